This is an optimization exercise on Yosys and OpenROAD, whose aim is small area, not a production implementation.
Function was checked by simulation only, so behaviour that the tests miss may differ from the original.
The runs stand in the order in which they began. Some may have run side by side, so a run need not build on the results above it, and the first need not be the original design.
Some runs may be left out. An edit can pass the tests and still lose a function that they never use.
No activity file was given, so power comes from the tool's default toggle rates. The flow treats the clock pin as an ideal source, which a real chip does not have.

==> flow/design.v <==
module mul32(input [31:0] a, input [31:0] b, output [31:0] p);
  wire ng1 = b[1];
  wire on2 = b[0] ^ 1'b0;
  wire tw3 = (b[1] & ~b[0] & ~1'b0) | (~b[1] & b[0] & 1'b0);
  wire pp4 = ((on2 & a[0]) | (tw3 & 1'b0)) ^ ng1;
  wire pp5 = ((on2 & a[1]) | (tw3 & a[0])) ^ ng1;
  wire pp6 = ((on2 & a[2]) | (tw3 & a[1])) ^ ng1;
  wire pp7 = ((on2 & a[3]) | (tw3 & a[2])) ^ ng1;
  wire pp8 = ((on2 & a[4]) | (tw3 & a[3])) ^ ng1;
  wire pp9 = ((on2 & a[5]) | (tw3 & a[4])) ^ ng1;
  wire pp10 = ((on2 & a[6]) | (tw3 & a[5])) ^ ng1;
  wire pp11 = ((on2 & a[7]) | (tw3 & a[6])) ^ ng1;
  wire pp12 = ((on2 & a[8]) | (tw3 & a[7])) ^ ng1;
  wire pp13 = ((on2 & a[9]) | (tw3 & a[8])) ^ ng1;
  wire pp14 = ((on2 & a[10]) | (tw3 & a[9])) ^ ng1;
  wire pp15 = ((on2 & a[11]) | (tw3 & a[10])) ^ ng1;
  wire pp16 = ((on2 & a[12]) | (tw3 & a[11])) ^ ng1;
  wire pp17 = ((on2 & a[13]) | (tw3 & a[12])) ^ ng1;
  wire pp18 = ((on2 & a[14]) | (tw3 & a[13])) ^ ng1;
  wire pp19 = ((on2 & a[15]) | (tw3 & a[14])) ^ ng1;
  wire pp20 = ((on2 & a[16]) | (tw3 & a[15])) ^ ng1;
  wire pp21 = ((on2 & a[17]) | (tw3 & a[16])) ^ ng1;
  wire pp22 = ((on2 & a[18]) | (tw3 & a[17])) ^ ng1;
  wire pp23 = ((on2 & a[19]) | (tw3 & a[18])) ^ ng1;
  wire pp24 = ((on2 & a[20]) | (tw3 & a[19])) ^ ng1;
  wire pp25 = ((on2 & a[21]) | (tw3 & a[20])) ^ ng1;
  wire pp26 = ((on2 & a[22]) | (tw3 & a[21])) ^ ng1;
  wire pp27 = ((on2 & a[23]) | (tw3 & a[22])) ^ ng1;
  wire pp28 = ((on2 & a[24]) | (tw3 & a[23])) ^ ng1;
  wire pp29 = ((on2 & a[25]) | (tw3 & a[24])) ^ ng1;
  wire pp30 = ((on2 & a[26]) | (tw3 & a[25])) ^ ng1;
  wire pp31 = ((on2 & a[27]) | (tw3 & a[26])) ^ ng1;
  wire pp32 = ((on2 & a[28]) | (tw3 & a[27])) ^ ng1;
  wire pp33 = ((on2 & a[29]) | (tw3 & a[28])) ^ ng1;
  wire pp34 = ((on2 & a[30]) | (tw3 & a[29])) ^ ng1;
  wire pp35 = ((on2 & a[31]) | (tw3 & a[30])) ^ ng1;
  wire ng36 = b[3];
  wire on37 = b[2] ^ b[1];
  wire tw38 = (b[3] & ~b[2] & ~b[1]) | (~b[3] & b[2] & b[1]);
  wire pp39 = ((on37 & a[0]) | (tw38 & 1'b0)) ^ ng36;
  wire pp40 = ((on37 & a[1]) | (tw38 & a[0])) ^ ng36;
  wire pp41 = ((on37 & a[2]) | (tw38 & a[1])) ^ ng36;
  wire pp42 = ((on37 & a[3]) | (tw38 & a[2])) ^ ng36;
  wire pp43 = ((on37 & a[4]) | (tw38 & a[3])) ^ ng36;
  wire pp44 = ((on37 & a[5]) | (tw38 & a[4])) ^ ng36;
  wire pp45 = ((on37 & a[6]) | (tw38 & a[5])) ^ ng36;
  wire pp46 = ((on37 & a[7]) | (tw38 & a[6])) ^ ng36;
  wire pp47 = ((on37 & a[8]) | (tw38 & a[7])) ^ ng36;
  wire pp48 = ((on37 & a[9]) | (tw38 & a[8])) ^ ng36;
  wire pp49 = ((on37 & a[10]) | (tw38 & a[9])) ^ ng36;
  wire pp50 = ((on37 & a[11]) | (tw38 & a[10])) ^ ng36;
  wire pp51 = ((on37 & a[12]) | (tw38 & a[11])) ^ ng36;
  wire pp52 = ((on37 & a[13]) | (tw38 & a[12])) ^ ng36;
  wire pp53 = ((on37 & a[14]) | (tw38 & a[13])) ^ ng36;
  wire pp54 = ((on37 & a[15]) | (tw38 & a[14])) ^ ng36;
  wire pp55 = ((on37 & a[16]) | (tw38 & a[15])) ^ ng36;
  wire pp56 = ((on37 & a[17]) | (tw38 & a[16])) ^ ng36;
  wire pp57 = ((on37 & a[18]) | (tw38 & a[17])) ^ ng36;
  wire pp58 = ((on37 & a[19]) | (tw38 & a[18])) ^ ng36;
  wire pp59 = ((on37 & a[20]) | (tw38 & a[19])) ^ ng36;
  wire pp60 = ((on37 & a[21]) | (tw38 & a[20])) ^ ng36;
  wire pp61 = ((on37 & a[22]) | (tw38 & a[21])) ^ ng36;
  wire pp62 = ((on37 & a[23]) | (tw38 & a[22])) ^ ng36;
  wire pp63 = ((on37 & a[24]) | (tw38 & a[23])) ^ ng36;
  wire pp64 = ((on37 & a[25]) | (tw38 & a[24])) ^ ng36;
  wire pp65 = ((on37 & a[26]) | (tw38 & a[25])) ^ ng36;
  wire pp66 = ((on37 & a[27]) | (tw38 & a[26])) ^ ng36;
  wire pp67 = ((on37 & a[28]) | (tw38 & a[27])) ^ ng36;
  wire pp68 = ((on37 & a[29]) | (tw38 & a[28])) ^ ng36;
  wire ng69 = b[5];
  wire on70 = b[4] ^ b[3];
  wire tw71 = (b[5] & ~b[4] & ~b[3]) | (~b[5] & b[4] & b[3]);
  wire pp72 = ((on70 & a[0]) | (tw71 & 1'b0)) ^ ng69;
  wire pp73 = ((on70 & a[1]) | (tw71 & a[0])) ^ ng69;
  wire pp74 = ((on70 & a[2]) | (tw71 & a[1])) ^ ng69;
  wire pp75 = ((on70 & a[3]) | (tw71 & a[2])) ^ ng69;
  wire pp76 = ((on70 & a[4]) | (tw71 & a[3])) ^ ng69;
  wire pp77 = ((on70 & a[5]) | (tw71 & a[4])) ^ ng69;
  wire pp78 = ((on70 & a[6]) | (tw71 & a[5])) ^ ng69;
  wire pp79 = ((on70 & a[7]) | (tw71 & a[6])) ^ ng69;
  wire pp80 = ((on70 & a[8]) | (tw71 & a[7])) ^ ng69;
  wire pp81 = ((on70 & a[9]) | (tw71 & a[8])) ^ ng69;
  wire pp82 = ((on70 & a[10]) | (tw71 & a[9])) ^ ng69;
  wire pp83 = ((on70 & a[11]) | (tw71 & a[10])) ^ ng69;
  wire pp84 = ((on70 & a[12]) | (tw71 & a[11])) ^ ng69;
  wire pp85 = ((on70 & a[13]) | (tw71 & a[12])) ^ ng69;
  wire pp86 = ((on70 & a[14]) | (tw71 & a[13])) ^ ng69;
  wire pp87 = ((on70 & a[15]) | (tw71 & a[14])) ^ ng69;
  wire pp88 = ((on70 & a[16]) | (tw71 & a[15])) ^ ng69;
  wire pp89 = ((on70 & a[17]) | (tw71 & a[16])) ^ ng69;
  wire pp90 = ((on70 & a[18]) | (tw71 & a[17])) ^ ng69;
  wire pp91 = ((on70 & a[19]) | (tw71 & a[18])) ^ ng69;
  wire pp92 = ((on70 & a[20]) | (tw71 & a[19])) ^ ng69;
  wire pp93 = ((on70 & a[21]) | (tw71 & a[20])) ^ ng69;
  wire pp94 = ((on70 & a[22]) | (tw71 & a[21])) ^ ng69;
  wire pp95 = ((on70 & a[23]) | (tw71 & a[22])) ^ ng69;
  wire pp96 = ((on70 & a[24]) | (tw71 & a[23])) ^ ng69;
  wire pp97 = ((on70 & a[25]) | (tw71 & a[24])) ^ ng69;
  wire pp98 = ((on70 & a[26]) | (tw71 & a[25])) ^ ng69;
  wire pp99 = ((on70 & a[27]) | (tw71 & a[26])) ^ ng69;
  wire ng100 = b[7];
  wire on101 = b[6] ^ b[5];
  wire tw102 = (b[7] & ~b[6] & ~b[5]) | (~b[7] & b[6] & b[5]);
  wire pp103 = ((on101 & a[0]) | (tw102 & 1'b0)) ^ ng100;
  wire pp104 = ((on101 & a[1]) | (tw102 & a[0])) ^ ng100;
  wire pp105 = ((on101 & a[2]) | (tw102 & a[1])) ^ ng100;
  wire pp106 = ((on101 & a[3]) | (tw102 & a[2])) ^ ng100;
  wire pp107 = ((on101 & a[4]) | (tw102 & a[3])) ^ ng100;
  wire pp108 = ((on101 & a[5]) | (tw102 & a[4])) ^ ng100;
  wire pp109 = ((on101 & a[6]) | (tw102 & a[5])) ^ ng100;
  wire pp110 = ((on101 & a[7]) | (tw102 & a[6])) ^ ng100;
  wire pp111 = ((on101 & a[8]) | (tw102 & a[7])) ^ ng100;
  wire pp112 = ((on101 & a[9]) | (tw102 & a[8])) ^ ng100;
  wire pp113 = ((on101 & a[10]) | (tw102 & a[9])) ^ ng100;
  wire pp114 = ((on101 & a[11]) | (tw102 & a[10])) ^ ng100;
  wire pp115 = ((on101 & a[12]) | (tw102 & a[11])) ^ ng100;
  wire pp116 = ((on101 & a[13]) | (tw102 & a[12])) ^ ng100;
  wire pp117 = ((on101 & a[14]) | (tw102 & a[13])) ^ ng100;
  wire pp118 = ((on101 & a[15]) | (tw102 & a[14])) ^ ng100;
  wire pp119 = ((on101 & a[16]) | (tw102 & a[15])) ^ ng100;
  wire pp120 = ((on101 & a[17]) | (tw102 & a[16])) ^ ng100;
  wire pp121 = ((on101 & a[18]) | (tw102 & a[17])) ^ ng100;
  wire pp122 = ((on101 & a[19]) | (tw102 & a[18])) ^ ng100;
  wire pp123 = ((on101 & a[20]) | (tw102 & a[19])) ^ ng100;
  wire pp124 = ((on101 & a[21]) | (tw102 & a[20])) ^ ng100;
  wire pp125 = ((on101 & a[22]) | (tw102 & a[21])) ^ ng100;
  wire pp126 = ((on101 & a[23]) | (tw102 & a[22])) ^ ng100;
  wire pp127 = ((on101 & a[24]) | (tw102 & a[23])) ^ ng100;
  wire pp128 = ((on101 & a[25]) | (tw102 & a[24])) ^ ng100;
  wire ng129 = b[9];
  wire on130 = b[8] ^ b[7];
  wire tw131 = (b[9] & ~b[8] & ~b[7]) | (~b[9] & b[8] & b[7]);
  wire pp132 = ((on130 & a[0]) | (tw131 & 1'b0)) ^ ng129;
  wire pp133 = ((on130 & a[1]) | (tw131 & a[0])) ^ ng129;
  wire pp134 = ((on130 & a[2]) | (tw131 & a[1])) ^ ng129;
  wire pp135 = ((on130 & a[3]) | (tw131 & a[2])) ^ ng129;
  wire pp136 = ((on130 & a[4]) | (tw131 & a[3])) ^ ng129;
  wire pp137 = ((on130 & a[5]) | (tw131 & a[4])) ^ ng129;
  wire pp138 = ((on130 & a[6]) | (tw131 & a[5])) ^ ng129;
  wire pp139 = ((on130 & a[7]) | (tw131 & a[6])) ^ ng129;
  wire pp140 = ((on130 & a[8]) | (tw131 & a[7])) ^ ng129;
  wire pp141 = ((on130 & a[9]) | (tw131 & a[8])) ^ ng129;
  wire pp142 = ((on130 & a[10]) | (tw131 & a[9])) ^ ng129;
  wire pp143 = ((on130 & a[11]) | (tw131 & a[10])) ^ ng129;
  wire pp144 = ((on130 & a[12]) | (tw131 & a[11])) ^ ng129;
  wire pp145 = ((on130 & a[13]) | (tw131 & a[12])) ^ ng129;
  wire pp146 = ((on130 & a[14]) | (tw131 & a[13])) ^ ng129;
  wire pp147 = ((on130 & a[15]) | (tw131 & a[14])) ^ ng129;
  wire pp148 = ((on130 & a[16]) | (tw131 & a[15])) ^ ng129;
  wire pp149 = ((on130 & a[17]) | (tw131 & a[16])) ^ ng129;
  wire pp150 = ((on130 & a[18]) | (tw131 & a[17])) ^ ng129;
  wire pp151 = ((on130 & a[19]) | (tw131 & a[18])) ^ ng129;
  wire pp152 = ((on130 & a[20]) | (tw131 & a[19])) ^ ng129;
  wire pp153 = ((on130 & a[21]) | (tw131 & a[20])) ^ ng129;
  wire pp154 = ((on130 & a[22]) | (tw131 & a[21])) ^ ng129;
  wire pp155 = ((on130 & a[23]) | (tw131 & a[22])) ^ ng129;
  wire ng156 = b[11];
  wire on157 = b[10] ^ b[9];
  wire tw158 = (b[11] & ~b[10] & ~b[9]) | (~b[11] & b[10] & b[9]);
  wire pp159 = ((on157 & a[0]) | (tw158 & 1'b0)) ^ ng156;
  wire pp160 = ((on157 & a[1]) | (tw158 & a[0])) ^ ng156;
  wire pp161 = ((on157 & a[2]) | (tw158 & a[1])) ^ ng156;
  wire pp162 = ((on157 & a[3]) | (tw158 & a[2])) ^ ng156;
  wire pp163 = ((on157 & a[4]) | (tw158 & a[3])) ^ ng156;
  wire pp164 = ((on157 & a[5]) | (tw158 & a[4])) ^ ng156;
  wire pp165 = ((on157 & a[6]) | (tw158 & a[5])) ^ ng156;
  wire pp166 = ((on157 & a[7]) | (tw158 & a[6])) ^ ng156;
  wire pp167 = ((on157 & a[8]) | (tw158 & a[7])) ^ ng156;
  wire pp168 = ((on157 & a[9]) | (tw158 & a[8])) ^ ng156;
  wire pp169 = ((on157 & a[10]) | (tw158 & a[9])) ^ ng156;
  wire pp170 = ((on157 & a[11]) | (tw158 & a[10])) ^ ng156;
  wire pp171 = ((on157 & a[12]) | (tw158 & a[11])) ^ ng156;
  wire pp172 = ((on157 & a[13]) | (tw158 & a[12])) ^ ng156;
  wire pp173 = ((on157 & a[14]) | (tw158 & a[13])) ^ ng156;
  wire pp174 = ((on157 & a[15]) | (tw158 & a[14])) ^ ng156;
  wire pp175 = ((on157 & a[16]) | (tw158 & a[15])) ^ ng156;
  wire pp176 = ((on157 & a[17]) | (tw158 & a[16])) ^ ng156;
  wire pp177 = ((on157 & a[18]) | (tw158 & a[17])) ^ ng156;
  wire pp178 = ((on157 & a[19]) | (tw158 & a[18])) ^ ng156;
  wire pp179 = ((on157 & a[20]) | (tw158 & a[19])) ^ ng156;
  wire pp180 = ((on157 & a[21]) | (tw158 & a[20])) ^ ng156;
  wire ng181 = b[13];
  wire on182 = b[12] ^ b[11];
  wire tw183 = (b[13] & ~b[12] & ~b[11]) | (~b[13] & b[12] & b[11]);
  wire pp184 = ((on182 & a[0]) | (tw183 & 1'b0)) ^ ng181;
  wire pp185 = ((on182 & a[1]) | (tw183 & a[0])) ^ ng181;
  wire pp186 = ((on182 & a[2]) | (tw183 & a[1])) ^ ng181;
  wire pp187 = ((on182 & a[3]) | (tw183 & a[2])) ^ ng181;
  wire pp188 = ((on182 & a[4]) | (tw183 & a[3])) ^ ng181;
  wire pp189 = ((on182 & a[5]) | (tw183 & a[4])) ^ ng181;
  wire pp190 = ((on182 & a[6]) | (tw183 & a[5])) ^ ng181;
  wire pp191 = ((on182 & a[7]) | (tw183 & a[6])) ^ ng181;
  wire pp192 = ((on182 & a[8]) | (tw183 & a[7])) ^ ng181;
  wire pp193 = ((on182 & a[9]) | (tw183 & a[8])) ^ ng181;
  wire pp194 = ((on182 & a[10]) | (tw183 & a[9])) ^ ng181;
  wire pp195 = ((on182 & a[11]) | (tw183 & a[10])) ^ ng181;
  wire pp196 = ((on182 & a[12]) | (tw183 & a[11])) ^ ng181;
  wire pp197 = ((on182 & a[13]) | (tw183 & a[12])) ^ ng181;
  wire pp198 = ((on182 & a[14]) | (tw183 & a[13])) ^ ng181;
  wire pp199 = ((on182 & a[15]) | (tw183 & a[14])) ^ ng181;
  wire pp200 = ((on182 & a[16]) | (tw183 & a[15])) ^ ng181;
  wire pp201 = ((on182 & a[17]) | (tw183 & a[16])) ^ ng181;
  wire pp202 = ((on182 & a[18]) | (tw183 & a[17])) ^ ng181;
  wire pp203 = ((on182 & a[19]) | (tw183 & a[18])) ^ ng181;
  wire ng204 = b[15];
  wire on205 = b[14] ^ b[13];
  wire tw206 = (b[15] & ~b[14] & ~b[13]) | (~b[15] & b[14] & b[13]);
  wire pp207 = ((on205 & a[0]) | (tw206 & 1'b0)) ^ ng204;
  wire pp208 = ((on205 & a[1]) | (tw206 & a[0])) ^ ng204;
  wire pp209 = ((on205 & a[2]) | (tw206 & a[1])) ^ ng204;
  wire pp210 = ((on205 & a[3]) | (tw206 & a[2])) ^ ng204;
  wire pp211 = ((on205 & a[4]) | (tw206 & a[3])) ^ ng204;
  wire pp212 = ((on205 & a[5]) | (tw206 & a[4])) ^ ng204;
  wire pp213 = ((on205 & a[6]) | (tw206 & a[5])) ^ ng204;
  wire pp214 = ((on205 & a[7]) | (tw206 & a[6])) ^ ng204;
  wire pp215 = ((on205 & a[8]) | (tw206 & a[7])) ^ ng204;
  wire pp216 = ((on205 & a[9]) | (tw206 & a[8])) ^ ng204;
  wire pp217 = ((on205 & a[10]) | (tw206 & a[9])) ^ ng204;
  wire pp218 = ((on205 & a[11]) | (tw206 & a[10])) ^ ng204;
  wire pp219 = ((on205 & a[12]) | (tw206 & a[11])) ^ ng204;
  wire pp220 = ((on205 & a[13]) | (tw206 & a[12])) ^ ng204;
  wire pp221 = ((on205 & a[14]) | (tw206 & a[13])) ^ ng204;
  wire pp222 = ((on205 & a[15]) | (tw206 & a[14])) ^ ng204;
  wire pp223 = ((on205 & a[16]) | (tw206 & a[15])) ^ ng204;
  wire pp224 = ((on205 & a[17]) | (tw206 & a[16])) ^ ng204;
  wire ng225 = b[17];
  wire on226 = b[16] ^ b[15];
  wire tw227 = (b[17] & ~b[16] & ~b[15]) | (~b[17] & b[16] & b[15]);
  wire pp228 = ((on226 & a[0]) | (tw227 & 1'b0)) ^ ng225;
  wire pp229 = ((on226 & a[1]) | (tw227 & a[0])) ^ ng225;
  wire pp230 = ((on226 & a[2]) | (tw227 & a[1])) ^ ng225;
  wire pp231 = ((on226 & a[3]) | (tw227 & a[2])) ^ ng225;
  wire pp232 = ((on226 & a[4]) | (tw227 & a[3])) ^ ng225;
  wire pp233 = ((on226 & a[5]) | (tw227 & a[4])) ^ ng225;
  wire pp234 = ((on226 & a[6]) | (tw227 & a[5])) ^ ng225;
  wire pp235 = ((on226 & a[7]) | (tw227 & a[6])) ^ ng225;
  wire pp236 = ((on226 & a[8]) | (tw227 & a[7])) ^ ng225;
  wire pp237 = ((on226 & a[9]) | (tw227 & a[8])) ^ ng225;
  wire pp238 = ((on226 & a[10]) | (tw227 & a[9])) ^ ng225;
  wire pp239 = ((on226 & a[11]) | (tw227 & a[10])) ^ ng225;
  wire pp240 = ((on226 & a[12]) | (tw227 & a[11])) ^ ng225;
  wire pp241 = ((on226 & a[13]) | (tw227 & a[12])) ^ ng225;
  wire pp242 = ((on226 & a[14]) | (tw227 & a[13])) ^ ng225;
  wire pp243 = ((on226 & a[15]) | (tw227 & a[14])) ^ ng225;
  wire ng244 = b[19];
  wire on245 = b[18] ^ b[17];
  wire tw246 = (b[19] & ~b[18] & ~b[17]) | (~b[19] & b[18] & b[17]);
  wire pp247 = ((on245 & a[0]) | (tw246 & 1'b0)) ^ ng244;
  wire pp248 = ((on245 & a[1]) | (tw246 & a[0])) ^ ng244;
  wire pp249 = ((on245 & a[2]) | (tw246 & a[1])) ^ ng244;
  wire pp250 = ((on245 & a[3]) | (tw246 & a[2])) ^ ng244;
  wire pp251 = ((on245 & a[4]) | (tw246 & a[3])) ^ ng244;
  wire pp252 = ((on245 & a[5]) | (tw246 & a[4])) ^ ng244;
  wire pp253 = ((on245 & a[6]) | (tw246 & a[5])) ^ ng244;
  wire pp254 = ((on245 & a[7]) | (tw246 & a[6])) ^ ng244;
  wire pp255 = ((on245 & a[8]) | (tw246 & a[7])) ^ ng244;
  wire pp256 = ((on245 & a[9]) | (tw246 & a[8])) ^ ng244;
  wire pp257 = ((on245 & a[10]) | (tw246 & a[9])) ^ ng244;
  wire pp258 = ((on245 & a[11]) | (tw246 & a[10])) ^ ng244;
  wire pp259 = ((on245 & a[12]) | (tw246 & a[11])) ^ ng244;
  wire pp260 = ((on245 & a[13]) | (tw246 & a[12])) ^ ng244;
  wire ng261 = b[21];
  wire on262 = b[20] ^ b[19];
  wire tw263 = (b[21] & ~b[20] & ~b[19]) | (~b[21] & b[20] & b[19]);
  wire pp264 = ((on262 & a[0]) | (tw263 & 1'b0)) ^ ng261;
  wire pp265 = ((on262 & a[1]) | (tw263 & a[0])) ^ ng261;
  wire pp266 = ((on262 & a[2]) | (tw263 & a[1])) ^ ng261;
  wire pp267 = ((on262 & a[3]) | (tw263 & a[2])) ^ ng261;
  wire pp268 = ((on262 & a[4]) | (tw263 & a[3])) ^ ng261;
  wire pp269 = ((on262 & a[5]) | (tw263 & a[4])) ^ ng261;
  wire pp270 = ((on262 & a[6]) | (tw263 & a[5])) ^ ng261;
  wire pp271 = ((on262 & a[7]) | (tw263 & a[6])) ^ ng261;
  wire pp272 = ((on262 & a[8]) | (tw263 & a[7])) ^ ng261;
  wire pp273 = ((on262 & a[9]) | (tw263 & a[8])) ^ ng261;
  wire pp274 = ((on262 & a[10]) | (tw263 & a[9])) ^ ng261;
  wire pp275 = ((on262 & a[11]) | (tw263 & a[10])) ^ ng261;
  wire ng276 = b[23];
  wire on277 = b[22] ^ b[21];
  wire tw278 = (b[23] & ~b[22] & ~b[21]) | (~b[23] & b[22] & b[21]);
  wire pp279 = ((on277 & a[0]) | (tw278 & 1'b0)) ^ ng276;
  wire pp280 = ((on277 & a[1]) | (tw278 & a[0])) ^ ng276;
  wire pp281 = ((on277 & a[2]) | (tw278 & a[1])) ^ ng276;
  wire pp282 = ((on277 & a[3]) | (tw278 & a[2])) ^ ng276;
  wire pp283 = ((on277 & a[4]) | (tw278 & a[3])) ^ ng276;
  wire pp284 = ((on277 & a[5]) | (tw278 & a[4])) ^ ng276;
  wire pp285 = ((on277 & a[6]) | (tw278 & a[5])) ^ ng276;
  wire pp286 = ((on277 & a[7]) | (tw278 & a[6])) ^ ng276;
  wire pp287 = ((on277 & a[8]) | (tw278 & a[7])) ^ ng276;
  wire pp288 = ((on277 & a[9]) | (tw278 & a[8])) ^ ng276;
  wire ng289 = b[25];
  wire on290 = b[24] ^ b[23];
  wire tw291 = (b[25] & ~b[24] & ~b[23]) | (~b[25] & b[24] & b[23]);
  wire pp292 = ((on290 & a[0]) | (tw291 & 1'b0)) ^ ng289;
  wire pp293 = ((on290 & a[1]) | (tw291 & a[0])) ^ ng289;
  wire pp294 = ((on290 & a[2]) | (tw291 & a[1])) ^ ng289;
  wire pp295 = ((on290 & a[3]) | (tw291 & a[2])) ^ ng289;
  wire pp296 = ((on290 & a[4]) | (tw291 & a[3])) ^ ng289;
  wire pp297 = ((on290 & a[5]) | (tw291 & a[4])) ^ ng289;
  wire pp298 = ((on290 & a[6]) | (tw291 & a[5])) ^ ng289;
  wire pp299 = ((on290 & a[7]) | (tw291 & a[6])) ^ ng289;
  wire ng300 = b[27];
  wire on301 = b[26] ^ b[25];
  wire tw302 = (b[27] & ~b[26] & ~b[25]) | (~b[27] & b[26] & b[25]);
  wire pp303 = ((on301 & a[0]) | (tw302 & 1'b0)) ^ ng300;
  wire pp304 = ((on301 & a[1]) | (tw302 & a[0])) ^ ng300;
  wire pp305 = ((on301 & a[2]) | (tw302 & a[1])) ^ ng300;
  wire pp306 = ((on301 & a[3]) | (tw302 & a[2])) ^ ng300;
  wire pp307 = ((on301 & a[4]) | (tw302 & a[3])) ^ ng300;
  wire pp308 = ((on301 & a[5]) | (tw302 & a[4])) ^ ng300;
  wire ng309 = b[29];
  wire on310 = b[28] ^ b[27];
  wire tw311 = (b[29] & ~b[28] & ~b[27]) | (~b[29] & b[28] & b[27]);
  wire pp312 = ((on310 & a[0]) | (tw311 & 1'b0)) ^ ng309;
  wire pp313 = ((on310 & a[1]) | (tw311 & a[0])) ^ ng309;
  wire pp314 = ((on310 & a[2]) | (tw311 & a[1])) ^ ng309;
  wire pp315 = ((on310 & a[3]) | (tw311 & a[2])) ^ ng309;
  wire ng316 = b[31];
  wire on317 = b[30] ^ b[29];
  wire tw318 = (b[31] & ~b[30] & ~b[29]) | (~b[31] & b[30] & b[29]);
  wire pp319 = ((on317 & a[0]) | (tw318 & 1'b0)) ^ ng316;
  wire pp320 = ((on317 & a[1]) | (tw318 & a[0])) ^ ng316;
  wire s321 = pp28 ^ pp61;
  wire c322 = pp28 & pp61;
  wire s323 = pp29 ^ pp62;
  wire c324 = pp29 & pp62;
  wire s325 = pp30 ^ pp63 ^ pp94;
  wire c326 = (pp30 & pp63) | (pp30 & pp94) | (pp63 & pp94);
  wire s327 = pp123 ^ pp150;
  wire c328 = pp123 & pp150;
  wire s329 = pp31 ^ pp64 ^ pp95;
  wire c330 = (pp31 & pp64) | (pp31 & pp95) | (pp64 & pp95);
  wire s331 = pp124 ^ pp151;
  wire c332 = pp124 & pp151;
  wire s333 = pp32 ^ pp65 ^ pp96;
  wire c334 = (pp32 & pp65) | (pp32 & pp96) | (pp65 & pp96);
  wire s335 = pp125 ^ pp152 ^ pp177;
  wire c336 = (pp125 & pp152) | (pp125 & pp177) | (pp152 & pp177);
  wire s337 = pp200 ^ pp221;
  wire c338 = pp200 & pp221;
  wire s339 = pp33 ^ pp66 ^ pp97;
  wire c340 = (pp33 & pp66) | (pp33 & pp97) | (pp66 & pp97);
  wire s341 = pp126 ^ pp153 ^ pp178;
  wire c342 = (pp126 & pp153) | (pp126 & pp178) | (pp153 & pp178);
  wire s343 = pp201 ^ pp222;
  wire c344 = pp201 & pp222;
  wire s345 = pp34 ^ pp67 ^ pp98;
  wire c346 = (pp34 & pp67) | (pp34 & pp98) | (pp67 & pp98);
  wire s347 = pp127 ^ pp154 ^ pp179;
  wire c348 = (pp127 & pp154) | (pp127 & pp179) | (pp154 & pp179);
  wire s349 = pp202 ^ pp223 ^ pp242;
  wire c350 = (pp202 & pp223) | (pp202 & pp242) | (pp223 & pp242);
  wire s351 = pp259 ^ pp274;
  wire c352 = pp259 & pp274;
  wire s353 = pp35 ^ pp68 ^ pp99;
  wire c354 = (pp35 & pp68) | (pp35 & pp99) | (pp68 & pp99);
  wire s355 = pp128 ^ pp155 ^ pp180;
  wire c356 = (pp128 & pp155) | (pp128 & pp180) | (pp155 & pp180);
  wire s357 = pp203 ^ pp224 ^ pp243;
  wire c358 = (pp203 & pp224) | (pp203 & pp243) | (pp224 & pp243);
  wire s359 = pp260 ^ pp275;
  wire c360 = pp260 & pp275;
  wire s361 = pp20 ^ pp53;
  wire c362 = pp20 & pp53;
  wire s363 = pp21 ^ pp54;
  wire c364 = pp21 & pp54;
  wire s365 = pp22 ^ pp55 ^ pp86;
  wire c366 = (pp22 & pp55) | (pp22 & pp86) | (pp55 & pp86);
  wire s367 = pp115 ^ pp142;
  wire c368 = pp115 & pp142;
  wire s369 = pp23 ^ pp56 ^ pp87;
  wire c370 = (pp23 & pp56) | (pp23 & pp87) | (pp56 & pp87);
  wire s371 = pp116 ^ pp143;
  wire c372 = pp116 & pp143;
  wire s373 = pp24 ^ pp57 ^ pp88;
  wire c374 = (pp24 & pp57) | (pp24 & pp88) | (pp57 & pp88);
  wire s375 = pp117 ^ pp144 ^ pp169;
  wire c376 = (pp117 & pp144) | (pp117 & pp169) | (pp144 & pp169);
  wire s377 = pp192 ^ pp213;
  wire c378 = pp192 & pp213;
  wire s379 = pp25 ^ pp58 ^ pp89;
  wire c380 = (pp25 & pp58) | (pp25 & pp89) | (pp58 & pp89);
  wire s381 = pp118 ^ pp145 ^ pp170;
  wire c382 = (pp118 & pp145) | (pp118 & pp170) | (pp145 & pp170);
  wire s383 = pp193 ^ pp214;
  wire c384 = pp193 & pp214;
  wire s385 = pp26 ^ pp59 ^ pp90;
  wire c386 = (pp26 & pp59) | (pp26 & pp90) | (pp59 & pp90);
  wire s387 = pp119 ^ pp146 ^ pp171;
  wire c388 = (pp119 & pp146) | (pp119 & pp171) | (pp146 & pp171);
  wire s389 = pp194 ^ pp215 ^ pp234;
  wire c390 = (pp194 & pp215) | (pp194 & pp234) | (pp215 & pp234);
  wire s391 = pp251 ^ pp266;
  wire c392 = pp251 & pp266;
  wire s393 = pp27 ^ pp60 ^ pp91;
  wire c394 = (pp27 & pp60) | (pp27 & pp91) | (pp60 & pp91);
  wire s395 = pp120 ^ pp147 ^ pp172;
  wire c396 = (pp120 & pp147) | (pp120 & pp172) | (pp147 & pp172);
  wire s397 = pp195 ^ pp216 ^ pp235;
  wire c398 = (pp195 & pp216) | (pp195 & pp235) | (pp216 & pp235);
  wire s399 = pp252 ^ pp267;
  wire c400 = pp252 & pp267;
  wire s401 = pp92 ^ pp121 ^ pp148;
  wire c402 = (pp92 & pp121) | (pp92 & pp148) | (pp121 & pp148);
  wire s403 = pp173 ^ pp196 ^ pp217;
  wire c404 = (pp173 & pp196) | (pp173 & pp217) | (pp196 & pp217);
  wire s405 = pp236 ^ pp253 ^ pp268;
  wire c406 = (pp236 & pp253) | (pp236 & pp268) | (pp253 & pp268);
  wire s407 = pp281 ^ pp292 ^ ng289;
  wire c408 = (pp281 & pp292) | (pp281 & ng289) | (pp292 & ng289);
  wire s409 = pp93 ^ pp122 ^ pp149;
  wire c410 = (pp93 & pp122) | (pp93 & pp149) | (pp122 & pp149);
  wire s411 = pp174 ^ pp197 ^ pp218;
  wire c412 = (pp174 & pp197) | (pp174 & pp218) | (pp197 & pp218);
  wire s413 = pp237 ^ pp254 ^ pp269;
  wire c414 = (pp237 & pp254) | (pp237 & pp269) | (pp254 & pp269);
  wire s415 = pp282 ^ pp293 ^ s323;
  wire c416 = (pp282 & pp293) | (pp282 & s323) | (pp293 & s323);
  wire s417 = pp175 ^ pp198 ^ pp219;
  wire c418 = (pp175 & pp198) | (pp175 & pp219) | (pp198 & pp219);
  wire s419 = pp238 ^ pp255 ^ pp270;
  wire c420 = (pp238 & pp255) | (pp238 & pp270) | (pp255 & pp270);
  wire s421 = pp283 ^ pp294 ^ pp303;
  wire c422 = (pp283 & pp294) | (pp283 & pp303) | (pp294 & pp303);
  wire s423 = ng300 ^ s325 ^ s327;
  wire c424 = (ng300 & s325) | (ng300 & s327) | (s325 & s327);
  wire s425 = pp176 ^ pp199 ^ pp220;
  wire c426 = (pp176 & pp199) | (pp176 & pp220) | (pp199 & pp220);
  wire s427 = pp239 ^ pp256 ^ pp271;
  wire c428 = (pp239 & pp256) | (pp239 & pp271) | (pp256 & pp271);
  wire s429 = pp284 ^ pp295 ^ pp304;
  wire c430 = (pp284 & pp295) | (pp284 & pp304) | (pp295 & pp304);
  wire s431 = s329 ^ s331 ^ c326;
  wire c432 = (s329 & s331) | (s329 & c326) | (s331 & c326);
  wire s433 = pp240 ^ pp257 ^ pp272;
  wire c434 = (pp240 & pp257) | (pp240 & pp272) | (pp257 & pp272);
  wire s435 = pp285 ^ pp296 ^ pp305;
  wire c436 = (pp285 & pp296) | (pp285 & pp305) | (pp296 & pp305);
  wire s437 = pp312 ^ ng309 ^ s333;
  wire c438 = (pp312 & ng309) | (pp312 & s333) | (ng309 & s333);
  wire s439 = s335 ^ s337 ^ c330;
  wire c440 = (s335 & s337) | (s335 & c330) | (s337 & c330);
  wire s441 = pp241 ^ pp258 ^ pp273;
  wire c442 = (pp241 & pp258) | (pp241 & pp273) | (pp258 & pp273);
  wire s443 = pp286 ^ pp297 ^ pp306;
  wire c444 = (pp286 & pp297) | (pp286 & pp306) | (pp297 & pp306);
  wire s445 = pp313 ^ s339 ^ s341;
  wire c446 = (pp313 & s339) | (pp313 & s341) | (s339 & s341);
  wire s447 = s343 ^ c334 ^ c336;
  wire c448 = (s343 & c334) | (s343 & c336) | (c334 & c336);
  wire s449 = pp287 ^ pp298 ^ pp307;
  wire c450 = (pp287 & pp298) | (pp287 & pp307) | (pp298 & pp307);
  wire s451 = pp314 ^ pp319 ^ ng316;
  wire c452 = (pp314 & pp319) | (pp314 & ng316) | (pp319 & ng316);
  wire s453 = s345 ^ s347 ^ s349;
  wire c454 = (s345 & s347) | (s345 & s349) | (s347 & s349);
  wire s455 = s351 ^ c340 ^ c342;
  wire c456 = (s351 & c340) | (s351 & c342) | (c340 & c342);
  wire s457 = pp288 ^ pp299 ^ pp308;
  wire c458 = (pp288 & pp299) | (pp288 & pp308) | (pp299 & pp308);
  wire s459 = pp315 ^ pp320 ^ s353;
  wire c460 = (pp315 & pp320) | (pp315 & s353) | (pp320 & s353);
  wire s461 = s355 ^ s357 ^ s359;
  wire c462 = (s355 & s357) | (s355 & s359) | (s357 & s359);
  wire s463 = c346 ^ c348 ^ c350;
  wire c464 = (c346 & c348) | (c346 & c350) | (c348 & c350);
  wire s465 = pp14 ^ pp47;
  wire c466 = pp14 & pp47;
  wire s467 = pp15 ^ pp48;
  wire c468 = pp15 & pp48;
  wire s469 = pp16 ^ pp49 ^ pp80;
  wire c470 = (pp16 & pp49) | (pp16 & pp80) | (pp49 & pp80);
  wire s471 = pp109 ^ pp136;
  wire c472 = pp109 & pp136;
  wire s473 = pp17 ^ pp50 ^ pp81;
  wire c474 = (pp17 & pp50) | (pp17 & pp81) | (pp50 & pp81);
  wire s475 = pp110 ^ pp137;
  wire c476 = pp110 & pp137;
  wire s477 = pp18 ^ pp51 ^ pp82;
  wire c478 = (pp18 & pp51) | (pp18 & pp82) | (pp51 & pp82);
  wire s479 = pp111 ^ pp138 ^ pp163;
  wire c480 = (pp111 & pp138) | (pp111 & pp163) | (pp138 & pp163);
  wire s481 = pp186 ^ pp207;
  wire c482 = pp186 & pp207;
  wire s483 = pp19 ^ pp52 ^ pp83;
  wire c484 = (pp19 & pp52) | (pp19 & pp83) | (pp52 & pp83);
  wire s485 = pp112 ^ pp139 ^ pp164;
  wire c486 = (pp112 & pp139) | (pp112 & pp164) | (pp139 & pp164);
  wire s487 = pp187 ^ pp208;
  wire c488 = pp187 & pp208;
  wire s489 = pp84 ^ pp113 ^ pp140;
  wire c490 = (pp84 & pp113) | (pp84 & pp140) | (pp113 & pp140);
  wire s491 = pp165 ^ pp188 ^ pp209;
  wire c492 = (pp165 & pp188) | (pp165 & pp209) | (pp188 & pp209);
  wire s493 = pp228 ^ ng225 ^ s361;
  wire c494 = (pp228 & ng225) | (pp228 & s361) | (ng225 & s361);
  wire s495 = pp85 ^ pp114 ^ pp141;
  wire c496 = (pp85 & pp114) | (pp85 & pp141) | (pp114 & pp141);
  wire s497 = pp166 ^ pp189 ^ pp210;
  wire c498 = (pp166 & pp189) | (pp166 & pp210) | (pp189 & pp210);
  wire s499 = pp229 ^ s363 ^ c362;
  wire c500 = (pp229 & s363) | (pp229 & c362) | (s363 & c362);
  wire s501 = pp167 ^ pp190 ^ pp211;
  wire c502 = (pp167 & pp190) | (pp167 & pp211) | (pp190 & pp211);
  wire s503 = pp230 ^ pp247 ^ ng244;
  wire c504 = (pp230 & pp247) | (pp230 & ng244) | (pp247 & ng244);
  wire s505 = s365 ^ s367 ^ c364;
  wire c506 = (s365 & s367) | (s365 & c364) | (s367 & c364);
  wire s507 = pp168 ^ pp191 ^ pp212;
  wire c508 = (pp168 & pp191) | (pp168 & pp212) | (pp191 & pp212);
  wire s509 = pp231 ^ pp248 ^ s369;
  wire c510 = (pp231 & pp248) | (pp231 & s369) | (pp248 & s369);
  wire s511 = s371 ^ c366 ^ c368;
  wire c512 = (s371 & c366) | (s371 & c368) | (c366 & c368);
  wire s513 = pp232 ^ pp249 ^ pp264;
  wire c514 = (pp232 & pp249) | (pp232 & pp264) | (pp249 & pp264);
  wire s515 = ng261 ^ s373 ^ s375;
  wire c516 = (ng261 & s373) | (ng261 & s375) | (s373 & s375);
  wire s517 = s377 ^ c370 ^ c372;
  wire c518 = (s377 & c370) | (s377 & c372) | (c370 & c372);
  wire s519 = pp233 ^ pp250 ^ pp265;
  wire c520 = (pp233 & pp250) | (pp233 & pp265) | (pp250 & pp265);
  wire s521 = s379 ^ s381 ^ s383;
  wire c522 = (s379 & s381) | (s379 & s383) | (s381 & s383);
  wire s523 = c374 ^ c376 ^ c378;
  wire c524 = (c374 & c376) | (c374 & c378) | (c376 & c378);
  wire s525 = pp279 ^ ng276 ^ s385;
  wire c526 = (pp279 & ng276) | (pp279 & s385) | (ng276 & s385);
  wire s527 = s387 ^ s389 ^ s391;
  wire c528 = (s387 & s389) | (s387 & s391) | (s389 & s391);
  wire s529 = c380 ^ c382 ^ c384;
  wire c530 = (c380 & c382) | (c380 & c384) | (c382 & c384);
  wire s531 = pp280 ^ s393 ^ s395;
  wire c532 = (pp280 & s393) | (pp280 & s395) | (s393 & s395);
  wire s533 = s397 ^ s399 ^ c386;
  wire c534 = (s397 & s399) | (s397 & c386) | (s399 & c386);
  wire s535 = c388 ^ c390 ^ c392;
  wire c536 = (c388 & c390) | (c388 & c392) | (c390 & c392);
  wire s537 = s321 ^ s401 ^ s403;
  wire c538 = (s321 & s401) | (s321 & s403) | (s401 & s403);
  wire s539 = s405 ^ s407 ^ c394;
  wire c540 = (s405 & s407) | (s405 & c394) | (s407 & c394);
  wire s541 = c396 ^ c398 ^ c400;
  wire c542 = (c396 & c398) | (c396 & c400) | (c398 & c400);
  wire s543 = c322 ^ s409 ^ s411;
  wire c544 = (c322 & s409) | (c322 & s411) | (s409 & s411);
  wire s545 = s413 ^ s415 ^ c402;
  wire c546 = (s413 & s415) | (s413 & c402) | (s415 & c402);
  wire s547 = c404 ^ c406 ^ c408;
  wire c548 = (c404 & c406) | (c404 & c408) | (c406 & c408);
  wire s549 = c324 ^ s417 ^ s419;
  wire c550 = (c324 & s417) | (c324 & s419) | (s417 & s419);
  wire s551 = s421 ^ s423 ^ c410;
  wire c552 = (s421 & s423) | (s421 & c410) | (s423 & c410);
  wire s553 = c412 ^ c414 ^ c416;
  wire c554 = (c412 & c414) | (c412 & c416) | (c414 & c416);
  wire s555 = c328 ^ s425 ^ s427;
  wire c556 = (c328 & s425) | (c328 & s427) | (s425 & s427);
  wire s557 = s429 ^ s431 ^ c418;
  wire c558 = (s429 & s431) | (s429 & c418) | (s431 & c418);
  wire s559 = c420 ^ c422 ^ c424;
  wire c560 = (c420 & c422) | (c420 & c424) | (c422 & c424);
  wire s561 = c332 ^ s433 ^ s435;
  wire c562 = (c332 & s433) | (c332 & s435) | (s433 & s435);
  wire s563 = s437 ^ s439 ^ c426;
  wire c564 = (s437 & s439) | (s437 & c426) | (s439 & c426);
  wire s565 = c428 ^ c430 ^ c432;
  wire c566 = (c428 & c430) | (c428 & c432) | (c430 & c432);
  wire s567 = c338 ^ s441 ^ s443;
  wire c568 = (c338 & s441) | (c338 & s443) | (s441 & s443);
  wire s569 = s445 ^ s447 ^ c434;
  wire c570 = (s445 & s447) | (s445 & c434) | (s447 & c434);
  wire s571 = c436 ^ c438 ^ c440;
  wire c572 = (c436 & c438) | (c436 & c440) | (c438 & c440);
  wire s573 = c344 ^ s449 ^ s451;
  wire c574 = (c344 & s449) | (c344 & s451) | (s449 & s451);
  wire s575 = s453 ^ s455 ^ c442;
  wire c576 = (s453 & s455) | (s453 & c442) | (s455 & c442);
  wire s577 = c444 ^ c446 ^ c448;
  wire c578 = (c444 & c446) | (c444 & c448) | (c446 & c448);
  wire s579 = c352 ^ s457 ^ s459;
  wire c580 = (c352 & s457) | (c352 & s459) | (s457 & s459);
  wire s581 = s461 ^ s463 ^ c450;
  wire c582 = (s461 & s463) | (s461 & c450) | (s463 & c450);
  wire s583 = c452 ^ c454 ^ c456;
  wire c584 = (c452 & c454) | (c452 & c456) | (c454 & c456);
  wire s585 = pp10 ^ pp43;
  wire c586 = pp10 & pp43;
  wire s587 = pp11 ^ pp44;
  wire c588 = pp11 & pp44;
  wire s589 = pp12 ^ pp45 ^ pp76;
  wire c590 = (pp12 & pp45) | (pp12 & pp76) | (pp45 & pp76);
  wire s591 = pp105 ^ pp132;
  wire c592 = pp105 & pp132;
  wire s593 = pp13 ^ pp46 ^ pp77;
  wire c594 = (pp13 & pp46) | (pp13 & pp77) | (pp46 & pp77);
  wire s595 = pp106 ^ pp133;
  wire c596 = pp106 & pp133;
  wire s597 = pp78 ^ pp107 ^ pp134;
  wire c598 = (pp78 & pp107) | (pp78 & pp134) | (pp107 & pp134);
  wire s599 = pp159 ^ ng156 ^ s465;
  wire c600 = (pp159 & ng156) | (pp159 & s465) | (ng156 & s465);
  wire s601 = pp79 ^ pp108 ^ pp135;
  wire c602 = (pp79 & pp108) | (pp79 & pp135) | (pp108 & pp135);
  wire s603 = pp160 ^ s467 ^ c466;
  wire c604 = (pp160 & s467) | (pp160 & c466) | (s467 & c466);
  wire s605 = pp161 ^ pp184 ^ ng181;
  wire c606 = (pp161 & pp184) | (pp161 & ng181) | (pp184 & ng181);
  wire s607 = s469 ^ s471 ^ c468;
  wire c608 = (s469 & s471) | (s469 & c468) | (s471 & c468);
  wire s609 = pp162 ^ pp185 ^ s473;
  wire c610 = (pp162 & pp185) | (pp162 & s473) | (pp185 & s473);
  wire s611 = s475 ^ c470 ^ c472;
  wire c612 = (s475 & c470) | (s475 & c472) | (c470 & c472);
  wire s613 = ng204 ^ s477 ^ s479;
  wire c614 = (ng204 & s477) | (ng204 & s479) | (s477 & s479);
  wire s615 = s481 ^ c474 ^ c476;
  wire c616 = (s481 & c474) | (s481 & c476) | (c474 & c476);
  wire s617 = s483 ^ s485 ^ s487;
  wire c618 = (s483 & s485) | (s483 & s487) | (s485 & s487);
  wire s619 = c478 ^ c480 ^ c482;
  wire c620 = (c478 & c480) | (c478 & c482) | (c480 & c482);
  wire s621 = s489 ^ s491 ^ s493;
  wire c622 = (s489 & s491) | (s489 & s493) | (s491 & s493);
  wire s623 = c484 ^ c486 ^ c488;
  wire c624 = (c484 & c486) | (c484 & c488) | (c486 & c488);
  wire s625 = s495 ^ s497 ^ s499;
  wire c626 = (s495 & s497) | (s495 & s499) | (s497 & s499);
  wire s627 = c490 ^ c492 ^ c494;
  wire c628 = (c490 & c492) | (c490 & c494) | (c492 & c494);
  wire s629 = s501 ^ s503 ^ s505;
  wire c630 = (s501 & s503) | (s501 & s505) | (s503 & s505);
  wire s631 = c496 ^ c498 ^ c500;
  wire c632 = (c496 & c498) | (c496 & c500) | (c498 & c500);
  wire s633 = s507 ^ s509 ^ s511;
  wire c634 = (s507 & s509) | (s507 & s511) | (s509 & s511);
  wire s635 = c502 ^ c504 ^ c506;
  wire c636 = (c502 & c504) | (c502 & c506) | (c504 & c506);
  wire s637 = s513 ^ s515 ^ s517;
  wire c638 = (s513 & s515) | (s513 & s517) | (s515 & s517);
  wire s639 = c508 ^ c510 ^ c512;
  wire c640 = (c508 & c510) | (c508 & c512) | (c510 & c512);
  wire s641 = s519 ^ s521 ^ s523;
  wire c642 = (s519 & s521) | (s519 & s523) | (s521 & s523);
  wire s643 = c514 ^ c516 ^ c518;
  wire c644 = (c514 & c516) | (c514 & c518) | (c516 & c518);
  wire s645 = s525 ^ s527 ^ s529;
  wire c646 = (s525 & s527) | (s525 & s529) | (s527 & s529);
  wire s647 = c520 ^ c522 ^ c524;
  wire c648 = (c520 & c522) | (c520 & c524) | (c522 & c524);
  wire s649 = s531 ^ s533 ^ s535;
  wire c650 = (s531 & s533) | (s531 & s535) | (s533 & s535);
  wire s651 = c526 ^ c528 ^ c530;
  wire c652 = (c526 & c528) | (c526 & c530) | (c528 & c530);
  wire s653 = s537 ^ s539 ^ s541;
  wire c654 = (s537 & s539) | (s537 & s541) | (s539 & s541);
  wire s655 = c532 ^ c534 ^ c536;
  wire c656 = (c532 & c534) | (c532 & c536) | (c534 & c536);
  wire s657 = s543 ^ s545 ^ s547;
  wire c658 = (s543 & s545) | (s543 & s547) | (s545 & s547);
  wire s659 = c538 ^ c540 ^ c542;
  wire c660 = (c538 & c540) | (c538 & c542) | (c540 & c542);
  wire s661 = s549 ^ s551 ^ s553;
  wire c662 = (s549 & s551) | (s549 & s553) | (s551 & s553);
  wire s663 = c544 ^ c546 ^ c548;
  wire c664 = (c544 & c546) | (c544 & c548) | (c546 & c548);
  wire s665 = s555 ^ s557 ^ s559;
  wire c666 = (s555 & s557) | (s555 & s559) | (s557 & s559);
  wire s667 = c550 ^ c552 ^ c554;
  wire c668 = (c550 & c552) | (c550 & c554) | (c552 & c554);
  wire s669 = s561 ^ s563 ^ s565;
  wire c670 = (s561 & s563) | (s561 & s565) | (s563 & s565);
  wire s671 = c556 ^ c558 ^ c560;
  wire c672 = (c556 & c558) | (c556 & c560) | (c558 & c560);
  wire s673 = s567 ^ s569 ^ s571;
  wire c674 = (s567 & s569) | (s567 & s571) | (s569 & s571);
  wire s675 = c562 ^ c564 ^ c566;
  wire c676 = (c562 & c564) | (c562 & c566) | (c564 & c566);
  wire s677 = s573 ^ s575 ^ s577;
  wire c678 = (s573 & s575) | (s573 & s577) | (s575 & s577);
  wire s679 = c568 ^ c570 ^ c572;
  wire c680 = (c568 & c570) | (c568 & c572) | (c570 & c572);
  wire s681 = s579 ^ s581 ^ s583;
  wire c682 = (s579 & s581) | (s579 & s583) | (s581 & s583);
  wire s683 = c574 ^ c576 ^ c578;
  wire c684 = (c574 & c576) | (c574 & c578) | (c576 & c578);
  wire s685 = pp8 ^ pp41;
  wire c686 = pp8 & pp41;
  wire s687 = pp9 ^ pp42;
  wire c688 = pp9 & pp42;
  wire s689 = pp74 ^ pp103 ^ ng100;
  wire c690 = (pp74 & pp103) | (pp74 & ng100) | (pp103 & ng100);
  wire s691 = pp75 ^ pp104 ^ s587;
  wire c692 = (pp75 & pp104) | (pp75 & s587) | (pp104 & s587);
  wire s693 = ng129 ^ s589 ^ s591;
  wire c694 = (ng129 & s589) | (ng129 & s591) | (s589 & s591);
  wire s695 = s593 ^ s595 ^ c590;
  wire c696 = (s593 & s595) | (s593 & c590) | (s595 & c590);
  wire s697 = s597 ^ s599 ^ c594;
  wire c698 = (s597 & s599) | (s597 & c594) | (s599 & c594);
  wire s699 = s601 ^ s603 ^ c598;
  wire c700 = (s601 & s603) | (s601 & c598) | (s603 & c598);
  wire s701 = s605 ^ s607 ^ c602;
  wire c702 = (s605 & s607) | (s605 & c602) | (s607 & c602);
  wire s703 = s609 ^ s611 ^ c606;
  wire c704 = (s609 & s611) | (s609 & c606) | (s611 & c606);
  wire s705 = s613 ^ s615 ^ c610;
  wire c706 = (s613 & s615) | (s613 & c610) | (s615 & c610);
  wire s707 = s617 ^ s619 ^ c614;
  wire c708 = (s617 & s619) | (s617 & c614) | (s619 & c614);
  wire s709 = s621 ^ s623 ^ c618;
  wire c710 = (s621 & s623) | (s621 & c618) | (s623 & c618);
  wire s711 = s625 ^ s627 ^ c622;
  wire c712 = (s625 & s627) | (s625 & c622) | (s627 & c622);
  wire s713 = s629 ^ s631 ^ c626;
  wire c714 = (s629 & s631) | (s629 & c626) | (s631 & c626);
  wire s715 = s633 ^ s635 ^ c630;
  wire c716 = (s633 & s635) | (s633 & c630) | (s635 & c630);
  wire s717 = s637 ^ s639 ^ c634;
  wire c718 = (s637 & s639) | (s637 & c634) | (s639 & c634);
  wire s719 = s641 ^ s643 ^ c638;
  wire c720 = (s641 & s643) | (s641 & c638) | (s643 & c638);
  wire s721 = s645 ^ s647 ^ c642;
  wire c722 = (s645 & s647) | (s645 & c642) | (s647 & c642);
  wire s723 = s649 ^ s651 ^ c646;
  wire c724 = (s649 & s651) | (s649 & c646) | (s651 & c646);
  wire s725 = s653 ^ s655 ^ c650;
  wire c726 = (s653 & s655) | (s653 & c650) | (s655 & c650);
  wire s727 = s657 ^ s659 ^ c654;
  wire c728 = (s657 & s659) | (s657 & c654) | (s659 & c654);
  wire s729 = s661 ^ s663 ^ c658;
  wire c730 = (s661 & s663) | (s661 & c658) | (s663 & c658);
  wire s731 = s665 ^ s667 ^ c662;
  wire c732 = (s665 & s667) | (s665 & c662) | (s667 & c662);
  wire s733 = s669 ^ s671 ^ c666;
  wire c734 = (s669 & s671) | (s669 & c666) | (s671 & c666);
  wire s735 = s673 ^ s675 ^ c670;
  wire c736 = (s673 & s675) | (s673 & c670) | (s675 & c670);
  wire s737 = s677 ^ s679 ^ c674;
  wire c738 = (s677 & s679) | (s677 & c674) | (s679 & c674);
  wire s739 = s681 ^ s683 ^ c678;
  wire c740 = (s681 & s683) | (s681 & c678) | (s683 & c678);
  wire s741 = pp6 ^ pp39;
  wire c742 = pp6 & pp39;
  wire s743 = pp7 ^ pp40;
  wire c744 = pp7 & pp40;
  wire s745 = pp72 ^ ng69 ^ s685;
  wire c746 = (pp72 & ng69) | (pp72 & s685) | (ng69 & s685);
  wire s747 = pp73 ^ s687 ^ c686;
  wire c748 = (pp73 & s687) | (pp73 & c686) | (s687 & c686);
  wire s749 = s585 ^ s689 ^ c688;
  wire c750 = (s585 & s689) | (s585 & c688) | (s689 & c688);
  wire s751 = c586 ^ s691 ^ c690;
  wire c752 = (c586 & s691) | (c586 & c690) | (s691 & c690);
  wire s753 = c588 ^ s693 ^ c692;
  wire c754 = (c588 & s693) | (c588 & c692) | (s693 & c692);
  wire s755 = c592 ^ s695 ^ c694;
  wire c756 = (c592 & s695) | (c592 & c694) | (s695 & c694);
  wire s757 = c596 ^ s697 ^ c696;
  wire c758 = (c596 & s697) | (c596 & c696) | (s697 & c696);
  wire s759 = c600 ^ s699 ^ c698;
  wire c760 = (c600 & s699) | (c600 & c698) | (s699 & c698);
  wire s761 = c604 ^ s701 ^ c700;
  wire c762 = (c604 & s701) | (c604 & c700) | (s701 & c700);
  wire s763 = c608 ^ s703 ^ c702;
  wire c764 = (c608 & s703) | (c608 & c702) | (s703 & c702);
  wire s765 = c612 ^ s705 ^ c704;
  wire c766 = (c612 & s705) | (c612 & c704) | (s705 & c704);
  wire s767 = c616 ^ s707 ^ c706;
  wire c768 = (c616 & s707) | (c616 & c706) | (s707 & c706);
  wire s769 = c620 ^ s709 ^ c708;
  wire c770 = (c620 & s709) | (c620 & c708) | (s709 & c708);
  wire s771 = c624 ^ s711 ^ c710;
  wire c772 = (c624 & s711) | (c624 & c710) | (s711 & c710);
  wire s773 = c628 ^ s713 ^ c712;
  wire c774 = (c628 & s713) | (c628 & c712) | (s713 & c712);
  wire s775 = c632 ^ s715 ^ c714;
  wire c776 = (c632 & s715) | (c632 & c714) | (s715 & c714);
  wire s777 = c636 ^ s717 ^ c716;
  wire c778 = (c636 & s717) | (c636 & c716) | (s717 & c716);
  wire s779 = c640 ^ s719 ^ c718;
  wire c780 = (c640 & s719) | (c640 & c718) | (s719 & c718);
  wire s781 = c644 ^ s721 ^ c720;
  wire c782 = (c644 & s721) | (c644 & c720) | (s721 & c720);
  wire s783 = c648 ^ s723 ^ c722;
  wire c784 = (c648 & s723) | (c648 & c722) | (s723 & c722);
  wire s785 = c652 ^ s725 ^ c724;
  wire c786 = (c652 & s725) | (c652 & c724) | (s725 & c724);
  wire s787 = c656 ^ s727 ^ c726;
  wire c788 = (c656 & s727) | (c656 & c726) | (s727 & c726);
  wire s789 = c660 ^ s729 ^ c728;
  wire c790 = (c660 & s729) | (c660 & c728) | (s729 & c728);
  wire s791 = c664 ^ s731 ^ c730;
  wire c792 = (c664 & s731) | (c664 & c730) | (s731 & c730);
  wire s793 = c668 ^ s733 ^ c732;
  wire c794 = (c668 & s733) | (c668 & c732) | (s733 & c732);
  wire s795 = c672 ^ s735 ^ c734;
  wire c796 = (c672 & s735) | (c672 & c734) | (s735 & c734);
  wire s797 = c676 ^ s737 ^ c736;
  wire c798 = (c676 & s737) | (c676 & c736) | (s737 & c736);
  wire s799 = c680 ^ s739 ^ c738;
  wire c800 = (c680 & s739) | (c680 & c738) | (s739 & c738);
  wire [31:0] r0 = {s799,s797,s795,s793,s791,s789,s787,s785,s783,s781,s779,s777,s775,s773,s771,s769,s767,s765,s763,s761,s759,s757,s755,s753,s751,s749,s747,s745,s743,ng36,pp5,pp4};
  wire [31:0] r1 = {c798,c796,c794,c792,c790,c788,c786,c784,c782,c780,c778,c776,c774,c772,c770,c768,c766,c764,c762,c760,c758,c756,c754,c752,c750,c748,c746,c744,c742,s741,1'b0,ng1};
  assign p = r0 + r1;
endmodule
module rf1
    #(parameter [31:0] X5 = 32'd0)
    (
    input clk,
    input res,
    input we,
    input [4:0] wa,
    input [31:0] wd,
    input [4:0] ra,
    output [31:0] rq
);
    wire [31:0] wdz = wd & {32{~res}};
    wire [31:0] wd5 = (wd & {32{~res}}) | (X5 & {32{res}});
    wire [32*32-1:0] all;
    assign all[31:0] = 32'd0;
    genvar g;
    generate
        for (g = 1; g < 32; g = g + 1) begin : R
            reg [31:0] r;
            always @(posedge clk)
                if (res | (we & (wa == g)))
                    r <= (g == 5) ? wd5 : wdz;
            assign all[32*g +: 32] = r;
        end
    endgenerate
    reg [31:0] q;
    integer i;
    always @* begin
        q = 32'd0;
        for (i = 1; i < 32; i = i + 1)
            q = q | (all[32*i +: 32] & {32{ra == i}});
    end
    assign rq = q;
endmodule
module core
    #(parameter [31:0] CORE_ID = 32'd0)
    (
    input clk,
    input res,
    input iwr,                
    input [27:0] iwcode,      
    input igc,                
    input ivl,                
    output ireq,              
    input dgc,                
    input [31:0] data_read,   
    output dreq,
    output dst,               
    output [31:0] dadr,
    output x_c,               
    output x_d,               
    output [31:0] x_b,        
    output [4:0] x_ctl,       
    input [31:0] xres,
    output [31:0] pc_o,
    output [31:0] rs1_o,
    output [31:0] h2_o
);
    localparam [3:0] R0 = 4'd0, RL = 4'd1, RM = 4'd2, IF = 4'd3, PR = 4'd4,
                     WRW = 4'd5, WJI = 4'd6, WDR = 4'd7, WDW = 4'd8;
    reg [3:0] st;
    reg [31:0] pc;
    reg [31:0] h2;
    wire ready = (st == R0) || (st == RL) || (st == RM);
    wire inpr = (st == PR);
    wire [27:0] code;
    wire hit;
    icache_store cs(.clk(clk), .res(res), .pcw(pc[31:2]), .we(iwr), .wcode(iwcode),
                    .code(code), .hit(hit));
    wire hit_eff = hit & ~ivl;
    assign ireq = (st == RL) & ~hit_eff;
    wire [2:0] cls = code[27:25];
    wire [24:0] p = code[24:0];
    wire cLUI = (cls == 3'd0);
    wire cAUIPC = (cls == 3'd1);
    wire cJAL = (cls == 3'd2);
    wire cOPI = (cls == 3'd3);
    wire cBR = (cls == 3'd4);
    wire cOP = (cls == 3'd5);
    wire cMISC = (cls == 3'd6);
    wire [2:0] f3 = p[7:5];
    wire cLD = cMISC & (f3 == 3'd0);
    wire cST = cMISC & (f3 == 3'd1);
    wire cJALR = cMISC & (f3 == 3'd2);
    wire cSYS = cMISC & (f3 == 3'd3);
    wire [1:0] f7c = p[19:18];
    wire [4:0] rd = p[4:0];
    wire [4:0] rs1 = p[12:8];
    wire [4:0] rs2 = p[17:13];
    wire [31:0] immI = {{20{p[24]}}, p[24:13]};
    wire [31:0] immS = {{20{p[24]}}, p[24:18], p[4:0]};
    wire [31:0] immB = {{19{p[24]}}, p[24], p[0], p[23:18], p[4:1], 1'b0};
    wire [31:0] immU = {p[24:5], 12'b0};
    wire [31:0] immJ = {{11{p[24]}}, p[24], p[12:5], p[13], p[23:14], 1'b0};
    wire rf_we;
    wire [31:0] rf_wd;
    wire [31:0] rq;
    rf1 #(.X5(CORE_ID)) rf(.clk(clk), .res(res), .we(rf_we), .wa(rd), .wd(rf_wd),
                           .ra(ready ? rs2 : rs1), .rq(rq));
    always @(posedge clk)
        if (ready) h2 <= rq;
    wire brc = cBR & ~inpr;
    wire [31:0] opa = (cAUIPC | cJAL | (cBR & inpr)) ? pc : rq;
    wire [31:0] imm = cAUIPC ? immU : cJAL ? immJ : cST ? immS : cBR ? immB : immI;
    wire [31:0] opb = (cOP | brc) ? h2 : imm;
    wire slt_op = (f3 == 3'd2) | (f3 == 3'd3);
    wire sub = brc | ((cOP | cOPI) & slt_op) | (cOP & (f7c == 2'd1) & (f3 == 3'd0));
    wire [32:0] sum33 = {1'b0, opa} + {1'b0, sub ? ~opb : opb} + {32'd0, sub};
    wire [31:0] sum = sum33[31:0];
    wire ltu = ~sum33[32];
    wire lt = (opa[31] ^ opb[31]) ? opa[31] : ltu;
    wire eq = (sum == 32'd0);
    wire xneed = (cOP | cOPI) & ~slt_op & ((f3 != 3'd0) | (cOP & (f7c == 2'd2)));
    assign x_c = (st == IF) & xneed;
    assign x_d = inpr & xneed;
    assign x_b = opb;
    assign x_ctl = {cOP & (|opb[31:5]), cOP ? (f7c == 2'd1) : p[23], f3};
    reg [31:0] alu;
    always @* begin
        case (f3)
            3'd0: alu = (cOP & (f7c == 2'd2)) ? xres : sum;
            3'd2: alu = {31'd0, lt};
            3'd3: alu = {31'd0, ltu};
            default: alu = xres;
        endcase
    end
    wire op_zero = cOP & ((f7c == 2'd3) | ((f7c == 2'd2) & (f3 != 3'd0)) |
                          ((f7c == 2'd1) & (f3 != 3'd0) & (f3 != 3'd5)));
    wire [30:0] incc;
    wire [29:0] inc;
    assign incc[0] = 1'b1;
    genvar gi;
    generate
        for (gi = 0; gi < 30; gi = gi + 1) begin : INC
            assign inc[gi] = pc[gi + 2] ^ incc[gi];
            assign incc[gi + 1] = pc[gi + 2] & incc[gi];
        end
    endgenerate
    wire [31:0] pc4 = {inc, pc[1:0]};
    wire [31:0] res_v = cLUI ? immU :
                        cAUIPC ? sum :
                        (cJAL | cJALR) ? pc4 :
                        op_zero ? 32'd0 : alu;
    assign rf_we = inpr & ((cLUI | cAUIPC | cJAL | cOPI | cOP | cJALR) | (cLD & dgc));
    assign rf_wd = cLD ? data_read : res_v;
    reg taken;
    always @* begin
        case (f3)
            3'd0: taken = eq;
            3'd1: taken = ~eq;
            3'd4: taken = lt;
            3'd5: taken = ~lt;
            3'd6: taken = ltu;
            3'd7: taken = ~ltu;
            default: taken = 1'b0;
        endcase
    end
    reg tk;
    always @(posedge clk)
        if (st == IF) tk <= taken;
    always @(posedge clk) begin
        if (res)
            pc <= 32'h1A00_0000;
        else if (inpr) begin
            if (cJAL | cJALR) pc <= sum;
            else if (cBR) pc <= tk ? sum : pc4;
            else if (cSYS) pc <= 32'd0;
        end else if (st == WRW || st == WDW)
            pc <= pc4;
    end
    always @(posedge clk) begin
        if (res)
            st <= R0;
        else case (st)
            R0: st <= RL;
            RL: st <= hit_eff ? IF : (igc ? RM : RL);
            RM: st <= RL;
            IF: st <= PR;
            PR: begin
                if (cLUI | cAUIPC | cOPI | cOP) st <= WRW;
                else if (cJAL | cJALR) st <= WJI;
                else if (cLD) st <= dgc ? WDR : PR;
                else if (cST) st <= dgc ? WDW : PR;
                else st <= R0;
            end
            WDR: st <= WRW;
            default: st <= R0;
        endcase
    end
    assign dreq = inpr & (cLD | cST);
    assign dst = cST;
    assign dadr = sum;
    assign pc_o = pc;
    assign rs1_o = rq;
    assign h2_o = h2;
endmodule
module icache_store(
    input clk,
    input res,
    input [29:0] pcw,         
    input we,
    input [27:0] wcode,
    output [27:0] code,
    output hit
);
    wire [4:0] idx = pcw[4:0];
    wire [2:0] wcls = wcode[27:25] | {3{res}};
    reg [2:0]  cls  [0:31];
    reg [24:0] pay  [0:31];
    reg [24:0] tags [0:31];
    genvar g;
    generate
        for (g = 0; g < 32; g = g + 1) begin : L
            always @(posedge clk)
                if (res | (we & (idx == g)))
                    cls[g] <= wcls;
            always @(posedge clk)
                if (we & (idx == g)) begin
                    pay[g] <= wcode[24:0];
                    tags[g] <= pcw[29:5];
                end
        end
    endgenerate
    assign code = {cls[idx], pay[idx]};
    assign hit = (cls[idx] != 3'b111) && (tags[idx] == pcw[29:5]);
endmodule
module arb(
    input clk,
    input res,
    input ireq1,
    input ireq2,
    input dreq1,
    input dreq2,
    input dst1,
    input dst2,
    input [31:0] dadr1,
    input [31:0] dadr2,
    input [31:0] pc1,
    input [31:0] pc2,
    input [31:0] h2_1,
    input [31:0] h2_2,
    input instr_gnt,
    input instr_r_valid,
    input data_gnt,
    input data_r_valid,
    output iwr1,
    output iwr2,
    output reg igc1,
    output reg igc2,
    output reg ivl1,
    output reg ivl2,
    output reg dgc1,
    output reg dgc2,
    output instr_req,
    output [31:0] instr_adr,
    output data_req,
    output reg data_write_enable,
    output reg [31:0] data_adr,
    output [31:0] data_write
);
    localparam [2:0] C1_IREQ = 3'd0, C1_IFILL = 3'd1, C2_IREQ = 3'd2, C2_IFILL = 3'd3,
                     C1_DREQ = 3'd4, C1_DWR = 3'd5, C2_DREQ = 3'd6, C2_DWR = 3'd7;
    reg [2:0] st;
    reg tick;
    reg f1, f2, w1, w2;
    wire busy = instr_r_valid | data_r_valid;
    always @(posedge clk) begin
        if (res) begin
            st <= C1_IREQ;
            tick <= 1'b0;
        end else begin
            tick <= 1'b0;
            case (st)
                C1_IREQ, C2_IREQ, C1_DREQ, C2_DREQ: begin
                    if (busy) ;
                    else if (tick) st <= st + 3'd2;
                    else if ((st == C1_IREQ) ? ireq1 : (st == C2_IREQ) ? ireq2 :
                             (st == C1_DREQ) ? dreq1 : dreq2)
                        st <= st + 3'd1;
                    else tick <= 1'b1;
                end
                C1_IFILL, C2_IFILL:
                    if (instr_r_valid) st <= st + 3'd1;
                default:
                    if (data_r_valid) st <= st + 3'd1;
            endcase
        end
    end
    always @(posedge clk) begin
        if (res) begin
            f1 <= 1'b0; f2 <= 1'b0; w1 <= 1'b0; w2 <= 1'b0;
            igc1 <= 1'b0; igc2 <= 1'b0; ivl1 <= 1'b0; ivl2 <= 1'b0;
            dgc1 <= 1'b0; dgc2 <= 1'b0;
            data_write_enable <= 1'b0;
            data_adr <= 32'd0;
        end else begin
            f1 <= (st == C1_IFILL);
            f2 <= (st == C2_IFILL);
            w1 <= (st == C1_DWR);
            w2 <= (st == C2_DWR);
            igc1 <= (st == C1_IFILL) & instr_gnt;
            igc2 <= (st == C2_IFILL) & instr_gnt;
            ivl1 <= iwr1;
            ivl2 <= iwr2;
            dgc1 <= (st == C1_DWR) & data_gnt;
            dgc2 <= (st == C2_DWR) & data_gnt;
            data_write_enable <= ((st == C1_DWR) & dst1) | ((st == C2_DWR) & dst2);
            data_adr <= (st == C1_DWR) ? dadr1 : (st == C2_DWR) ? dadr2 : 32'd0;
        end
    end
    assign iwr1 = (st == C1_IFILL) & instr_r_valid;
    assign iwr2 = (st == C2_IFILL) & instr_r_valid;
    assign instr_req = f1 | f2;
    assign instr_adr = f1 ? pc1 : f2 ? pc2 : 32'd0;
    assign data_req = w1 | w2;
    assign data_write = w1 ? h2_1 : w2 ? h2_2 : 32'd0;
endmodule
`timescale 1ns / 1ps
module dual_core(
    input clk,
    input res,
    output instr_req,
    output [31 : 0] instr_adr,
    input instr_gnt,
    input instr_r_valid,
    input [31 : 0] instr_read,
    output data_req,
    output data_write_enable,
    output [31 : 0] data_adr,
    output [31 : 0] data_write,
    input data_gnt,
    input data_r_valid,
    input [31 : 0] data_read
);
    reg [27:0] wcode;
    always @* begin
        wcode = {3'd6, instr_read[31:7]};
        case (instr_read[6:0])
            7'h37: wcode[27:25] = 3'd0;
            7'h17: wcode[27:25] = 3'd1;
            7'h6f: wcode[27:25] = 3'd2;
            7'h13: wcode[27:25] = 3'd3;
            7'h63: wcode[27:25] = 3'd4;
            7'h33: begin
                wcode[27:25] = 3'd5;
                wcode[19:18] = (instr_read[31:25] == 7'b0000000) ? 2'd0 :
                               (instr_read[31:25] == 7'b0100000) ? 2'd1 :
                               (instr_read[31:25] == 7'b0000001) ? 2'd2 : 2'd3;
            end
            7'h03: wcode[7:5] = 3'd0;
            7'h23: wcode[7:5] = 3'd1;
            7'h67: wcode[7:5] = 3'd2;
            7'h73: wcode[7:5] = 3'd3;
            default: wcode[7:5] = 3'd4;
        endcase
    end
    wire iwr1, iwr2, igc1, igc2, ivl1, ivl2, dgc1, dgc2;
    wire ireq1, ireq2, dreq1, dreq2, dst1, dst2;
    wire [31:0] dadr1, dadr2, pc1, pc2, rs1_1, rs1_2, h2_1, h2_2;
    wire xc1, xd1, xc2, xd2;
    wire [31:0] xb1, xb2;
    wire [4:0] xctl1, xctl2;
    wire [31:0] xres1, xres2;
    core #(.CORE_ID(32'd0)) c1(
        .clk(clk), .res(res),
        .iwr(iwr1), .iwcode(wcode), .igc(igc1), .ivl(ivl1), .ireq(ireq1),
        .dgc(dgc1), .data_read(data_read), .dreq(dreq1), .dst(dst1), .dadr(dadr1),
        .x_c(xc1), .x_d(xd1), .x_b(xb1), .x_ctl(xctl1), .xres(xres1),
        .pc_o(pc1), .rs1_o(rs1_1), .h2_o(h2_1));
    core #(.CORE_ID(32'd1)) c2(
        .clk(clk), .res(res),
        .iwr(iwr2), .iwcode(wcode), .igc(igc2), .ivl(ivl2), .ireq(ireq2),
        .dgc(dgc2), .data_read(data_read), .dreq(dreq2), .dst(dst2), .dadr(dadr2),
        .x_c(xc2), .x_d(xd2), .x_b(xb2), .x_ctl(xctl2), .xres(xres2),
        .pc_o(pc2), .rs1_o(rs1_2), .h2_o(h2_2));
    reg [31:0] xreg;
    reg xst1, xst2;
    wire nd1 = xd1 & ~xst1;
    wire nd2 = xd2 & ~xst2;
    wire s1 = nd1 | (~nd2 & xc1);
    wire [31:0] xa = s1 ? rs1_1 : rs1_2;
    wire [31:0] xb = s1 ? xb1 : xb2;
    wire [4:0] xctl = s1 ? xctl1 : xctl2;
    wire [2:0] f3 = xctl[2:0];
    wire [31:0] prod;
    mul32 mul(.a(xa), .b(xb), .p(prod));
    wire left = (f3 == 3'd1);
    wire fill = ~left & xctl[3] & xa[31];
    reg [31:0] shin, shout;
    integer k;
    always @* begin
        for (k = 0; k < 32; k = k + 1)
            shin[k] = left ? xa[31 - k] : xa[k];
    end
    wire [63:0] shx = {{32{fill}}, shin} >> xb[4:0];
    wire [31:0] shr = xctl[4] ? {32{fill}} : shx[31:0];
    always @* begin
        for (k = 0; k < 32; k = k + 1)
            shout[k] = left ? shr[31 - k] : shr[k];
    end
    reg [31:0] xout;
    always @* begin
        case (f3)
            3'd1, 3'd5: xout = shout;
            3'd4: xout = xa ^ xb;
            3'd6: xout = xa | xb;
            3'd7: xout = xa & xb;
            default: xout = prod;
        endcase
    end
    wire pre = ~nd1 & ~nd2 & (xc1 | xc2);
    always @(posedge clk) begin
        if (res) begin
            xst1 <= 1'b0;
            xst2 <= 1'b0;
        end else begin
            xst1 <= pre & xc1;
            xst2 <= pre & ~xc1;
        end
    end
    always @(posedge clk)
        if (pre) xreg <= xout;
    assign xres1 = xst1 ? xreg : xout;
    assign xres2 = xst2 ? xreg : xout;
    arb arbiter(
        .clk(clk), .res(res),
        .ireq1(ireq1), .ireq2(ireq2), .dreq1(dreq1), .dreq2(dreq2),
        .dst1(dst1), .dst2(dst2), .dadr1(dadr1), .dadr2(dadr2),
        .pc1(pc1), .pc2(pc2), .h2_1(h2_1), .h2_2(h2_2),
        .instr_gnt(instr_gnt), .instr_r_valid(instr_r_valid),
        .data_gnt(data_gnt), .data_r_valid(data_r_valid),
        .iwr1(iwr1), .iwr2(iwr2), .igc1(igc1), .igc2(igc2), .ivl1(ivl1), .ivl2(ivl2),
        .dgc1(dgc1), .dgc2(dgc2),
        .instr_req(instr_req), .instr_adr(instr_adr), .data_req(data_req),
        .data_write_enable(data_write_enable), .data_adr(data_adr), .data_write(data_write));
endmodule
==> flow/flow/run.sh <==
#!/bin/bash
# Layout flow: the standard flow (standard.sh) for every step, with two
# changes: ABC maps the logic for area rather than for speed (the clock is
# slow), and clock tree synthesis uses larger sink clusters and no dummy
# loads. Every tool's output goes to the ORFS logs under orfs/logs and to
# standard_flow.log here.
set -euo pipefail
W=$PWD

cat > "$W/abc_area_map.script" <<'EOF'
&get -n
&st
&dc2
&dch -f
&nf -R 1000 -p
&put
topo
stime -c
EOF

# The standard flow's synthesis script, with every abc call using the script above
{
  sed -n 1p synth_recipe.tcl
  echo "proc abc {args} { set i [lsearch -exact \$args -script]; if {\$i >= 0} { lset args [expr {\$i + 1}] $W/abc_area_map.script }; yosys abc {*}\$args }"
  sed -n '2,$p' synth_recipe.tcl
} > "$W/synth_area.tcl"

export CTS_ARGS="-sink_clustering_enable -repair_clock_nets -dont_use_dummy_load -sink_clustering_size 30 -sink_clustering_max_diameter 100"

bash standard.sh SYNTH_SCRIPT="$W/synth_area.tcl" finish > "$W/standard_flow.log" 2>&1
==> flow/standard.sh <==
#!/bin/bash
# synth_recipe.tcl (not shown) runs the flow's synth.tcl, then flattens the netlist and writes it again
# the make line also repeats each setting of config.mk as NAME=value (left out here)
make -C /OpenROAD-flow-scripts/flow DESIGN_CONFIG=/design/flow/config.mk WORK_HOME=/design/flow/orfs CLKGATE_MAP_FILE= SYNTH_SCRIPT=/design/flow/synth_recipe.tcl "${@:-finish}"
==> flow/config.mk <==
export PLATFORM = sky130hd
export DESIGN_NAME = dual_core
export DESIGN_NICKNAME = dual_core
export VERILOG_FILES = /design/flow/design.v
export SDC_FILE = /design/flow/constraint.sdc
export NUM_CORES = 4
export LEC_CHECK = 0
export CAP_MARGIN = 20
export CORE_MARGIN = 2
export CORE_UTILIZATION = 65
export PLACE_DENSITY = 0.72
export SLEW_MARGIN = 20
==> flow/constraint.sdc <==
create_clock -name core_clock -period 20.0 [get_ports {clk}]
set_input_delay 4.0000 -clock core_clock [delete_from_list [all_inputs] [get_ports {clk}]]
set_output_delay 4.0000 -clock core_clock [all_outputs]
set_load 0.01 [all_outputs]
==> results of run 1 <==
## flip-flops by register name (all words and copies together) (netlist names), 4 cells and up
signal / cells
arbiter.data_adr: 32
c1.cs.cls: 96
c1.cs.pay: 800
c1.cs.tags: 800
c1.h2: 32
c1.pc: 32
c1.rf.R.r: 992
c1.st: 4
c2.cs.cls: 96
c2.cs.pay: 800
c2.cs.tags: 800
c2.h2: 32
c2.pc: 32
c2.rf.R.r: 992
c2.st: 4
xreg: 32
## cell usage in the layout, fill, tap and decap left out, types with 40 or more instances in the layout
| master | instances |
|---|---|
| a211oi_1 | 80 |
| a211oi_4 | 40 |
| a21oi_1 | 470 |
| a221oi_1 | 183 |
| a222oi_1 | 826 |
| a22o_1 | 167 |
| a22oi_1 | 948 |
| buf_4 | 709 |
| clkbuf_16 | 218 |
| clkdlybuf4s50_1 | 147 |
| clkinv_1 | 322 |
| dfxtp_1 | 113 |
| diode_2 | 58 |
| edfxtp_1 | 5474 |
| fa_1 | 188 |
| ha_1 | 254 |
| mux2_1 | 48 |
| mux2i_1 | 147 |
| nand2_1 | 757 |
| nand2b_1 | 44 |
| nand3_1 | 180 |
| nand4_1 | 507 |
| nor2_1 | 562 |
| nor2_4 | 54 |
| nor2b_1 | 46 |
| nor2b_4 | 47 |
| nor3_1 | 140 |
| nor3_2 | 57 |
| o211ai_1 | 80 |
| o21a_1 | 51 |
| o21ai_0 | 473 |
| o22ai_1 | 284 |
| or2_0 | 72 |
| xnor2_1 | 366 |
| xor2_1 | 81 |
## cell type report
cell class | count | area, µm² | area share (%)
clock buffers | 218 | 5460 | 2.23
diodes | 58 | 145 | 0.0592
well taps | 4557 | 5700 | 2.33
inverters | 323 | 1210 | 0.495
flip-flops and latches | 5595 | 167000 | 68.0
multi-input cells | 7743 | 58100 | 23.7
repair buffers | 921 | 7690 | 3.14
## layer usage
metal  GRT usage, %  wire length [µm]  vias up
met5              0               547        -
met1           65.6            274000    76275
met3           19.9            171000     4594
met4           37.0             85800       70
li1               -                 -    59492
met2           72.8            378000    18976
## cell families (layout without fill, tap and decap cells)
family	Yosys count	count (layout)	synth area share, %
buf+inv	323	1462	0.542
other cells	0	58	0
compound gates	3901	3901	13.0
simple gates	2712	2712	5.88
xor+xnor	457	457	1.79
mux	231	231	1.06
flops	5595	5595	74.6
fa+ha+maj	442	442	3.10
## worst max-delay path by stage
| stage | endpoint | slack [ns] | cells after the start |
|---|---|---|---|
| floorplan | c2.rf.R[10].r[30] | 0.55 | 47 |
| global placement | c2.rf.R[2].r[30] | 2.45 | 53 |
| detailed placement | c2.rf.R[2].r[30] | 2.56 | 57 |
| CTS | c2.rf.R[9].r[30] | 2.40 | 57 |
| global route | c2.rf.R[21].r[30] | 0.91 | 60 |
| finish | c1.rf.R[27].r[28] | 1.43 | 56 |
## critical path, delay by kind of cell (launching register included)
kind,cells,cell delay [ns]
AOI/OAI and AO/OA,21,6.65
buffers and inverters,8,2.36
DFF,1,0.62
and+or+nand+nor,21,5.80
muxes,1,0.49
adders and majority gates,5,2.14
## power breakdown
| group | internal (mW) | switching (mW) |
|---|---|---|
| clock network | 1.96 | 3.37 |
| logic | 3.93 | 9.11 |
| registers | 15.1 | 0.500 |
| total | 21.0 | 13.0 |
==> reports/qor.yml, run 1 <==
sta:
  max_freq_mhz: 53.9
  tightestPinTransition_ns: 1.29
  rsz0062_at_grt: "false"
  setup_violations: 0
  hold_viol: 0
  holdWs_ns: 0.479
  timing.final.crit_share_pct: 92.8
  drv_slew: 0
  finalSetupTns_ns: 0
  max_slew_margin_pct: 13.3
  setup_ws_ns: 1.43
  fin_crit_ns: 18.57
  fin_skew_ns: 0.205
worst_setup_path:
  critPathMaxStageDelay_ns: 0.97
  start_kind: "register"
  crit_slowest_cell: "a211oi_4"
  r2r-start: "c2.pc[4]"
  r2r_slack_ns: 1.43
  cp-startpoint: "c2.pc[4]"
  crit_required_ns: 20.65
  critPathMaxFanout: 31
  crit_path_frequent_cell: "nor2_1"
  regToRegEndpoint: "c1.rf.R[27].r[28]"
  worstSetupEndpointType: "register"
  critPathKind: "reg2reg"
  reg2reg_depth: 56
  arrival_ns: 19.22
clock_tree:
  cts_buffer_depth: 4
  cts_setup_buffers: 0
  cts_buffers: 218
  clock_sinks: 5595
  cts_htree_levels: 4
  path_clk_slew_ns: 0.11
  tritoncts: "yes"
  insertion_delay_ns: 1.12
  cts_resized: 0
  hold_buffers: 0
  cts-root-buf: "clkbuf_16"
layout:
  fin_nets: 15314
  drive_gt1_share_pct: 9.58
  finalInstanceArea_um2: 245000
  final_util_pct: 71.5
  stdcell_count: 19415
  area_growth_pct: 9.63
  nFillCells: 20669
hold_path:
  min_from: "arbiter.dgc1"
  hold_class: "reg2reg"
  worstHoldEndpoint: "c1.st[3]"
  hold_depth: 2
power_and_ir_drop:
  p_leak_nw: 77.8
  peakVddDrop_uv: 536
  p_per_area_nw_per_um2: 139
  finalPower_mw: 34.0
yosys:
  syn_inst: 13661
  synth_nets: 14173
  postSynth.asyncResetShare_pct: 0
  post-synth-top-count-cell: "edfxtp_1"
  ys_types: 64
  synth.area.top_cells: "edfxtp_1 (74%), a222oi_1 (3.7%), a22oi_1 (3.2%), fa_1 (1.7%), xnor2_1 (1.5%)"
  synth_warnings: 10
  synth_top_area_share_pct: 73.5
  ys.flop_type: "edfxtp_1"
  synth_area_um2: 224000
  yosys.area.top_type: "edfxtp_1"
  yosysSeqAreaShare_pct: 74.6
  synth_edf_count: 5474
  synth.avg_cell_area_um2: 16.4
  yosys-top-cells-count: "edfxtp_1 (5,474), a22oi_1 (948), a222oi_1 (826)"
  ys_ff_latch: 5595
drt:
  totalWireLength_um: 909000
  detail_route.iter0.violations: 39136
  route.vias.total: 159407
  drt-wirelength-per-cell_um: 46.8
  via_per_inst: 8.21
  firstDrtPassIters: 15
  drc: 0
  drtAntennaViolNets: 0
global_routing:
  grt_usage_pct: 51.6
  grt_pass1_wl_um: 1220000
  grt_pass1_vias: 151427
  gr-total-overflow: 0
  antenna_found_initial: 85
  grt_max_degree: 75
die:
  die_x_um: 591
  io_pins: 169
  core_um2: 343000
  die_y_um: 591
  dieArea_um2: 349000
  start_util_pct: 65.3
  num_rows: 215
placement:
  placed_area_um2: 239000
  dp_cells: 19107
  pre_cts_ws_ns: 2.56
  port_buffers: 168
  place_congestion: 1.05
  hpwl_um: 547000
outcome:
  outcome: "no timing/DRC/antenna violations"
flow_run:
  cap_violations: 0
==> inputs of run 2 (changes only) <==
--- a/flow/flow/run.sh
+++ b/flow/flow/run.sh
@@ -25,6 +25,8 @@
   sed -n '2,$p' synth_recipe.tcl
 } > "$W/synth_area.tcl"
 
-export CTS_ARGS="-sink_clustering_enable -repair_clock_nets -dont_use_dummy_load -sink_clustering_size 30 -sink_clustering_max_diameter 100"
+export CTS_ARGS="-sink_clustering_enable -repair_clock_nets -dont_use_dummy_load -sink_clustering_size 40 -sink_clustering_max_diameter 120"
+# port buffers: the smallest buffer
+export BUFFER_PORTS_ARGS="-buffer_cell sky130_fd_sc_hd__buf_1"
 
 bash standard.sh SYNTH_SCRIPT="$W/synth_area.tcl" finish > "$W/standard_flow.log" 2>&1
==> flow/config.mk (replaced) <==
export PLATFORM = sky130hd
export DESIGN_NAME = dual_core
export DESIGN_NICKNAME = dual_core
export VERILOG_FILES = /design/flow/design.v
export SDC_FILE = /design/flow/constraint.sdc
export NUM_CORES = 4
export LEC_CHECK = 0
export CAP_MARGIN = 10
export CORE_MARGIN = 2
export CORE_UTILIZATION = 75
export PLACE_DENSITY = 0.8
export SLEW_MARGIN = 10
==> reports/qor.yml, run 2 <==
yosys:
  ys.flop_type: "edfxtp_1"
  synth_area_um2: 224000
  synth_nets: 14173
  yosysSeqAreaShare_pct: 74.6
  synth_fa_ha_area_share_pct: 3.10
  ys_ff_latch: 5595
  synth_warnings: 10
  synthSimpleGateAreaFrac_pct: 5.88
  synth.area.top_cells: "edfxtp_1 (74%), a222oi_1 (3.7%), a22oi_1 (3.2%), fa_1 (1.7%), xnor2_1 (1.5%)"
  post-synth-top-count-cell: "edfxtp_1"
  yosys.area.top_type: "edfxtp_1"
  postSynth.asyncResetShare_pct: 0
  synth.avg_cell_area_um2: 16.4
  ys_types: 64
  yosys-top-cells-count: "edfxtp_1 (5,474), a22oi_1 (948), a222oi_1 (826)"
  syn_inst: 13661
  synth-compound-area-share_pct: 13.0
  synth_xor_area_share_pct: 1.79
  synth_edf_count: 5474
  synthMuxAreaShare_pct: 1.06
  synth_top_family_by_area: "compound AO/OA/AOI/OAI gates"
  synth_top_area_share_pct: 73.5
clock_tree:
  cts_resized: 0
  clock_sinks: 5595
  cts_buffer_depth: 4
  cts-root-buf: "clkbuf_16"
  cts_htree_levels: 4
  cts_buffers: 170
  hold_buffers: 0
  cts_setup_buffers: 0
die:
  die_x_um: 550
  start_util_pct: 75.3
  num_rows: 200
  io_pins: 169
  die_y_um: 550
sta:
  crit_endpoint: "c2.rf.R[17].r[28]$_DFFE_PP_/D"
  worst-ep-kind: "register data pin"
placement:
  port_buffers: 168
  place_congestion: 1.09
  hpwl_um: 599000
  placed_area_um2: 237000
  pre_cts_ws_ns: 1.44
global_routing:
  antenna_found_initial: 185
  grt_max_degree: 106
  grt_usage_pct: 81.9
  gr-total-overflow: 117
outcome:
  lastStage: "global routing"
  outcome: "aborted with a tool error"
  stop_error: "[ERROR GRT-0232] Routing congestion too high. Check the congestion heatmap in the GUI."
[run 2: cell counts after synthesis]
Identical to the previous run, type by type.
[run 2: power by group through the flow]
stage	Sequential (mW)	Clock, mW	Combinational [mW]
after floorplan	15.7	0	6.76
after global placement	15.8	0	12.3
after detailed placement	16.0	0	12.7
after CTS	15.8	4.77	13.0
[run 2: worst min path at each step]
| stage | slack (ns) | cells past startpoint | end |
|---|---|---|---|
| CTS | 0.51 | 2 | c1.pc[22] |
| detailed placement | 0.50 | 2 | c1.pc[22] |
| global placement | 0.47 | 2 | c1.pc[22] |
| floorplan | 0.44 | 2 | c2.st[3] |
[run 2: kinds of logic after synthesis]
family	Yosys count
flops	5595
buf+inv	323
compound gates	3901
mux	231
fa+ha+maj	442
xor+xnor	457
simple gates	2712
[run 2: per-stage QoR]
step | total power, mW | hold slack (ns) | util, % | instances
floorplan | 22.5 | 0.443 | - | 13661
detailed placement | 28.6 | 0.503 | 79.8 | 18459
global placement | 28.1 | 0.468 | 79.8 | 18459
CTS | 33.6 | 0.509 | 81.2 | 18629
[run 2: routing by layer]
metal  global-route usage [%]  overflow
met5                     49.9         7
met4                     76.9        51
met3                     73.5        18
met2                     92.4        31
met1                     83.3        10

[port drivers added, routing unchanged]
The results above use ideal ports. As a check the final layout listed here was re-extracted and re-timed, cells and wires unchanged.
Step 1, drivers: a clkbuf_16 drives clk and a buf_2 each remaining input, both assumed.
Step 2 also shifts input and output timing later by t, the mid clock arrival at the registers, as if the neighbouring blocks saw the same clock.
a / b / c = ideal / step 1 / step 2; a / b = the first two.
run: run 1
t, ns: 1.121
setup slack, ns: 1.431 / 1.431 / 1.431
hold slack, ns: 0.479 / 0.479 / 0.479
worst setup path after step 2: register to register
clock arrival spread, ns: 0.205 / 0.205
After both steps setup and hold are still met in run 1. For run 1, drivers alone change the setup slack by 0.000 ns; drivers and shift together by 0.000 ns.
